This design comes from an exercise in tuning for small area, a short achievable clock period and few clock cycles per item on the open sky130 flow, not from production work. Only simulation tests tie the RTL to the original design; equivalence was not proved. The runs stand in the order in which they began. Some may have run side by side, so a run need not build on the results above it, and the first need not be the original design. Not every run is shown, and edits may drop behaviour that the tests do not exercise.

==> run.sh <==
#!/bin/bash
# synth_recipe.tcl (not shown) runs the flow's synth.tcl, then flattens the netlist and writes it again
# the make line also repeats each setting of config.mk as NAME=value (left out here)
make -C /OpenROAD-flow-scripts/flow DESIGN_CONFIG=/design/flow/config.mk WORK_HOME=/design/flow/orfs CLKGATE_MAP_FILE= SYNTH_SCRIPT=/design/flow/synth_recipe.tcl finish
==> config.mk <==
export PLATFORM = sky130hd
export DESIGN_NAME = sdram_top
export DESIGN_NICKNAME = sdram_top
export VERILOG_FILES = /design/flow/design.v
export SDC_FILE = /design/flow/constraint.sdc
export NUM_CORES = 4
export LEC_CHECK = 0
export CAP_MARGIN = 20
export CORE_MARGIN = 2
export CORE_UTILIZATION = 40
export SLEW_MARGIN = 20
export SYNTH_MEMORY_MAX_BITS = 8192
==> constraint.sdc <==
create_clock -name core_clock -period 5.0 [get_ports {in_HCLK}]
set_input_delay 1.0000 -clock core_clock [delete_from_list [all_inputs] [get_ports {in_HCLK}]]
set_output_delay 1.0000 -clock core_clock [all_outputs]
set_load 0.01 [all_outputs]
==> design.v <==
module sdram_controller(
input        in_HCLK,
input        in_HRESET,
input        in_HWRITE,
input        in_HSEL,
input [31:0] in_HWDATA,
input [31:0] in_HADDR,
output reg        out_HREADY,
output reg [31:0] out_HRDATA,
input [31:0] in_sdram_read_data,
output reg       out_CS,               
output reg       out_write_en,
output reg       out_CAS,              
output reg       out_RAS,              
output reg[1:0]  out_bank_select,      
output reg[13:0] out_sdram_addr,      
output reg[31:0] out_sdram_write_data 
);
	reg [31:0] hold_HWDATA;
	reg [31:0] hold_sdram_read_data;
	reg [3:0] state, next_state;
	localparam IDLE       = 4'b0000,
			READ_ACT      = 4'b0001,
			READ_NOP1     = 4'b0010,
			READ_CAS      = 4'b0011,
			READ_NOP2     = 4'b0100,
			READ_NOP3     = 4'b0101,
			WRITE_ACT     = 4'b0110,
			WRITE_NOP1    = 4'b0111,
			WRITE_CAS     = 4'b1000,
			WRITE_NOP2    = 4'b1001,
			WRITE_NOP3    = 4'b1010;
	always @(posedge (in_HRESET) or posedge(in_HCLK))begin
		if (in_HRESET)begin
			state                            <= IDLE;
		end
		else begin
			state                            <= next_state;
		end
	end
	always @(posedge in_HCLK) begin
		if (state == IDLE && in_HSEL == 1'b1 && in_HWRITE == 1'b1)
			hold_HWDATA <= in_HWDATA;
		if (state == READ_NOP2)
			hold_sdram_read_data <= in_sdram_read_data;
	end
	always @(*) begin
		out_HREADY           = 1'b0;
		out_HRDATA           = hold_sdram_read_data;
		out_sdram_write_data = hold_HWDATA;
		out_sdram_addr       = 14'b0;
		out_bank_select      = 2'b0;
		out_CS               = 1'b1;
		out_RAS              = 1'b1;
		out_CAS              = 1'b1;
		out_write_en         = 1'b1;
		next_state           = IDLE;
		case(state)
		IDLE: begin
			if (in_HSEL == 1'b1 && in_HWRITE == 1'b0) begin   
				out_HREADY = 1'b0;
				next_state = READ_ACT;
			end
			else if(in_HSEL == 1'b1 && in_HWRITE == 1'b1) begin   
				out_HREADY = 1'b0;
				next_state = WRITE_ACT;                
			end
			else begin
				out_HREADY = 1'b1;   
				next_state = IDLE;
			end
		end
			READ_ACT: begin          
				out_sdram_addr[13:0] = in_HADDR[13:0];
				out_bank_select[1:0] = in_HADDR[15:14];				
				out_CS       = 1'b0;
				out_RAS      = 1'b0;
				out_CAS      = 1'b1;
				out_write_en = 1'b1;
				next_state = READ_NOP1;
			end
			READ_NOP1: begin 
				out_CS       = 1'b0;
				out_RAS      = 1'b1;
				out_CAS      = 1'b1;
				out_write_en = 1'b1;
				next_state   = READ_CAS;
			end
			READ_CAS: begin 
				out_sdram_addr[13:0] = {5'b0, in_HADDR[24:16]};
				out_bank_select[1:0] = in_HADDR[15:14];			
				out_CS       = 1'b0;
				out_RAS      = 1'b1;
				out_CAS      = 1'b0;
				out_write_en = 1'b1;
				next_state   = READ_NOP2;				
			end
			READ_NOP2: begin 
				out_CS = 1'b0;
				out_RAS = 1'b1;
				out_CAS = 1'b1;
				out_write_en = 1'b1;
				next_state = READ_NOP3;
			end
			READ_NOP3: begin 
				out_HREADY       = 1'b1;
				out_CS       = 1'b0;
				out_RAS      = 1'b1;
				out_CAS      = 1'b1;
				out_write_en = 1'b1;
				next_state   = IDLE;
			end
			WRITE_ACT: begin          
				out_sdram_addr[13:0] = in_HADDR[13:0];
				out_bank_select[1:0] = in_HADDR[15:14];				
				out_CS       = 1'b0;
				out_RAS      = 1'b0;
				out_CAS      = 1'b1;
				out_write_en = 1'b1;
				next_state = WRITE_NOP1;
			end
			WRITE_NOP1: begin 
				out_CS       = 1'b0;
				out_RAS      = 1'b1;
				out_CAS      = 1'b1;
				out_write_en = 1'b1;
				next_state   = WRITE_CAS;
			end		
			WRITE_CAS: begin 
				out_sdram_addr[13:0] = {5'b0, in_HADDR[24:16]};
				out_bank_select[1:0] = in_HADDR[15:14];
				out_CS       = 1'b0;
				out_RAS      = 1'b1;
				out_CAS      = 1'b0;
				out_write_en = 1'b0;
				next_state   = WRITE_NOP2;					
			end
			WRITE_NOP2: begin 
				out_CS       = 1'b0;
				out_RAS      = 1'b1;
				out_CAS      = 1'b1;
				out_write_en = 1'b1;
				next_state   = WRITE_NOP3;
			end
			WRITE_NOP3: begin 
				out_HREADY   = 1'b1;
				out_CS       = 1'b0;
				out_RAS      = 1'b1;
				out_CAS      = 1'b1;
				out_write_en = 1'b1;
				next_state   = IDLE;
			end		
			default: begin  
				out_CS       = 1'b1;
				out_RAS      = 1'b1;
				out_CAS      = 1'b1;
				out_write_en = 1'b1;
				next_state   = IDLE;
			end
		endcase
	end
endmodule
module sdram_model
(
input       in_CLK,
input       in_CS,               
input       in_write_en,
input       in_CAS,              
input       in_RAS,              
input[1:0]  in_bank_select,      
input[13:0] in_sdram_addr,      
input[31:0] in_sdram_write_data,
output [31:0] out_sdram_read_data 
);
	parameter DATA     = 32,
			  ROW_BITS = 2,
			  COL_BITS = 3;
	localparam ROW    = 1 << ROW_BITS,
			   COLUMN = 1 << COL_BITS,
			   WORDS  = 4 * ROW * COLUMN;
	wire ACT,
		 READ_CAS,
		 WRITE_CAS,
		 NOP,
		 WRITE_READY;
	reg [ROW_BITS-1:0] registered_row;
	reg [COL_BITS-1:0] registered_column;
	reg [1:0]          registered_bank_sel;
	reg                write_cas_d1, write_cas_d2;
	assign ACT         = ~in_CS && ~in_RAS && in_CAS && in_write_en;
	assign READ_CAS    = ~in_CS && in_RAS && ~in_CAS && in_write_en;
	assign WRITE_CAS   = ~in_CS && in_RAS && ~in_CAS && ~in_write_en;
	assign NOP         = ~in_CS && in_RAS && in_CAS && in_write_en;
	assign WRITE_READY = write_cas_d2 && NOP; 
	reg [DATA-1 : 0] mem [0 : WORDS-1];
	wire [ROW_BITS+COL_BITS+1:0] word_addr = {registered_bank_sel, registered_row, registered_column};
	always @(posedge in_CLK)begin
		if(ACT) begin
			registered_row           <= in_sdram_addr[ROW_BITS-1:0];
			registered_bank_sel[1:0] <= in_bank_select[1:0];
		end
		else if (READ_CAS || WRITE_CAS)begin
			registered_column        <= in_sdram_addr[COL_BITS-1:0];
			registered_bank_sel[1:0] <= in_bank_select[1:0];
		end
		write_cas_d1 <= WRITE_CAS;
		write_cas_d2 <= write_cas_d1 && NOP;
		if(WRITE_READY)
			mem[word_addr] <= in_sdram_write_data;
	end
	assign out_sdram_read_data = mem[word_addr];
endmodule
module sdram_top
(input        in_HCLK,        
 input        in_HRESET,      
 input        in_HWRITE,         
 input        in_HSEL,        
 input [31:0] in_HWDATA,      
 input [31:0] in_HADDR,       
 output         out_HREADY,
 output  [31:0] out_HRDATA
);
    wire [31:0]sdram_read_data;
    wire CS, write_en, CAS, RAS;
    wire [1:0]bank_select;
    wire [13:0]sdram_addr;
    wire [31:0]sdram_write_data;
        sdram_controller sdram_controller(in_HCLK, in_HRESET, in_HWRITE, in_HSEL, in_HWDATA,in_HADDR,
                                          out_HREADY, out_HRDATA,
                                          sdram_read_data,
                                          CS, write_en, CAS, RAS, bank_select, sdram_addr, sdram_write_data); 
        sdram_model sdram_model(in_HCLK, CS, write_en, CAS, RAS, bank_select, sdram_addr, sdram_write_data, sdram_read_data); 
endmodule
==> results of run 1 <==
[layout by cell type (no fill, tap or decap), types with 9 or more instances in the layout]
cell	Yosys	final
sky130_fd_sc_hd__clkbuf_16	0	421
sky130_fd_sc_hd__buf_4	0	268
sky130_fd_sc_hd__mux2_2	32	32
sky130_fd_sc_hd__diode_2	0	32
sky130_fd_sc_hd__clkbuf_1	188	83
sky130_fd_sc_hd__nor2_4	0	128
sky130_fd_sc_hd__clkinv_1	0	93
sky130_fd_sc_hd__nand2_1	14	14
sky130_fd_sc_hd__mux4_2	1344	1344
sky130_fd_sc_hd__clkinv_2	0	85
sky130_fd_sc_hd__clkinvlp_4	0	14
sky130_fd_sc_hd__bufinv_16	0	30
sky130_fd_sc_hd__inv_6	0	9
sky130_fd_sc_hd__edfxtp_1	4167	4167
sky130_fd_sc_hd__buf_12	0	76
sky130_fd_sc_hd__clkdlybuf4s50_1	0	76
[layout make-up]
class | instances | share of cell area
well taps | 5220 | 0.0359
flip-flops and latches | 4173 | 0.689
multi-input cells | 1576 | 0.180
diodes | 32 | 0.000440
inverters | 6 | 0.000124
clock buffers | 507 | 0.0599
repair buffers | 423 | 0.0240
clock inverters | 247 | 0.0114
[through the flow]
stage / instance area, sq um / hold slack, ns / util
floorplan: 158000 / 0.410 / -
global placement: 169000 / 0.436 / 0.429
detailed placement: 169000 / 0.422 / 0.429
CTS: 182000 / 0.215 / 0.462
global route: 182000 / 0.284 / 0.463
finish: 182000 / 0.293 / 0.463
[Yosys cell counts]
cell,count
sky130_fd_sc_hd__clkbuf_1,188
sky130_fd_sc_hd__buf_6,1
sky130_fd_sc_hd__mux4_2,1344
sky130_fd_sc_hd__dfrtp_1,4
sky130_fd_sc_hd__a21oi_1,5
sky130_fd_sc_hd__a2111oi_0,1
sky130_fd_sc_hd__o22ai_1,2
sky130_fd_sc_hd__buf_2,91
sky130_fd_sc_hd__a22o_1,3
sky130_fd_sc_hd__mux2_2,32
sky130_fd_sc_hd__nor3_1,3
sky130_fd_sc_hd__inv_1,6
sky130_fd_sc_hd__o32ai_1,1
sky130_fd_sc_hd__nand2b_1,3
sky130_fd_sc_hd__o21ai_0,2
sky130_fd_sc_hd__o21a_1,1
sky130_fd_sc_hd__nor2b_1,8
sky130_fd_sc_hd__or3b_2,2
sky130_fd_sc_hd__nand4_1,1
sky130_fd_sc_hd__buf_1,40
sky130_fd_sc_hd__o2111ai_1,8
sky130_fd_sc_hd__nand3_1,4
sky130_fd_sc_hd__nand3b_1,3
sky130_fd_sc_hd__nand2_1,14
sky130_fd_sc_hd__and2_1,2
sky130_fd_sc_hd__nor2_1,136
sky130_fd_sc_hd__dfxtp_1,2
sky130_fd_sc_hd__edfxtp_1,4167
sky130_fd_sc_hd__o211ai_1,1
[worst max-delay path by stage]
stage                                                    start                                             endpoint  slack [ns]  depth (start not counted)
global placement    sdram_model.registered_column[2]$_DFFE_PP_  sdram_controller.hold_sdram_read_data[20]$_DFFE_PP_        0.78                          6
finish              sdram_model.registered_column[0]$_DFFE_PP_  sdram_controller.hold_sdram_read_data[10]$_DFFE_PP_        1.04                          7
CTS                 sdram_model.registered_column[0]$_DFFE_PP_  sdram_controller.hold_sdram_read_data[11]$_DFFE_PP_        1.05                          7
global route        sdram_model.registered_column[0]$_DFFE_PP_  sdram_controller.hold_sdram_read_data[11]$_DFFE_PP_        1.00                          7
detailed placement  sdram_model.registered_column[0]$_DFFE_PP_  sdram_controller.hold_sdram_read_data[25]$_DFFE_PP_        1.04                          7
floorplan           sdram_model.registered_column[2]$_DFFE_PP_                    sdram_model.mem[109][0]$_DFFE_PP_        1.25                          7
[routing by layer]
metal / vias to the layer above / GRT usage
li1: 27900 / -
met1: 39500 / 0.280
met2: 2976 / 0.319
met3: 542 / 0.0355
met4: 6 / 0.0632
met5: - / 0
[registers in the layout, indices dropped and copies added, names as in the netlist]
signal and cells:
sdram_controller.hold_HWDATA 32, sdram_controller.hold_sdram_read_data 32, sdram_controller.state 4, sdram_model.mem 4096, sdram_model.registered_bank_sel 2, sdram_model.registered_column 3, sdram_model.registered_row 2, sdram_model.write_cas_d1 1
sdram_model.write_cas_d2 1
[cells by family after synthesis]
family          after synthesis  share of synthesized area
simple gates                176                    0.00459
flops                      4173                      0.792
mux                        1376                      0.194
buf+inv                     326                    0.00851
compound gates               24                    0.00112
==> impl_metrics.ini, run 1 <==
[status]
result_of_the_run = timing/DRC/antenna clean

[synth]
synth.net_count = 6143
synth_seq_cells = 4173
synthCells = 6075
synth.distinct_cells = 29
synth_area_per_cell_sq_um = 26.0
ys_seq_area_frac = 0.792
synth.top_cells.by_area = sky130_fd_sc_hd__edfxtp_1 79%, sky130_fd_sc_hd__mux4_2 19%, sky130_fd_sc_hd__clkbuf_1 0.45%
yosys.area.top_type_share = 0.791
synth-warning-count = 2
synthesis.area_sq_um = 158000
largest_area_contributor_in_the_synthesized_netlist = sky130_fd_sc_hd__edfxtp_1

[final_layout]
layout-area-overhead-vs-synth_pct = 15.0
fraction_of_layout_cells_with_a_size_suffix_above_1 = 0.353
final.fill_count = 31700
instances_no_fill = 12200
design.final.nets = 6661
multi_input_comb_area_sq_um = 32700
final-seq-area_sq_um = 125000

[drt]
detailedRoute.firstIterationViolations = 9724
dr_wl_met3_microns = 32800
detailedRoute.firstPassIterationCount = 8
detail_route.wirelength_microns = 403000
ant_nets = 0
wire_per_inst_microns = 33.1
m1WireLength_microns = 163000
maxUsedRoutingLayer = met5
drc_errors = 0
avgViaCountPerCell = 5.82
met2RoutedLength_microns = 194000
vias = 70900

[clock_network]
clock_sink_count = 4173
cts_hold_repair.buffers = 0
clock_insertion_delay_worst_skew_ns = 0.96
cts_inserted_buffers = 413
root_buffer = sky130_fd_sc_hd__clkbuf_16
post_cts.repair.setup_buffers = 0
clk_pin_slew_ns = 0.07
htree_levels = 5
tritoncts_clock_tree = yes
postCtsResizedCells = 0
max-clock-path-buffers = 4

[timing]
fin_worst_skew_ns = 0.0394
worst_slack_ns = 1.04
period_needed_ns = 3.96
setup_viol = 0
setup_total_negative_slack_ns = 0
grt_setup_unrepaired = no
final-max-slew-violation-count = 0
timing_worst_slew_pin_value_ns = 1.17
slew_headroom = 0.218
maxClockFrequency_ghz = 0.252
timing.final.crit_share = 0.793
hold_viol_final = 0

[grt]
grt_start_max_net_pins = 129
grt.overflow.total = 0
grt_pass1_vias = 71800
grt_resource_usage_total = 0.200
grt_pass1_wl_microns = 560000
initial_antenna_violation_count = 45

[placement]
gp_congestion = 0.846
numPlacedInstances = 11400
place_worst_setup_slack_ns = 1.04
numPortBuffers = 76
detailed_place_hpwl_microns = 223000

[floorplan]
initial_utilization = 0.402
top_level_ports = 101
floorplan.core_area_sq_um = 393000
die-area_sq_um = 400000
die_height_microns = 633
horizontal_extent_of_the_die_microns = 633
rows = 230

[min_path]
hold_crit_class = in -> async

[setup_path]
timing.rr.start = sdram_model.registered_column[0]$_DFFE_PP_
crit_family = multiplexers
largest_fanout_of_any_net_on_the_critical_path = 31
cpMaxStageDelayCell = sky130_fd_sc_hd__mux4_2
cp_data_required_time_ns = 5.69
path_buf_inv = 3
cp-start-kind = register
depth_of_the_worst_register_to_register_path = 7
timing.rr.end = sdram_controller.hold_sdram_read_data[10]$_DFFE_PP_
crit_chain = buf_12 -> buf_12 -> buf_12 -> mux4_2 -> mux4_2 -> mux4_2 -> mux2_2
worstSetupEndpointType = register
critical_path.max_stage_delay_ns = 0.71
worst-endpoint-arrival_ns = 4.65
reg2reg_slack_ns = 1.04
crit_type = reg -> reg

[job]
drv_cap = 0
Testbench counts, summed over its fixed seeds: cycles 76,800, items 12,800.
Power of run 1 is not shown: the default activity estimate is doubtful for this run.
==> inputs of run 2 (changes only) <==
==> design.v (replaced) <==
module sdram_model
(
input        in_CLK,
input        in_we,
input  [6:0] in_addr,
input [31:0] in_wdata,
output [31:0] out_rdata
);
	reg [31:0] mem [0:127];
	always @(posedge in_CLK)
		if (in_we)
			mem[in_addr] <= in_wdata;
	wire [15:0] hi = 16'b1 << in_addr[6:3];
	wire [7:0]  lo = 8'b1 << in_addr[2:0];
	reg [31:0] rd;
	integer i;
	always @(*) begin
		rd = 32'b0;
		for (i = 0; i < 128; i = i + 1)
			rd = rd | ({32{hi[i >> 3] & lo[i & 7]}} & mem[i]);
	end
	assign out_rdata = rd;
endmodule
module sdram_top
(input        in_HCLK,
 input        in_HRESET,
 input        in_HWRITE,
 input        in_HSEL,
 input [31:0] in_HWDATA,
 input [31:0] in_HADDR,
 output         out_HREADY,
 output  [31:0] out_HRDATA
);
    wire [6:0] word = {in_HADDR[15:14], in_HADDR[1:0], in_HADDR[18:16]};
    wire [31:0] rdata;
    sdram_model sdram_model(
        .in_CLK(in_HCLK),
        .in_we(in_HSEL & in_HWRITE & ~in_HRESET),
        .in_addr(word),
        .in_wdata(in_HWDATA),
        .out_rdata(rdata));
    reg        read_pending;
    reg [31:0] hold_rdata;
    always @(posedge in_HRESET or posedge in_HCLK)
        if (in_HRESET)
            read_pending <= 1'b0;
        else
            read_pending <= in_HSEL & ~in_HWRITE & ~read_pending;
    always @(posedge in_HCLK)
        hold_rdata <= rdata;
    assign out_HREADY = in_HWRITE | read_pending;
    assign out_HRDATA = hold_rdata;
endmodule
==> config.mk (replaced) <==
export PLATFORM = sky130hd
export DESIGN_NAME = sdram_top
export DESIGN_NICKNAME = sdram_top
export VERILOG_FILES = /design/flow/design.v
export SDC_FILE = /design/flow/constraint.sdc
export NUM_CORES = 4
export LEC_CHECK = 0
export CAP_MARGIN = 10
export CORE_MARGIN = 2
export CORE_UTILIZATION = 60
export CTS_CLUSTER_DIAMETER = 80
export CTS_CLUSTER_SIZE = 30
export SETUP_SLACK_MARGIN = 2.7
export SLEW_MARGIN = 10
export SYNTH_MEMORY_MAX_BITS = 8192
==> impl_metrics.ini, run 2 <==
[status]
failing_step = 5_1_grt
firstError = [ERROR GRT-0116] Global routing finished with congestion. Check the congestion regions in the DRC Viewer.
result_of_the_run = aborted with a tool error

[floorplan]
rows = 184
horizontal_extent_of_the_die_microns = 508
initial_utilization = 0.604
die_height_microns = 508
top_level_ports = 101

[synth]
yosys.area.top_type_share = 0.809
synth.top_cells.by_area = sky130_fd_sc_hd__edfxtp_1 81%, sky130_fd_sc_hd__a22oi_1 5.4%, sky130_fd_sc_hd__nand3_1 1.7%
count_of_flip_flops_with_a_built_in_enable_after_synthesis = 4096
synth-simple-area-share = 0.0618
synth_compound_gate_area_share = 0.104
synth_seq_cells = 4129
ys_seq_area_frac = 0.813
synthCells = 8583
synth_async_sr_flop_share = 0.000242
largest_area_contributor_in_the_synthesized_netlist = sky130_fd_sc_hd__edfxtp_1
most_numerous_cell_types_in_the_synthesized_netlist = 4,096 x sky130_fd_sc_hd__edfxtp_1, 1,087 x sky130_fd_sc_hd__a22oi_1, 513 x sky130_fd_sc_hd__nand3_1
synth.mux.area_fraction = 0.00386
synth_xor_area_frac = 0
synthAdderAreaFrac = 0
synth_top_flop_cell = sky130_fd_sc_hd__edfxtp_1
synth.distinct_cells = 68
synthMostInstantiatedCell = sky130_fd_sc_hd__edfxtp_1
synthesis.area_sq_um = 152000
synth-warning-count = 2
synth_area_per_cell_sq_um = 17.7
synth_top_family_by_area = compound AO/OA/AOI/OAI gates
synth.net_count = 8651

[placement]
numPortBuffers = 75
detailed_place_hpwl_microns = 481000
gp_congestion = 1.05

[clock_network]
max-clock-path-buffers = 3
cts_inserted_buffers = 166
cts_hold_repair.buffers = 0
clock_sink_count = 4129
htree_levels = 4
root_buffer = sky130_fd_sc_hd__clkbuf_16

[grt]
grt.overflow.total = 657
grt_pass1_wl_microns = 1380000
grt_start_max_net_pins = 129
grt_resource_usage_total = 0.826
grt_pass1_vias = 127000
-- run 2: how the worst max path moves through the flow --
stage / cells after the start / start / to / slack, ns
4_1_cts: 10 / in_HADDR[18] / hold_rdata[21]$_DFF_P_ / 2.00
3_3_place_gp: 7 / in_HADDR[18] / sdram_model.mem[38][22]$_DFFE_PP_ / 0.06
3_5_place_dp: 7 / in_HADDR[18] / sdram_model.mem[38][22]$_DFFE_PP_ / 0.02
2_1_floorplan: 10 / in_HADDR[18] / sdram_model.mem[122][0]$_DFFE_PP_ / 1.71
-- run 2: kinds of logic after synthesis --
group / after synthesis
buf+inv: 622
simple gates: 1706
compound gates: 2070
flops: 4129
mux: 56
-- run 2: per-stage QoR --
| stage | worst slack (ns) | instance area [sq um] | util | hold WS, ns | instances |
|---|---|---|---|---|---|
| floorplan | 1.71 | 155000 | - | 0.465 | 8583 |
| global placement | 0.0551 | 168000 | 0.668 | 0.489 | 12400 |
| detailed placement | 0.0231 | 168000 | 0.668 | 0.492 | 12400 |
| CTS | 2.00 | 199000 | 0.791 | 0.209 | 13900 |
-- run 2: layer usage --
| layer | GRT usage | GRT overflow |
|---|---|---|
| met1 | 0.858 | 59 |
| met2 | 0.910 | 297 |
| met3 | 0.756 | 59 |
| met4 | 0.740 | 237 |
| met5 | 0.567 | 5 |
-- run 2: repair_timing --
action                                   CTS
pin swaps                                316
cloned                                   314
setup buffers                            912
endpoints found under the setup margin  4161
gates resized for setup                 1792
Testbench counts for the RTL of run 2, summed over its fixed seeds: cycles 19,172, items 12,800.
==> inputs of run 3 (changes only) <==
--- a/design.v
+++ b/design.v
@@ -10,16 +10,7 @@
 	always @(posedge in_CLK)
 		if (in_we)
 			mem[in_addr] <= in_wdata;
-	wire [15:0] hi = 16'b1 << in_addr[6:3];
-	wire [7:0]  lo = 8'b1 << in_addr[2:0];
-	reg [31:0] rd;
-	integer i;
-	always @(*) begin
-		rd = 32'b0;
-		for (i = 0; i < 128; i = i + 1)
-			rd = rd | ({32{hi[i >> 3] & lo[i & 7]}} & mem[i]);
-	end
-	assign out_rdata = rd;
+	assign out_rdata = mem[in_addr];
 endmodule
 module sdram_top
 (input        in_HCLK,
--- a/config.mk
+++ b/config.mk
@@ -7,9 +7,9 @@
 export LEC_CHECK = 0
 export CAP_MARGIN = 10
 export CORE_MARGIN = 2
-export CORE_UTILIZATION = 60
+export CORE_UTILIZATION = 40
 export CTS_CLUSTER_DIAMETER = 80
 export CTS_CLUSTER_SIZE = 30
-export SETUP_SLACK_MARGIN = 2.7
+export SETUP_SLACK_MARGIN = 2.0
 export SLEW_MARGIN = 10
 export SYNTH_MEMORY_MAX_BITS = 8192
==> impl_metrics.ini, run 3 <==
[status]
result_of_the_run = timing/DRC/antenna clean

[final_layout]
largest_registers = sdram_model.mem: 4096 flops, hold_rdata: 32 flops, read_pending: 1 flops
fraction_of_layout_cells_with_a_size_suffix_above_1 = 0.163
layout.cells.most_common = sky130_fd_sc_hd__edfxtp_1
instances_no_fill = 14600
final-seq-area_sq_um = 124000
largest-register = sdram_model.mem
layout-area-overhead-vs-synth_pct = 12.1
multi_input_comb_area_sq_um = 32000
design.final.nets = 9334
mostFrequentLayoutCells = 4,096 x sky130_fd_sc_hd__edfxtp_1, 606 x sky130_fd_sc_hd__a22oi_1, 495 x sky130_fd_sc_hd__buf_4, 483 x sky130_fd_sc_hd__a221oi_1, 390 x sky130_fd_sc_hd__a21oi_1
largest_reg_flops = 4096
final.fill_count = 33400

[synth]
synth.distinct_cells = 77
synth_async_sr_flop_share = 0.000242
synth_seq_cells = 4129
synth-warning-count = 2
most_numerous_cell_types_in_the_synthesized_netlist = 4,096 x sky130_fd_sc_hd__edfxtp_1, 606 x sky130_fd_sc_hd__a22oi_1, 499 x sky130_fd_sc_hd__a221oi_1
count_of_flip_flops_with_a_built_in_enable_after_synthesis = 4096
synthesis.area_sq_um = 157000
synth.top_cells.by_area = sky130_fd_sc_hd__edfxtp_1 78%, sky130_fd_sc_hd__a22oi_1 2.9%, sky130_fd_sc_hd__a221oi_1 2.8%
synth_area_per_cell_sq_um = 17.4
largest_area_contributor_in_the_synthesized_netlist = sky130_fd_sc_hd__edfxtp_1
synthCells = 9065
synthMostInstantiatedCell = sky130_fd_sc_hd__edfxtp_1
synth_top_flop_cell = sky130_fd_sc_hd__edfxtp_1
yosys.area.top_type_share = 0.782
ys_seq_area_frac = 0.786
synth.net_count = 9133

[drt]
detailedRoute.firstPassIterationCount = 10
detail_route.wirelength_microns = 510000
vias = 93800
ant_nets = 0
drc_errors = 0
detailedRoute.firstIterationViolations = 16300
wire_per_inst_microns = 34.9
avgViaCountPerCell = 6.42

[setup_path]
crit_type = in -> reg
cp_data_required_time_ns = 5.84
timing.rr.start = sdram_model.mem[47][11]$_DFFE_PP_
timing.rr.end = hold_rdata[11]$_DFF_P_
largest_fanout_of_any_net_on_the_critical_path = 59
cp-start-kind = input pin
worst-endpoint-arrival_ns = 3.97
depth_of_the_worst_register_to_register_path = 8
worstSetupEndpointType = register
reg2reg_slack_ns = 2.34

[grt]
grt_pass1_wl_microns = 701000
initial_antenna_violation_count = 53
grt_pass1_vias = 88800
grt.overflow.total = 0
grt_resource_usage_total = 0.247
grt_start_max_net_pins = 129

[placement]
numPortBuffers = 75
numPlacedInstances = 14300
gp_congestion = 0.915
place_worst_setup_slack_ns = 0.489
detailed_place_hpwl_microns = 301000

[job]
drv_cap = 0

[timing]
setup_total_negative_slack_ns = 0
hold_viol_final = 0
grt_setup_unrepaired = yes
setup_viol = 0
timing.final.crit_share = 0.627
maxClockFrequency_ghz = 0.319
timing_worst_slew_pin_value_ns = 1.26
period_needed_ns = 3.14
fin_worst_skew_ns = 0.0730
hold-worst-slack_ns = 0.184
final-max-slew-violation-count = 0
worst_slack_ns = 1.86
slew_headroom = 0.150

[floorplan]
floorplan.core_area_sq_um = 392000
horizontal_extent_of_the_die_microns = 631
initial_utilization = 0.401
top_level_ports = 101
rows = 230
die-area_sq_um = 398000
die_height_microns = 631

[clock_network]
clk_pin_slew_ns = 0.11
tritoncts_clock_tree = yes
htree_levels = 4
cts_inserted_buffers = 174
clock_sink_count = 4129
max-clock-path-buffers = 4
clock_insertion_delay_worst_skew_ns = 0.95
root_buffer = sky130_fd_sc_hd__clkbuf_16

[min_path]
hold_crit_class = in -> async
==> run 3: changes by cell type after synthesis, moves of 100 or more <==
cell / before / now
sky130_fd_sc_hd__o21ai_0: 38 / 208
sky130_fd_sc_hd__a21oi_1: 103 / 392
sky130_fd_sc_hd__mux2i_1: 35 / 174
sky130_fd_sc_hd__a22oi_1: 1087 / 606
sky130_fd_sc_hd__nand3_1: 513 / 25
sky130_fd_sc_hd__nor3_1: 34 / 204
sky130_fd_sc_hd__mux2_2: 21 / 152
sky130_fd_sc_hd__nand4_1: 249 / 26
sky130_fd_sc_hd__a21bo_2: 0 / 100
sky130_fd_sc_hd__nand2_1: 100 / 345
sky130_fd_sc_hd__a221oi_1: 83 / 499
sky130_fd_sc_hd__and3_1: 236 / 2
==> run 3: layout make-up <==
| class | count | share of cell area |
|---|---|---|
| flip-flops and latches | 4129 | 0.701 |
| multi-input cells | 4189 | 0.182 |
| repair buffers | 754 | 0.0484 |
| well taps | 5220 | 0.0370 |
| clock buffers | 204 | 0.0256 |
| clock inverters | 76 | 0.00552 |
| inverters | 17 | 0.000560 |
| diodes | 24 | 0.000340 |
| repair inverters | 1 | 0.0000496 |
==> run 3: routing by layer <==
metal | part of all wire | track usage
met2 | 0.46 | 0.391
met5 | 0.00033 | 0
met4 | 0.047 | 0.101
met1 | 0.38 | 0.332
met3 | 0.11 | 0.0568
==> run 3: repair_timing <==
| action | in CTS | in global routing |
|---|---|---|
| gates cloned | 11 | 1 |
| endpoints found under the setup margin | 1035 | 24 |
| resized for setup | 98 | 36 |
| hold buffers | 0 | 0 |
| buffers inserted | 15 | 3 |
| pin swaps | 7 | 6 |
==> run 3: cell families after synthesis <==
logic type,share of synthesized area
mux,0.0273
simple gates,0.0303
buf+inv,0.0213
compound gates,0.135
flops,0.786
==> run 3: worst max path at each step <==
stage / start / endpoint / slack (ns) / cells after the start
finish: in_HADDR[16] / hold_rdata[1]$_DFF_P_ / 1.86 / 10
global route: in_HADDR[17] / hold_rdata[18]$_DFF_P_ / 1.98 / 13
CTS: in_HADDR[17] / hold_rdata[19]$_DFF_P_ / 1.97 / 11
detailed placement: in_HADDR[16] / hold_rdata[7]$_DFF_P_ / 0.49 / 10
global placement: in_HADDR[1] / hold_rdata[13]$_DFF_P_ / 0.50 / 11
floorplan: in_HADDR[18] / sdram_model.mem[114][0]$_DFFE_PP_ / 1.83 / 9
==> run 3: critical path, cell delays in order <==
cell	delay (ns)
sky130_fd_sc_hd__buf_16	0.25
sky130_fd_sc_hd__buf_6	0.26
sky130_fd_sc_hd__nor2b_4	0.08
sky130_fd_sc_hd__buf_12	0.18
sky130_fd_sc_hd__buf_4	0.37
sky130_fd_sc_hd__a221oi_1	0.28
sky130_fd_sc_hd__nor2_1	0.07
sky130_fd_sc_hd__o21ai_0	0.34
sky130_fd_sc_hd__nand4_1	0.51
sky130_fd_sc_hd__a221o_1	0.43
==> run 3: per-stage QoR <==
step                 util  area (sq um)
detailed placement  0.434        170000
floorplan               -        159000
global placement    0.434        170000
CTS                 0.450        176000
finish              0.450        176000
global route        0.450        176000
Testbench counts for the RTL of run 3, summed over its fixed seeds: cycles 19,172, items 12,800.
Power of run 3 is not shown: the default activity estimate is doubtful for this run.
==> inputs of run 4 (changes only) <==
--- a/config.mk
+++ b/config.mk
@@ -10,6 +10,6 @@
 export CORE_UTILIZATION = 40
 export CTS_CLUSTER_DIAMETER = 80
 export CTS_CLUSTER_SIZE = 30
-export SETUP_SLACK_MARGIN = 2.0
+export SETUP_SLACK_MARGIN = 2.4
 export SLEW_MARGIN = 10
 export SYNTH_MEMORY_MAX_BITS = 8192
==> impl_metrics.ini, run 4 <==
[synth]
synth-simple-area-share = 0.0303
synthMostInstantiatedCell = sky130_fd_sc_hd__edfxtp_1
synth_async_sr_flop_share = 0.000242
synth_area_per_cell_sq_um = 17.4
synth_seq_cells = 4129
ys_seq_area_frac = 0.786
yosys.area.top_type_share = 0.782
synthCells = 9065
synth_top_family_by_area = compound AO/OA/AOI/OAI gates
synth.mux.area_fraction = 0.0273
synth.top_cells.by_area = sky130_fd_sc_hd__edfxtp_1 78%, sky130_fd_sc_hd__a22oi_1 2.9%, sky130_fd_sc_hd__a221oi_1 2.8%
count_of_flip_flops_with_a_built_in_enable_after_synthesis = 4096
synthAdderAreaFrac = 0
synth_xor_area_frac = 0
synth_top_flop_cell = sky130_fd_sc_hd__edfxtp_1
most_numerous_cell_types_in_the_synthesized_netlist = 4,096 x sky130_fd_sc_hd__edfxtp_1, 606 x sky130_fd_sc_hd__a22oi_1, 499 x sky130_fd_sc_hd__a221oi_1
synth_compound_gate_area_share = 0.135
largest_area_contributor_in_the_synthesized_netlist = sky130_fd_sc_hd__edfxtp_1
synth.distinct_cells = 77
synth.net_count = 9133
synth-warning-count = 2
synthesis.area_sq_um = 157000

[setup_path]
worst-endpoint-arrival_ns = 3.78
worstSetupEndpointType = register
depth_of_the_worst_register_to_register_path = 7
timing.rr.end = hold_rdata[22]$_DFF_P_
largest_fanout_of_any_net_on_the_critical_path = 41
crit_start = in_HADDR[17]
crit_type = in -> reg
timing.rr.start = sdram_model.mem[47][22]$_DFFE_PP_
cp-start-kind = input pin
reg2reg_slack_ns = 2.49
cp_data_required_time_ns = 5.82
endpoint = hold_rdata[19]$_DFF_P_

[floorplan]
rows = 230
top_level_ports = 101
die_height_microns = 631
initial_utilization = 0.401
floorplan.core_area_sq_um = 392000
horizontal_extent_of_the_die_microns = 631
die-area_sq_um = 398000

[timing]
timing_worst_slew_pin_value_ns = 1.39
fin_worst_skew_ns = 0.0635
slew_headroom = 0.0744
hold_viol_final = 0
setup_viol = 0
worst_slack_ns = 2.04
maxClockFrequency_ghz = 0.338
timing.final.crit_share = 0.592
grt_setup_unrepaired = yes
setup_total_negative_slack_ns = 0
final-max-slew-violation-count = 0
period_needed_ns = 2.96

[drt]
vias = 96300
ant_nets = 0
wire_per_inst_microns = 36.3
detailedRoute.firstIterationViolations = 16400
avgViaCountPerCell = 6.50
detailedRoute.firstPassIterationCount = 9
drc_errors = 0
detail_route.wirelength_microns = 538000

[clock_network]
root_buffer = sky130_fd_sc_hd__clkbuf_16
tritoncts_clock_tree = yes
htree_levels = 4
cts_hold_repair.buffers = 0
clock_sink_count = 4129
clk_pin_slew_ns = 0.11
max-clock-path-buffers = 4
clock_insertion_delay_worst_skew_ns = 0.93
cts_inserted_buffers = 173

[placement]
numPortBuffers = 75
gp_congestion = 0.879
dpl-instance-area_sq_um = 170000
place_worst_setup_slack_ns = 0.401
detailed_place_hpwl_microns = 304000

[job]
drv_cap = 0

[grt]
initial_antenna_violation_count = 40
grt_pass1_wl_microns = 729000
grt_resource_usage_total = 0.259
grt_start_max_net_pins = 129
grt_pass1_vias = 90000
grt.overflow.total = 0

[final_layout]
design.final.nets = 9560
design_area_sq_um = 182000
final.fill_count = 32900
layout-area-overhead-vs-synth_pct = 15.4
utilization = 0.463
largest-register = sdram_model.mem
largest_reg_flops = 4096
mostFrequentLayoutCells = 4,096 x sky130_fd_sc_hd__edfxtp_1, 560 x sky130_fd_sc_hd__buf_4, 548 x sky130_fd_sc_hd__a22oi_1, 444 x sky130_fd_sc_hd__a221oi_1, 384 x sky130_fd_sc_hd__a21oi_1
largest_registers = sdram_model.mem: 4096 flops, hold_rdata: 32 flops, read_pending: 1 flops
layout.cells.most_common = sky130_fd_sc_hd__edfxtp_1
fraction_of_layout_cells_with_a_size_suffix_above_1 = 0.210

[min_path]
hold_crit_class = in -> async

[status]
result_of_the_run = timing/DRC/antenna clean
==> run 4: cell counts after synthesis <==
No cell type changed its count.
==> run 4: routing by layer <==
layer	track usage	wire length (microns)
met5	0	109
met4	0.117	27600
met3	0.0714	70100
met2	0.394	241000
met1	0.349	200000
==> run 4: worst min-delay path by stage <==
stage,slack (ns),startpoint,end,cells past startpoint
CTS,0.17,in_HRESET,read_pending$_DFF_PP0_,2
global placement,0.48,read_pending$_DFF_PP0_,read_pending$_DFF_PP0_,2
detailed placement,0.50,read_pending$_DFF_PP0_,read_pending$_DFF_PP0_,2
floorplan,0.50,read_pending$_DFF_PP0_,read_pending$_DFF_PP0_,2
finish,0.22,in_HRESET,read_pending$_DFF_PP0_,2
global route,0.21,in_HRESET,read_pending$_DFF_PP0_,2
==> run 4: layout make-up <==
class	count	area, sq um	area share
tap	5220	6530	0.0360
antenna	18	45.0	0.000248
inverter	17	108	0.000593
clock inverter	61	851	0.00469
multi-input combinational	4202	33600	0.185
timing repair buffer	969	12000	0.0663
sequential	4129	124000	0.682
clock buffer	203	4590	0.0253
==> run 4: cells by family after synthesis <==
| logic type | after synthesis |
|---|---|
| AND/OR/NAND/NOR | 1056 |
| flip-flops | 4129 |
| AO/OA/AOI/OAI | 2765 |
| buffers and inverters | 752 |
| multiplexers | 363 |
==> run 4: per-stage QoR <==
step,std cells,hold WS (ns)
4_1_cts,14700,0.166
6_report,14800,0.216
3_3_place_gp,14300,0.484
5_1_grt,14800,0.206
2_1_floorplan,9065,0.500
3_5_place_dp,14300,0.500
==> run 4: what timing repair did <==
| item | CTS | global route |
|---|---|---|
| setup endpoints to repair | 3736 | 355 |
| resized for setup | 565 | 150 |
| pin swaps | 154 | 107 |
| gates cloned | 61 | 13 |
| buffers inserted | 154 | 49 |
==> run 4: worst max-delay path, cell delays in order <==
cell and delay (ns):
sky130_fd_sc_hd__buf_16 0.16, sky130_fd_sc_hd__nor3b_4 0.16, sky130_fd_sc_hd__buf_6 0.12, sky130_fd_sc_hd__buf_12 0.15
sky130_fd_sc_hd__buf_16 0.27, sky130_fd_sc_hd__a222oi_1 0.55, sky130_fd_sc_hd__o32ai_1 0.20, sky130_fd_sc_hd__nor3_2 0.32
sky130_fd_sc_hd__nand4_1 0.16, sky130_fd_sc_hd__buf_4 0.24, sky130_fd_sc_hd__a32o_2 0.33
Power of run 4 is not shown: the default activity estimate is doubtful for this run.
==> inputs of run 5 (changes only) <==
==> flow/run.sh (new file) <==
#!/bin/bash
# The standard layout (standard synthesis unchanged), with the clock tree
# built without dummy loads.
set -euo pipefail
here=$(pwd)
export CTS_ARGS="-sink_clustering_enable -repair_clock_nets -sink_clustering_size 30 -sink_clustering_max_diameter 80 -dont_use_dummy_load"
bash standard.sh > "$here/make_flow.log" 2>&1
==> standard.sh (new file) <==
#!/bin/bash
# synth_recipe.tcl (not shown) runs the flow's synth.tcl, then flattens the netlist and writes it again
# the make line also repeats each setting of config.mk as NAME=value (left out here)
make -C /OpenROAD-flow-scripts/flow DESIGN_CONFIG=/design/flow/config.mk WORK_HOME=/design/flow/orfs CLKGATE_MAP_FILE= SYNTH_SCRIPT=/design/flow/synth_recipe.tcl "${@:-finish}"
--- a/config.mk
+++ b/config.mk
@@ -10,6 +10,6 @@
 export CORE_UTILIZATION = 40
 export CTS_CLUSTER_DIAMETER = 80
 export CTS_CLUSTER_SIZE = 30
-export SETUP_SLACK_MARGIN = 2.4
+export SETUP_SLACK_MARGIN = 2.0
 export SLEW_MARGIN = 10
 export SYNTH_MEMORY_MAX_BITS = 8192
removed: run.sh
==> impl_metrics.ini, run 5 <==
[setup_path]
crit_start = in_HADDR[18]
timing.rr.start = sdram_model.mem[47][11]$_DFFE_PP_
worstSetupEndpointType = register
timing.rr.end = hold_rdata[11]$_DFF_P_
worst_path_most_repeated_cell = sky130_fd_sc_hd__or4_1
depth_of_the_worst_register_to_register_path = 8
crit_chain = buf_16 -> and3_4 -> buf_4 -> a22oi_1 -> a41o_1 -> nand4_1 -> or4_1 -> or4_1
worst-endpoint-arrival_ns = 3.99
cpMaxStageDelayCell = sky130_fd_sc_hd__or4_1
crit_type = in -> reg
crit_family = simple AND/OR/NAND/NOR gates
path_buf_inv = 2
cp-start-kind = input pin
path_depth = 8
largest_fanout_of_any_net_on_the_critical_path = 29
cp_data_required_time_ns = 5.79
reg2reg_slack_ns = 2.40
critical_path.max_stage_delay_ns = 0.57
endpoint = hold_rdata[31]$_DFF_P_

[drt]
wire_per_inst_microns = 35.1
drc_errors = 0
detailedRoute.firstPassIterationCount = 10
detail_route.wirelength_microns = 509000
detailedRoute.firstIterationViolations = 16000
vias = 93300
avgViaCountPerCell = 6.43
ant_nets = 0

[floorplan]
floorplan.core_area_sq_um = 392000
die_height_microns = 631
die-area_sq_um = 398000
horizontal_extent_of_the_die_microns = 631
top_level_ports = 101
initial_utilization = 0.401
rows = 230

[status]
result_of_the_run = timing/DRC/antenna clean

[placement]
gp_congestion = 0.915
detailed_place_hpwl_microns = 301000
numPortBuffers = 75

[clock_network]
tritoncts_clock_tree = yes
clock_insertion_delay_worst_skew_ns = 0.94
cts_inserted_buffers = 174
max-clock-path-buffers = 4
clk_pin_slew_ns = 0.11
root_buffer = sky130_fd_sc_hd__clkbuf_16
htree_levels = 4
clock_sink_count = 4129
cts_hold_repair.buffers = 0

[synth]
synth_area_per_cell_sq_um = 17.4
synth.top_cells.by_area = sky130_fd_sc_hd__edfxtp_1 78%, sky130_fd_sc_hd__a22oi_1 2.9%, sky130_fd_sc_hd__a221oi_1 2.8%
synthCells = 9065
ys_seq_area_frac = 0.786
synth_seq_cells = 4129
most_numerous_cell_types_in_the_synthesized_netlist = 4,096 x sky130_fd_sc_hd__edfxtp_1, 606 x sky130_fd_sc_hd__a22oi_1, 499 x sky130_fd_sc_hd__a221oi_1
count_of_flip_flops_with_a_built_in_enable_after_synthesis = 4096
yosys.area.top_type_share = 0.782
synthMostInstantiatedCell = sky130_fd_sc_hd__edfxtp_1
synthesis.area_sq_um = 157000
synth-warning-count = 2
largest_area_contributor_in_the_synthesized_netlist = sky130_fd_sc_hd__edfxtp_1
synth.net_count = 9133
synth_async_sr_flop_share = 0.000242
synth_top_flop_cell = sky130_fd_sc_hd__edfxtp_1
synth.distinct_cells = 77

[timing]
final-max-slew-violation-count = 0
slew_headroom = 0.204
maxClockFrequency_ghz = 0.312
fin_worst_skew_ns = 0.124
timing_worst_slew_pin_value_ns = 1.19
setup_total_negative_slack_ns = 0
hold-worst-slack_ns = 0.194
grt_setup_unrepaired = yes
timing.final.crit_share = 0.642
period_needed_ns = 3.21
hold_viol_final = 0
setup_viol = 0

[final_layout]
largest_reg_flops = 4096
largest_registers = sdram_model.mem: 4096 flops, hold_rdata: 32 flops, read_pending: 1 flops
final.fill_count = 33500
design.final.nets = 9339
largest-register = sdram_model.mem
fraction_of_layout_cells_with_a_size_suffix_above_1 = 0.157
mostFrequentLayoutCells = 4,096 x sky130_fd_sc_hd__edfxtp_1, 606 x sky130_fd_sc_hd__a22oi_1, 499 x sky130_fd_sc_hd__buf_4, 491 x sky130_fd_sc_hd__a221oi_1, 390 x sky130_fd_sc_hd__a21oi_1
layout-area-overhead-vs-synth_pct = 11.4
layout.cells.most_common = sky130_fd_sc_hd__edfxtp_1

[grt]
grt_pass1_vias = 88600
grt_resource_usage_total = 0.246
grt_pass1_wl_microns = 698000
initial_antenna_violation_count = 52
grt.overflow.total = 0
grt_start_max_net_pins = 129

[job]
drv_cap = 0

[min_path]
hold_crit_class = in -> async
run 5: cell counts after synthesis:
No cell type changed its count.
run 5: worst min path at each step:
stage	end	startpoint	cells after the start
after detailed placement	read_pending$_DFF_PP0_	read_pending$_DFF_PP0_	2
after CTS	read_pending$_DFF_PP0_	in_HRESET	2
after global routing	read_pending$_DFF_PP0_	in_HRESET	2
final	read_pending$_DFF_PP0_	in_HRESET	2
after global placement	read_pending$_DFF_PP0_	read_pending$_DFF_PP0_	2
after floorplan	read_pending$_DFF_PP0_	read_pending$_DFF_PP0_	2
run 5: stage by stage:
stage	cells	util	area [sq um]	setup slack [ns]
global placement	14300	0.434	170000	0.503
detailed placement	14300	0.434	170000	0.489
floorplan	9065	-	159000	1.83
CTS	14500	0.447	175000	1.94
finish	14500	0.447	175000	1.79
global route	14500	0.447	175000	1.88
run 5: per-layer routing:
layer | wire length [microns] | vias up | GRT usage
met5 | 233 | - | 0
met4 | 25200 | 36 | 0.103
met3 | 58100 | 765 | 0.0560
met2 | 233000 | 5740 | 0.387
met1 | 192000 | 48700 | 0.331
li1 | - | 38000 | -
run 5: final cells by class:
cell class	instances	area [sq um]	area share
Multi-Input combinational cell	4188	32000	0.182
Timing Repair inverter	1	8.76	0.0000500
Tap cell	5220	6530	0.0373
Sequential cell	4129	124000	0.705
Timing Repair Buffer	760	8600	0.0490
Antenna cell	27	67.6	0.000385
Clock buffer	174	4350	0.0248
Inverter	17	98.8	0.000564
run 5: repair_timing:
| item | CTS | global route |
|---|---|---|
| cloned | 8 | 4 |
| setup endpoints to repair | 1236 | 30 |
| pin swaps | 10 | 8 |
| buffers inserted | 18 | 5 |
| gates resized for setup | 90 | 32 |
run 5: worst register-to-register path, cell delays in order (launching register included):
cell and delay (ns):
sky130_fd_sc_hd__edfxtp_1 0.38, sky130_fd_sc_hd__a21bo_2 0.22, sky130_fd_sc_hd__a222oi_1 0.45, sky130_fd_sc_hd__nor3_1 0.19, sky130_fd_sc_hd__nor4_2 0.43, sky130_fd_sc_hd__buf_4 0.19, sky130_fd_sc_hd__nand3_1 0.10, sky130_fd_sc_hd__buf_4 0.20
sky130_fd_sc_hd__a311o_1 0.31
run 5: logic make-up (layout without fill, tap and decap cells):
group                  count (synthesis)  after routing  share of synthesized area
AOI/OAI and AO/OA                   2765           2765                      0.135
buffers and inverters                752            952                     0.0213
DFF                                 4129           4129                      0.786
muxes                                363            363                     0.0273
other                                  0             27                          0
and+or+nand+nor                     1056           1060                     0.0303
Power of run 5 is not shown: the default activity estimate is doubtful for this run.
==> inputs of run 6 (changes only) <==
==> run.sh (new file) <==
#!/bin/bash
# synth_recipe.tcl (not shown) runs the flow's synth.tcl, then flattens the netlist and writes it again
# the make line also repeats each setting of config.mk as NAME=value (left out here)
make -C /OpenROAD-flow-scripts/flow DESIGN_CONFIG=/design/flow/config.mk WORK_HOME=/design/flow/orfs CLKGATE_MAP_FILE= SYNTH_SCRIPT=/design/flow/synth_recipe.tcl finish
--- a/config.mk
+++ b/config.mk
@@ -7,9 +7,9 @@
 export LEC_CHECK = 0
 export CAP_MARGIN = 10
 export CORE_MARGIN = 2
-export CORE_UTILIZATION = 40
+export CORE_UTILIZATION = 48
 export CTS_CLUSTER_DIAMETER = 80
 export CTS_CLUSTER_SIZE = 30
-export SETUP_SLACK_MARGIN = 2.0
+export SETUP_SLACK_MARGIN = 2.4
 export SLEW_MARGIN = 10
 export SYNTH_MEMORY_MAX_BITS = 8192
removed: flow/run.sh
removed: standard.sh
==> impl_metrics.ini, run 6 <==
[timing]
setup_total_negative_slack_ns = 0
period_needed_ns = 2.95
hold_viol_final = 0
hold-worst-slack_ns = 0.222
maxClockFrequency_ghz = 0.340
timing.final.crit_share = 0.589
final-max-slew-violation-count = 0
timing_worst_slew_pin_value_ns = 1.29
setup_viol = 0
grt_setup_unrepaired = yes
fin_worst_skew_ns = 0.0497
slew_headroom = 0.141

[synth]
synthMostInstantiatedCell = sky130_fd_sc_hd__edfxtp_1
synth_async_sr_flop_share = 0.000242
synth_xor_area_frac = 0
synth-warning-count = 2
largest_area_contributor_in_the_synthesized_netlist = sky130_fd_sc_hd__edfxtp_1
count_of_flip_flops_with_a_built_in_enable_after_synthesis = 4096
synth.top_cells.by_area = sky130_fd_sc_hd__edfxtp_1 78%, sky130_fd_sc_hd__a22oi_1 2.9%, sky130_fd_sc_hd__a221oi_1 2.8%
synth_area_per_cell_sq_um = 17.4
most_numerous_cell_types_in_the_synthesized_netlist = 4,096 x sky130_fd_sc_hd__edfxtp_1, 606 x sky130_fd_sc_hd__a22oi_1, 499 x sky130_fd_sc_hd__a221oi_1
synthCells = 9065
synth_top_flop_cell = sky130_fd_sc_hd__edfxtp_1
synth.net_count = 9133
synth.mux.area_fraction = 0.0273
synthAdderAreaFrac = 0
synth_seq_cells = 4129
ys_seq_area_frac = 0.786
synth-simple-area-share = 0.0303
synth_compound_gate_area_share = 0.135
synth.distinct_cells = 77
yosys.area.top_type_share = 0.782
synth_top_family_by_area = compound AO/OA/AOI/OAI gates
synthesis.area_sq_um = 157000

[final_layout]
final-seq-area_sq_um = 124000
multi_input_comb_area_sq_um = 33700
design_area_sq_um = 180000
layout.cells.most_common = sky130_fd_sc_hd__edfxtp_1
instances_no_fill = 13900
largest-register = sdram_model.mem
fraction_of_layout_cells_with_a_size_suffix_above_1 = 0.206
design.final.nets = 9464
largest_registers = sdram_model.mem: 4096 flops, hold_rdata: 32 flops, read_pending: 1 flops
final.fill_count = 25000
layout-area-overhead-vs-synth_pct = 14.2
largest_reg_flops = 4096
mostFrequentLayoutCells = 4,096 x sky130_fd_sc_hd__edfxtp_1, 566 x sky130_fd_sc_hd__a22oi_1, 480 x sky130_fd_sc_hd__buf_4, 444 x sky130_fd_sc_hd__a221oi_1, 384 x sky130_fd_sc_hd__a21oi_1

[grt]
grt_pass1_vias = 89500
grt.overflow.total = 0
grt_start_max_net_pins = 129
grt_pass1_wl_microns = 723000
grt_resource_usage_total = 0.311
initial_antenna_violation_count = 50

[setup_path]
largest_fanout_of_any_net_on_the_critical_path = 32
timing.rr.start = sdram_model.mem[22][4]$_DFFE_PP_
cp_data_required_time_ns = 5.84
crit_type = in -> reg
cp-start-kind = input pin
depth_of_the_worst_register_to_register_path = 5
timing.rr.end = hold_rdata[4]$_DFF_P_
worst-endpoint-arrival_ns = 3.79
reg2reg_slack_ns = 2.37
worstSetupEndpointType = register

[placement]
detailed_place_hpwl_microns = 298000
gp_congestion = 0.872
numPlacedInstances = 13300
dpl-instance-area_sq_um = 168000
numPortBuffers = 75

[clock_network]
htree_levels = 4
root_buffer = sky130_fd_sc_hd__clkbuf_16
tritoncts_clock_tree = yes
clock_sink_count = 4129
cts_inserted_buffers = 179
clock_insertion_delay_worst_skew_ns = 0.94
max-clock-path-buffers = 4
clk_pin_slew_ns = 0.11

[drt]
ant_nets = 0
avgViaCountPerCell = 6.93
drc_errors = 0
detailedRoute.firstIterationViolations = 17100
detailedRoute.firstPassIterationCount = 12
wire_per_inst_microns = 38.6
detail_route.wirelength_microns = 535000
vias = 96200

[floorplan]
die-area_sq_um = 332000
die_height_microns = 577
floorplan.core_area_sq_um = 327000
rows = 210
top_level_ports = 101
horizontal_extent_of_the_die_microns = 577
initial_utilization = 0.482

[min_path]
hold_crit_class = in -> async

[job]
drv_cap = 0

[status]
result_of_the_run = timing/DRC/antenna clean
-- run 6: cell counts after synthesis --
Identical to the previous run, type by type.
-- run 6: worst max-delay path: stages --
cell                       delay, ns
sky130_fd_sc_hd__buf_16         0.20
sky130_fd_sc_hd__buf_12         0.14
sky130_fd_sc_hd__nor2_4         0.04
sky130_fd_sc_hd__buf_12         0.17
sky130_fd_sc_hd__a22o_1         0.22
sky130_fd_sc_hd__a222oi_1       0.79
sky130_fd_sc_hd__o311ai_2       0.35
sky130_fd_sc_hd__a311o_2        0.53
sky130_fd_sc_hd__a32o_1         0.24
-- run 6: worst max-delay path by stage --
stage	start	endpoint	slack, ns	cells past startpoint
after floorplan	in_HADDR[18]	sdram_model.mem[114][0]$_DFFE_PP_	1.83	9
after global placement	in_HADDR[17]	hold_rdata[0]$_DFF_P_	0.33	11
after detailed placement	in_HADDR[17]	hold_rdata[0]$_DFF_P_	0.37	11
after CTS	in_HADDR[16]	hold_rdata[1]$_DFF_P_	2.23	9
after global routing	in_HADDR[17]	hold_rdata[1]$_DFF_P_	2.15	10
final	in_HADDR[17]	hold_rdata[4]$_DFF_P_	2.05	9
-- run 6: area by class of cell --
cell class / count / area share
inverter: 17 / 0.000515
multi-input combinational: 4196 / 0.187
clock buffer: 203 / 0.0261
antenna: 18 / 0.000251
clock inverter: 94 / 0.00629
timing repair buffer: 873 / 0.0607
tap: 4346 / 0.0303
sequential: 4129 / 0.688
-- run 6: cell families (layout without fill, tap and decap cells) --
| logic type | count (synthesis) | in the layout |
|---|---|---|
| AO/OA/AOI/OAI | 2765 | 2765 |
| buffers and inverters | 752 | 1187 |
| flip-flops | 4129 | 4129 |
| multiplexers | 363 | 363 |
| other | 0 | 18 |
| AND/OR/NAND/NOR | 1056 | 1068 |
-- run 6: per-stage QoR --
step | util | worst slack, ns
global route | 0.550 | 2.15
global placement | 0.514 | 0.326
detailed placement | 0.514 | 0.365
finish | 0.550 | 2.05
CTS | 0.544 | 2.23
floorplan | - | 1.83
-- run 6: what timing repair did --
action / CTS / global route
gates cloned: 55 / 11
resized for setup: 530 / 236
buffers inserted: 107 / 69
hold buffers: 0 / 0
endpoints found under the setup margin: 3554 / 252
pin swaps: 82 / 117
-- run 6: layer usage --
metal / part of all wire / GRT usage
met5: 0.00037 / 0
met4: 0.042 / 0.111
met3: 0.13 / 0.0660
met2: 0.46 / 0.481
met1: 0.37 / 0.437
Power of run 6 is not shown: the default activity estimate is doubtful for this run.
==> inputs of run 7 (changes only) <==
==> flow/run.sh (new file) <==
#!/bin/bash
# The standard layout (standard synthesis unchanged), with the clock tree
# built without dummy loads.
set -euo pipefail
here=$(pwd)
export CTS_ARGS="-sink_clustering_enable -repair_clock_nets -sink_clustering_size 30 -sink_clustering_max_diameter 80 -dont_use_dummy_load"
bash standard.sh > "$here/make_flow.log" 2>&1
==> standard.sh (new file) <==
#!/bin/bash
# synth_recipe.tcl (not shown) runs the flow's synth.tcl, then flattens the netlist and writes it again
# the make line also repeats each setting of config.mk as NAME=value (left out here)
make -C /OpenROAD-flow-scripts/flow DESIGN_CONFIG=/design/flow/config.mk WORK_HOME=/design/flow/orfs CLKGATE_MAP_FILE= SYNTH_SCRIPT=/design/flow/synth_recipe.tcl "${@:-finish}"
removed: run.sh
==> impl_metrics.ini, run 7 <==
[drt]
detail_route.wirelength_microns = 541000
ant_nets = 0
wire_per_inst_microns = 39.2
detailedRoute.firstPassIterationCount = 9
avgViaCountPerCell = 6.98
vias = 96300
detailedRoute.firstIterationViolations = 17700
drc_errors = 0

[setup_path]
depth_of_the_worst_register_to_register_path = 8
worstSetupEndpointType = register
crit_start = in_HADDR[17]
timing.rr.start = sdram_model.mem[15][8]$_DFFE_PP_
largest_fanout_of_any_net_on_the_critical_path = 8
timing.rr.end = hold_rdata[8]$_DFF_P_
crit_type = in -> reg
cp_data_required_time_ns = 5.84
reg2reg_slack_ns = 2.51
cp-start-kind = input pin
worst-endpoint-arrival_ns = 3.77

[synth]
most_numerous_cell_types_in_the_synthesized_netlist = 4,096 x sky130_fd_sc_hd__edfxtp_1, 606 x sky130_fd_sc_hd__a22oi_1, 499 x sky130_fd_sc_hd__a221oi_1
synthCells = 9065
largest_area_contributor_in_the_synthesized_netlist = sky130_fd_sc_hd__edfxtp_1
synthesis.area_sq_um = 157000
synth_seq_cells = 4129
synth_top_flop_cell = sky130_fd_sc_hd__edfxtp_1
synth_area_per_cell_sq_um = 17.4
synth.net_count = 9133
yosys.area.top_type_share = 0.782
synth_async_sr_flop_share = 0.000242
synth.top_cells.by_area = sky130_fd_sc_hd__edfxtp_1 78%, sky130_fd_sc_hd__a22oi_1 2.9%, sky130_fd_sc_hd__a221oi_1 2.8%
ys_seq_area_frac = 0.786
synth.distinct_cells = 77
synth-warning-count = 2
synthMostInstantiatedCell = sky130_fd_sc_hd__edfxtp_1
count_of_flip_flops_with_a_built_in_enable_after_synthesis = 4096

[floorplan]
top_level_ports = 101
die_height_microns = 577
horizontal_extent_of_the_die_microns = 577
rows = 210
floorplan.core_area_sq_um = 327000
die-area_sq_um = 332000
initial_utilization = 0.482

[clock_network]
clock_insertion_delay_worst_skew_ns = 0.94
htree_levels = 4
cts_inserted_buffers = 179
clock_sink_count = 4129
root_buffer = sky130_fd_sc_hd__clkbuf_16
max-clock-path-buffers = 4
tritoncts_clock_tree = yes
clk_pin_slew_ns = 0.11

[final_layout]
final.fill_count = 24900
mostFrequentLayoutCells = 4,096 x sky130_fd_sc_hd__edfxtp_1, 568 x sky130_fd_sc_hd__a22oi_1, 480 x sky130_fd_sc_hd__buf_4, 401 x sky130_fd_sc_hd__a221oi_1, 381 x sky130_fd_sc_hd__a21oi_1
layout.cells.most_common = sky130_fd_sc_hd__edfxtp_1
largest_registers = sdram_model.mem: 4096 flops, hold_rdata: 32 flops, read_pending: 1 flops
fraction_of_layout_cells_with_a_size_suffix_above_1 = 0.209
largest_reg_flops = 4096
largest-register = sdram_model.mem
design.final.nets = 9503
layout-area-overhead-vs-synth_pct = 14.3

[grt]
grt_start_max_net_pins = 129
grt.overflow.total = 0
grt_pass1_vias = 89700
initial_antenna_violation_count = 55
grt_resource_usage_total = 0.313
grt_pass1_wl_microns = 725000

[timing]
maxClockFrequency_ghz = 0.341
worst_slack_ns = 2.07
fin_worst_skew_ns = 0.0889
setup_viol = 0
final-max-slew-violation-count = 0
grt_setup_unrepaired = yes
setup_total_negative_slack_ns = 0
hold_viol_final = 0
slew_headroom = 0.155
period_needed_ns = 2.93
timing.final.crit_share = 0.587
timing_worst_slew_pin_value_ns = 1.27

[status]
result_of_the_run = timing/DRC/antenna clean

[placement]
gp_congestion = 0.872
detailed_place_hpwl_microns = 298000
numPortBuffers = 75
place_worst_setup_slack_ns = 0.365

[job]
drv_cap = 0

[min_path]
hold_crit_class = in -> async
[run 7: per-layer routing]
metal	vias to the layer above	global-route usage	part of all wire
met5	-	0	0.00044
met4	36	0.111	0.041
met3	883	0.0722	0.13
met2	6707	0.484	0.46
met1	50200	0.436	0.37
li1	38500	-	-
[run 7: worst max path at each step]
stage	to	slack (ns)	depth (start not counted)
after floorplan	sdram_model.mem[114][0]$_DFFE_PP_	1.83	9
after global placement	hold_rdata[0]$_DFF_P_	0.33	11
after detailed placement	hold_rdata[0]$_DFF_P_	0.37	11
after CTS	hold_rdata[0]$_DFF_P_	2.22	11
after global routing	hold_rdata[4]$_DFF_P_	2.13	11
final	hold_rdata[4]$_DFF_P_	2.07	11
[run 7: cells by family (layout without fill, tap and decap cells)]
logic type	Yosys count	count (layout)	synth area share
buf+inv	752	1109	0.0213
mux	363	363	0.0273
simple gates	1056	1067	0.0303
other cells	0	28	0
flops	4129	4129	0.786
compound gates	2765	2765	0.135
[run 7: through the flow]
step	area (sq um)	utilization	instances	hold WS, ns
after floorplan	160000	-	9065	0.500
after global placement	168000	0.514	13300	0.486
after detailed placement	168000	0.514	13300	0.482
after CTS	177000	0.541	13700	0.205
after global routing	180000	0.550	13800	0.244
final	180000	0.550	13800	0.269
[run 7: worst max-delay path, stage by stage]
cell and delay (ns):
sky130_fd_sc_hd__buf_16 0.15, sky130_fd_sc_hd__buf_6 0.14, sky130_fd_sc_hd__nor2b_4 0.14, sky130_fd_sc_hd__buf_12 0.16
sky130_fd_sc_hd__buf_12 0.15, sky130_fd_sc_hd__buf_4 0.13, sky130_fd_sc_hd__a22o_1 0.17, sky130_fd_sc_hd__a222oi_1 0.65
sky130_fd_sc_hd__o311ai_2 0.32, sky130_fd_sc_hd__a311o_2 0.48, sky130_fd_sc_hd__a32o_1 0.23
[run 7: cell type report]
class                           instances  area, sq um  share of cell area
Sequential cell                      4129       124000               0.688
Multi-Input combinational cell       4195        34200               0.190
Timing Repair Buffer                  913        11800              0.0655
Tap cell                             4346         5440              0.0302
Clock buffer                          179         4480              0.0249
Inverter                               17          113            0.000626
Antenna cell                           28         70.1            0.000390
[run 7: timing repair]
action                                   CTS  global route
cloned                                    59            25
pin swaps                                 84           135
setup buffers                            116            81
endpoints found under the setup margin  3620           276
gates resized for setup                  556           323
hold buffers                               0             0
endpoints found under the hold margin      0             0
Power of run 7 is not shown: the default activity estimate is doubtful for this run.
==> inputs of run 8 (changes only) <==
==> run.sh (new file) <==
#!/bin/bash
# synth_recipe.tcl (not shown) runs the flow's synth.tcl, then flattens the netlist and writes it again
# the make line also repeats each setting of config.mk as NAME=value (left out here)
make -C /OpenROAD-flow-scripts/flow DESIGN_CONFIG=/design/flow/config.mk WORK_HOME=/design/flow/orfs CLKGATE_MAP_FILE= SYNTH_SCRIPT=/design/flow/synth_recipe.tcl finish
--- a/config.mk
+++ b/config.mk
@@ -7,7 +7,7 @@
 export LEC_CHECK = 0
 export CAP_MARGIN = 10
 export CORE_MARGIN = 2
-export CORE_UTILIZATION = 48
+export CORE_UTILIZATION = 55
 export CTS_CLUSTER_DIAMETER = 80
 export CTS_CLUSTER_SIZE = 30
 export SETUP_SLACK_MARGIN = 2.4
removed: flow/run.sh
removed: standard.sh
==> impl_metrics.ini, run 8 <==
[grt]
grt_resource_usage_total = 0.354
grt_pass1_wl_microns = 717000
grt.overflow.total = 0
grt_pass1_vias = 88700
grt_start_max_net_pins = 129
initial_antenna_violation_count = 51

[clock_network]
clock_sink_count = 4129
htree_levels = 4
max-clock-path-buffers = 4
cts_hold_repair.buffers = 0
clock_insertion_delay_worst_skew_ns = 0.95
tritoncts_clock_tree = yes
clk_pin_slew_ns = 0.12
cts_inserted_buffers = 177
root_buffer = sky130_fd_sc_hd__clkbuf_16

[final_layout]
design_area_sq_um = 179000
fraction_of_layout_cells_with_a_size_suffix_above_1 = 0.202
layout.cells.most_common = sky130_fd_sc_hd__edfxtp_1
design.final.nets = 9485
largest-register = sdram_model.mem
final.fill_count = 20200
layout-area-overhead-vs-synth_pct = 13.5
largest_registers = sdram_model.mem: 4096 flops, hold_rdata: 32 flops, read_pending: 1 flops
largest_reg_flops = 4096
mostFrequentLayoutCells = 4,096 x sky130_fd_sc_hd__edfxtp_1, 574 x sky130_fd_sc_hd__a22oi_1, 526 x sky130_fd_sc_hd__buf_4, 442 x sky130_fd_sc_hd__a221oi_1, 380 x sky130_fd_sc_hd__a21oi_1

[synth]
synth.mux.area_fraction = 0.0273
synth.top_cells.by_area = sky130_fd_sc_hd__edfxtp_1 78%, sky130_fd_sc_hd__a22oi_1 2.9%, sky130_fd_sc_hd__a221oi_1 2.8%
ys_seq_area_frac = 0.786
synthMostInstantiatedCell = sky130_fd_sc_hd__edfxtp_1
synthAdderAreaFrac = 0
synth-warning-count = 2
largest_area_contributor_in_the_synthesized_netlist = sky130_fd_sc_hd__edfxtp_1
synth_async_sr_flop_share = 0.000242
synth_top_flop_cell = sky130_fd_sc_hd__edfxtp_1
count_of_flip_flops_with_a_built_in_enable_after_synthesis = 4096
yosys.area.top_type_share = 0.782
synth_compound_gate_area_share = 0.135
synthCells = 9065
synthesis.area_sq_um = 157000
synth-simple-area-share = 0.0303
synth_top_family_by_area = compound AO/OA/AOI/OAI gates
synth_xor_area_frac = 0
synth.distinct_cells = 77
synth_area_per_cell_sq_um = 17.4
synth_seq_cells = 4129
synth.net_count = 9133
most_numerous_cell_types_in_the_synthesized_netlist = 4,096 x sky130_fd_sc_hd__edfxtp_1, 606 x sky130_fd_sc_hd__a22oi_1, 499 x sky130_fd_sc_hd__a221oi_1

[setup_path]
path_buf_inv = 6
depth_of_the_worst_register_to_register_path = 7
crit_family = compound AO/OA/AOI/OAI gates
crit_type = in -> reg
worst_path_most_repeated_cell = sky130_fd_sc_hd__buf_12
cp-start-kind = input pin
cpMaxStageDelayCell = sky130_fd_sc_hd__or4_4
crit_chain = buf_16 -> and2b_4 -> buf_12 -> buf_8 -> buf_12 -> buf_4 -> a22oi_2 -> o22ai_2 -> or4_4 -> o311a_1 -> buf_6 -> a311o_1
worst-endpoint-arrival_ns = 3.71
worstSetupEndpointType = register
largest_fanout_of_any_net_on_the_critical_path = 8
path_depth = 12
cp_data_required_time_ns = 5.84
crit_start = in_HADDR[17]
timing.rr.start = sdram_model.mem[15][17]$_DFFE_PP_
critical_path.max_stage_delay_ns = 0.48

[drt]
vias = 95500
detail_route.wirelength_microns = 528000
detailedRoute.firstIterationViolations = 17300
ant_nets = 0
detailedRoute.firstPassIterationCount = 9
avgViaCountPerCell = 7.17
drc_errors = 0
wire_per_inst_microns = 39.7

[timing]
hold_viol_final = 0
timing.final.crit_share = 0.573
period_needed_ns = 2.87
final-max-slew-violation-count = 0
fin_worst_skew_ns = 0.0457
slew_headroom = 0.130
timing_worst_slew_pin_value_ns = 1.31
grt_setup_unrepaired = yes
setup_total_negative_slack_ns = 0
maxClockFrequency_ghz = 0.349
worst_slack_ns = 2.13
setup_viol = 0
hold-worst-slack_ns = 0.203

[placement]
place_worst_setup_slack_ns = 0.519
dpl-instance-area_sq_um = 168000
detailed_place_hpwl_microns = 299000
gp_congestion = 0.916
numPortBuffers = 75

[status]
result_of_the_run = timing/DRC/antenna clean

[floorplan]
initial_utilization = 0.552
die_height_microns = 539
horizontal_extent_of_the_die_microns = 539
die-area_sq_um = 290000
rows = 196
top_level_ports = 101
floorplan.core_area_sq_um = 285000

[job]
drv_cap = 0

[min_path]
hold_crit_class = in -> async
[run 8: area by class of cell]
class / count / area [sq um] / area share
Sequential cell: 4129 / 124000 / 0.693
Multi-Input combinational cell: 4193 / 33200 / 0.186
Timing Repair Buffer: 897 / 10900 / 0.0613
Tap cell: 3762 / 4710 / 0.0264
Clock buffer: 204 / 4670 / 0.0261
Clock inverter: 92 / 1020 / 0.00573
Inverter: 17 / 116 / 0.000652
Antenna cell: 14 / 35.0 / 0.000196
Timing Repair inverter: 2 / 17.5 / 0.0000981
[run 8: path summary, 6_finish.rpt]
| check | end | slack, ns |
|---|---|---|
| max in group asynchronous | read_pending$_DFF_PP0_ | 4.70 |
| worst max register to register | hold_rdata[17]$_DFF_P_ | 2.47 |
| worst min-delay path | read_pending$_DFF_PP0_ | 0.20 |
| worst min register to register | read_pending$_DFF_PP0_ | 0.52 |
| worst max-delay path | hold_rdata[17]$_DFF_P_ | 2.13 |
| min in group core_clock | read_pending$_DFF_PP0_ | 0.48 |
[run 8: through the flow]
step	std cells	util
after floorplan	9065	-
after global placement	12800	0.588
after detailed placement	12800	0.588
after CTS	13200	0.621
after global routing	13300	0.626
final	13300	0.626
[run 8: repair_timing]
action	CTS	global route
hold endpoints to repair	0	0
setup endpoints to repair	3938	542
pin swaps	67	91
cloned	53	14
setup buffers	86	62
gates resized for setup	476	161
[run 8: worst reg2reg max path: cells and delay by family (launching register included)]
kind            cells  cell delay [ns]
mux                 1             0.27
simple gates        1             0.16
buf+inv             1             0.18
flops               1             0.38
compound gates      4             1.46
[run 8: kinds of logic (layout without fill, tap and decap cells)]
| logic type | count (synthesis) | after routing |
|---|---|---|
| AO/OA/AOI/OAI | 2765 | 2765 |
| buffers and inverters | 752 | 1212 |
| flip-flops | 4129 | 4129 |
| multiplexers | 363 | 363 |
| other | 0 | 14 |
| AND/OR/NAND/NOR | 1056 | 1065 |
[run 8: routing by layer]
metal,GRT usage,part of all wire
met1,0.505,0.38
met2,0.523,0.45
met3,0.0921,0.13
met4,0.142,0.044
met5,0,0.00023
Power of run 8 is not shown: the default activity estimate is doubtful for this run.

afterwards: timing with drivers on the ports:
The results above use ideal ports. As a check the final layouts listed here were re-extracted and re-timed, cells and wires unchanged.
Step 1, drivers: a clkbuf_16 drives in_HCLK and a buf_2 each remaining input, both assumed.
Step 2 moves the port delays by t, midway between the first and last clock arrival at a register: inputs arrive t later, outputs are due t later. That takes back most of the time a late clock gives input paths.
Three values: ideal, step 1, step 2; two values: the first two.
| run | shift t [ns] | setup slack, ns | worst hold slack (ns) |
|---|---|---|---|
| run 1 | 1.056 | 1.037 / 1.037 / 1.037 | 0.293 / 0.201 / 0.436 |
| run 3 | 1.033 | 1.865 / 1.580 / 0.547 | 0.184 / 0.096 / 0.497 |
| run 4 | 1.028 | 2.039 / 1.615 / 0.587 | 0.216 / 0.136 / 0.524 |
| run 5 | 1.010 | 1.792 / 1.528 / 0.518 | 0.194 / 0.108 / 0.497 |
| run 6 | 1.020 | 2.055 / 1.682 / 0.662 | 0.222 / 0.139 / 0.509 |
| run 7 | 0.988 | 2.067 / 1.754 / 0.766 | 0.269 / 0.186 / 0.505 |
| run 8 | 1.028 | 2.134 / 1.686 / 0.658 | 0.203 / 0.121 / 0.525 |
After both steps setup and hold are still met in every run listed. For run 8, which loses most, drivers alone change the setup slack by -0.448 ns; drivers and shift together by -1.476 ns.
